Background: an optimization exercise with open tools, aiming at small area, a short achievable clock period and few clock cycles. Do not read the settings as production practice. At most, simulation tests tie the RTL to the original design; equivalence was not proved. Runs are listed by start time; runs that overlapped did not see each other's results, and the first one shown may already differ from the original design. Not every run is shown, and edits may drop behaviour that the tests do not exercise. Function not checked in runs 2 to 4: the RTL went through the layout flow alone. Power and IR drop assume default switching activity.

File: flow/design.v
typedef enum logic[3:0] {
    ALU_NOP,
    ALU_ADD,
    ALU_SUB,
    ALU_MUL,
    ALU_DIV,
    ALU_MOD,
    ALU_CMP,
    ALU_RESERVED,
    ALU_SHL,
    ALU_SHR,
    ALU_XOR,
    ALU_AND,
    ALU_OR,
    ALU_NOT,
    ALU_BSET,
    ALU_BRESET
} ALUInstruction;
typedef enum logic[3:0] {
    FPU_NOP,
    FPU_INT_TO_FLOAT,
    FPU_FLOAT_TO_INT,
    FPU_ADD,
    FPU_SUB,
    FPU_MUL,
    FPU_DIV,
    FPU_CMP,
    FPU_FLAGS
} FPUInstruction;
typedef enum logic[2:0] {
    DATA_NOP,
    DATA_REG_TO_ACCU,
    DATA_ACCU_TO_REG,
    DATA_LOAD,
    DATA_STORE,
    DATA_SWAP,
    DATA_RESERVED0,
    DATA_RESERVED1
} DataInstruction;
typedef enum logic[3:0] {
    CONTROL_NOP,
    CONTROL_FLAG_TO_REG0,
    CONTROL_REG0_TO_FLAG,
    CONTROL_STACK_TO_REG0,
    CONTROL_REG0_TO_STACK,
    CONTROL_IP_TO_REG0,
    CONTROL_REG0_TO_IP,
    CONTROL_CPU_TO_REG1,
    CONTROL_REG1_TO_CPU,
    CONTROL_CALL_SYS,
    CONTROL_RET_USER,
    CONTROL_JUMP_REL,
    CONTROL_JUMP_ABS,
    CONTROL_CALL,
    CONTROL_RETURN
} ControlInstruction;
typedef enum logic[1:0] {
    STACK_NOP,
    STACK_PUSH,
    STACK_POP
} StackInstruction;
typedef logic[4:0] Arg;
typedef struct packed {
    logic z;
    logic nz;
    logic n;
    logic nn;
    logic c;
    logic nc;
    logic o;
    logic no;
} Conditionals;
typedef struct packed {
    logic move_bits;
    logic alu_use_carry;
    ALUInstruction alu;
    FPUInstruction fpu;
    logic accu_override;
    DataInstruction data;
    ControlInstruction control;
    StackInstruction stack;
    Arg arg_alu;
    Arg arg_fpu;
    Arg arg_data;
    Arg arg_control;
    Arg arg_stack;
    logic reserved;
    Conditionals conditionals;
} Instruction;
module ALU(
    input wire i_clk, i_rst,
    input wire i_start,
    input wire [3:0] i_inst,
    input wire[63:0] i_data0, i_data1,
    input wire i_c,
    output reg o_wait,
    output reg o_finished,
    output reg[63:0] o_result,
    output reg o_c,
    output wire o_o, o_z, o_n,
    output wire o_error_div_by_zero
);
    assign o_o = o_c & i_data0[63] & i_data1[63];
    assign o_z = o_result == 0;
    assign o_n = o_result[63];
    assign o_error_div_by_zero = ((i_inst == ALU_DIV) | (i_inst == ALU_MOD)) && (i_data1 == 0);
    reg stage;
    reg[63:0] Q, N;
    reg doing_div;
    reg[5:0] div_count;
    wire[64:0] div_shifted = {N, Q[63]};
    wire div_fits = div_shifted >= {1'b0, i_data1};
    wire[63:0] div_next_n = div_fits ? (div_shifted[63:0] - i_data1) : div_shifted[63:0];
    wire[63:0] div_next_q = {Q[62:0], div_fits};
    always @(posedge i_clk or posedge i_rst) begin
        if (i_rst) begin
            o_wait <= 0;
            o_finished <= 0;
            o_result <= 0;
            o_c <= 0;
            stage <= 0;
        end else if (o_error_div_by_zero) begin
            o_result <= 0;
            o_wait <= 0;
            o_finished <= 1;
            stage <= 0;
        end else if (o_wait || i_start) begin
            o_finished <= 0;
            case (stage)
                0: begin
                    case (i_inst)
                        ALU_ADD: begin
                            {o_c, o_result} <= i_data0 + i_data1 + i_c;
                            o_finished <= 1;
                        end
                        ALU_SUB: begin
                            {o_c, o_result} <= i_data0 - i_data1 - i_c;
                            o_finished <= 1;
                        end
                        ALU_MUL: begin
                            o_result <= i_data0 * i_data1;
                            o_finished <= 1;
                        end
                        ALU_DIV: begin
                            o_wait <= 1;
                            Q <= i_data0;
                            N <= 0;
                            div_count <= 0;
                            stage <= 1;
                            doing_div <= 1;
                        end
                        ALU_MOD: begin
                            o_wait <= 1;
                            Q <= i_data0;
                            N <= 0;
                            div_count <= 0;
                            stage <= 1;
                            doing_div <= 0;
                        end
                        ALU_CMP: begin
                            {o_c, o_result} <= i_data0 - i_data1 - i_c;
                            o_finished <= 1;
                        end
                        ALU_SHL: begin
                            {o_c, o_result} <= {i_data0, i_c} << i_data1;
                            o_finished <= 1;
                        end
                        ALU_SHR: begin
                            {o_c, o_result} <= {i_c, i_data0} >> i_data1;
                            o_finished <= 1;
                        end
                        ALU_XOR: begin
                            o_result <= i_data0 ^ i_data1;
                            o_finished <= 1;
                        end
                        ALU_AND: begin
                            o_result <= i_data0 & i_data1;
                            o_finished <= 1;
                        end
                        ALU_OR: begin
                            o_result <= i_data0 | i_data1;
                            o_finished <= 1;
                        end
                        ALU_NOT: begin
                            o_result <= ~i_data0;
                            o_finished <= 1;
                        end
                        ALU_BSET: begin
                            o_result <= i_data0 | (1 << i_data1);
                            o_finished <= 1;
                        end
                        ALU_BRESET: begin
                            o_result <= i_data0 & ~(1 << i_data1);
                            o_finished <= 1;
                        end
                    endcase
                end
                1: begin
                    Q <= div_next_q;
                    N <= div_next_n;
                    div_count <= div_count + 1;
                    if (div_count == 63) begin
                        o_wait <= 0;
                        o_finished <= 1;
                        stage <= 0;
                        if (doing_div) begin
                            o_result <= div_next_q;
                        end else begin
                            o_result <= div_next_n;
                        end
                    end
                end
            endcase
        end else begin
            o_finished <= 0;
        end
    end
endmodule
File: flow/run.sh
#!/bin/bash
# synth_recipe.tcl (not shown) runs the flow's synth.tcl, then flattens the netlist and writes it again
# the make line also repeats each setting of config.mk as NAME=value (left out here)
make -C /OpenROAD-flow-scripts/flow DESIGN_CONFIG=/design/flow/config.mk WORK_HOME=/design/flow/orfs CLKGATE_MAP_FILE= SYNTH_SCRIPT=/design/flow/synth_recipe.tcl finish
File: flow/constraint.sdc
create_clock -name core_clock -period 13.0 [get_ports {i_clk}]
set_input_delay 2.6000 -clock core_clock [delete_from_list [all_inputs] [get_ports {i_clk}]]
set_output_delay 2.6000 -clock core_clock [all_outputs]
set_load 0.01 [all_outputs]
File: flow/config.mk
export PLATFORM = sky130hd
export DESIGN_NAME = ALU
export DESIGN_NICKNAME = ALU
export VERILOG_FILES = /design/flow/design.v
export SDC_FILE = /design/flow/constraint.sdc
export NUM_CORES = 4
export LEC_CHECK = 0
export CAP_MARGIN = 40
export CORE_MARGIN = 2
export CORE_UTILIZATION = 35
export SLEW_MARGIN = 20
==> summary.md, run 1 <==
| Metric | Value |
|---|---|
| Status | finished clean |
| Clock root buffer master | clkbuf_16 |
| Max_cap viols | 0 |
| Effective utilization at floorplan | 0.352 |
| Largest net degree at the start of global routing | between 80 and 90 |
| Global-route wire length before repair | just over 800000 um |
| Critical path peak fanout | 8 |
| Top cells by area in the synthesized netlist | fa_1, inv_1, ha_1, nand2_1, nor2_1 |
| I/O pins | between 200 and 250 |
| Remaining max-slew budget at the tightest pin | 0.261 |
| Synthesis-to-finish area growth | 11.1% |
| Pre-Repair DR Iteration Count | 9 |
| Number of buffers added for setup after CTS | 0 |
| GRT overflow | 0 |
| Number of flops mapped to enable cells by yosys | approximately 140 |
| Buffer levels on the longest clock path | 3 |
| Seq/Total Area, Yosys | 0.0598 |
| Clock latency at the later pin of the worst-skew pair | about 0.7 ns |
| Highest attainable clock frequency | 80.8 MHz |
| Worst hold path class | reg -> reg |
| Final-layout setup total negative slack | 0 ns |
| Number of buffers inserted during clock tree synthesis | 28 |
| Worst path arrival time | roughly 13 ns |
| Crit end category | flip-flop |
| Most frequent cells in the layout | inv_1, fa_1, nand2_1 |
| Pins over their slew limit | 0 |
| Site Rows | 192 |
| Core Footprint | 274000 sq um |
| Most frequent cell on the critical path | fa_1 |
| Final min period | about 12 ns |
| Post-cts repair resize count | 0 |
| Vert. Die Dim | 529 um |
| Input/output buffers | ~200 |
| Worst-path cell with the longest stage delay | clkinv_1 |
| Final worst clock skew | between 0.05 and 0.06 ns |
| Yosys warning count | 1 |
| HPWL after detailed placement | 506000 um |
| Total detailed-routing wirelength | roughly 600000 um |
| Count of endpoints failing setup in the final report | 0 |
| Weighted congestion at the end of routability-driven global placement | approximately 1.2 |
| Syn Area/Cell | 7.99 sq um |
| Antenna violations before repair | 77 |
| Total track usage | 0.437 |
| CTS tree | yes |
| Async set-reset flop share out of synthesis | 0.335 |
| Fraction of final layout cells with drive strength greater than 1 | 0.0865 |
| Worst stage delay on the critical path | between 0.7 and 0.8 ns |
| Count of mapped cells out of synthesis | 12050 |
| CTS hold repair buffers | 0 |
| Per-cell via count in the routed design | 6.18 |
| Via Count | roughly 100000 |
| Share of the synthesized area in the top cell type | 0.382 |
| RSZ-0062 raised after global routing | false |
| Bufs and invs on worst path | 14 |
| Most used flip-flop cell after synthesis | edfxtp_1 |
| Die ar. | 279000 sq um |
| Clock net sink count | between 200 and 250 |
| Crit path kind | in -> reg |
| Number of endpoints with negative hold slack in the final report | 0 |
| Transition at the pin with the smallest max-transition slack | 1.08 ns |
| Number of global-route vias before repair | 96408 |
| H-tree levels | 1 |
| Number of nets in the finished design | around 15000 |
| Number of antenna-violating nets in the routed design | 0 |
| DR WL/cell | 39.0 um |
| Largest area contributor in the netlist | fa_1 |
| Clock slew at the register clock pins of the worst setup and hold paths | approximately 0.070 ns |
| Initial DRC count | 13946 |
| Mapped cell area | 96300 sq um |
| Most common cell after layout, fill and taps aside | inv_1 |
| Family with the most delay on the worst path | adder cells |
| Total of flip-flops plus latches after synthesis | just over 200 |
| Crit share post-route | 0.952 |
| Data required time of the critical path | around 14 ns |
| # DRC | 0 |
| Kind of start point of the critical path | primary input |
| Die width | ~530 um |
| Distinct cell type count of the synthesized netlist | 95 |
layer usage:
metal  part of all wire  up-vias  GRT usage  wire length, um
met3               0.13     1880      0.146            79000
met4               0.10       32      0.351            62400
met2               0.39     7324      0.595           242000
met1               0.38    49941      0.559           234000
li1                   -    38662          -                -
met5            0.00033        -          0              202
cell usage after synthesis (20+ instances only):
master     count
inv_1       2224
fa_1        1836
nand2_1     1704
nor2_1      1291
clkbuf_1     608
ha_1         566
a21oi_1      491
o21ai_0      407
xnor2_1      257
buf_1        208
nand3_1      208
mux2i_1      167
nand4_1      166
edfxtp_1     135
nor3_1       116
o211ai_1     102
a21o_1        95
xor2_1        94
nor4_1        81
a221oi_1      78
a211oi_1      75
a31oi_1       75
dfrtp_1       68
o21bai_1      65
o22ai_1       65
o221ai_1      53
o31ai_1       50
o2111ai_1     46
a2111oi_0     45
and2_1        45
mux4_2        43
and3_1        41
a221o_1       38
buf_2         32
nor2b_1       31
o21a_1        31
a22oi_1       30
mux2_2        27
clkinv_1      26
nand2b_1      26
or3_1         20
per-stage QoR:
stage                     setup slack, ns   util  std cells  instance area, sq um  hold slack (ns)
after CTS                           0.909  0.390      15777                107000            0.544
after floorplan                     0.331      -      12050                 96300            0.509
after global routing                0.533  0.391      15797                107000            0.579
after global placement              0.214  0.384      15668                105000            0.530
final                               0.627  0.391      15838                107000            0.540
after detailed placement            0.309  0.386      15725                106000            0.529
final timing paths:
check	start	end	cells past startpoint	slack (ns)
hold / removal	o_result[40]$_DFFE_PP0P_	o_result[40]$_DFFE_PP0P_	1	0.54
setup reg to reg	N[38]$_SDFFCE_PN0P_	o_result[21]$_DFFE_PP0P_	12	6.70
hold reg to reg	o_result[40]$_DFFE_PP0P_	o_result[40]$_DFFE_PP0P_	1	0.54
max in group asynchronous	i_rst	o_c$_DFFE_PP0P_	3	9.16
setup / recovery	i_data0[11]	o_result[45]$_DFFE_PP0P_	36	0.63
min in group asynchronous	i_rst	o_wait$_DFFE_PP0P_	2	2.47
cell type report:
class	instances	area (sq um)
antenna	50	125
clock buffer	33	719
clock inverter	19	293
fill	28547	167000
inverter	2258	8480
multi-input combinational	8729	79000
sequential	203	5760
tap	3589	4490
timing repair buffer	957	8160
sequential cells by signal (all words and copies together), names as in the netlist:
register and count:
o_result 64, N 64, o_finished 1, Q 64
stage 1, doing_div 1, o_c 1, div_count 6
o_wait 1
cells by family after synthesis:
logic type      count (synthesis)  share of synthesized area
simple gates                 3823                      0.169
fa+ha+maj                    2402                      0.455
compound gates               1916                      0.130
buf+inv                      3118                      0.123
xor+xnor                      351                     0.0319
flops                         203                     0.0598
mux                           237                     0.0306
Testbench counts, summed over its fixed seeds: cycles 68,288.
Power of run 1 is left out: the tool's default activity adds up to more than one toggle a clock period on the data nets, which glitch-free logic cannot reach.
==> inputs of run 2 (changes only) <==
==> flow/design.v (replaced) <==
typedef enum logic[3:0] {
    ALU_NOP,
    ALU_ADD,
    ALU_SUB,
    ALU_MUL,
    ALU_DIV,
    ALU_MOD,
    ALU_CMP,
    ALU_RESERVED,
    ALU_SHL,
    ALU_SHR,
    ALU_XOR,
    ALU_AND,
    ALU_OR,
    ALU_NOT,
    ALU_BSET,
    ALU_BRESET
} ALUInstruction;
typedef enum logic[3:0] {
    FPU_NOP,
    FPU_INT_TO_FLOAT,
    FPU_FLOAT_TO_INT,
    FPU_ADD,
    FPU_SUB,
    FPU_MUL,
    FPU_DIV,
    FPU_CMP,
    FPU_FLAGS
} FPUInstruction;
typedef enum logic[2:0] {
    DATA_NOP,
    DATA_REG_TO_ACCU,
    DATA_ACCU_TO_REG,
    DATA_LOAD,
    DATA_STORE,
    DATA_SWAP,
    DATA_RESERVED0,
    DATA_RESERVED1
} DataInstruction;
typedef enum logic[3:0] {
    CONTROL_NOP,
    CONTROL_FLAG_TO_REG0,
    CONTROL_REG0_TO_FLAG,
    CONTROL_STACK_TO_REG0,
    CONTROL_REG0_TO_STACK,
    CONTROL_IP_TO_REG0,
    CONTROL_REG0_TO_IP,
    CONTROL_CPU_TO_REG1,
    CONTROL_REG1_TO_CPU,
    CONTROL_CALL_SYS,
    CONTROL_RET_USER,
    CONTROL_JUMP_REL,
    CONTROL_JUMP_ABS,
    CONTROL_CALL,
    CONTROL_RETURN
} ControlInstruction;
typedef enum logic[1:0] {
    STACK_NOP,
    STACK_PUSH,
    STACK_POP
} StackInstruction;
typedef logic[4:0] Arg;
typedef struct packed {
    logic z;
    logic nz;
    logic n;
    logic nn;
    logic c;
    logic nc;
    logic o;
    logic no;
} Conditionals;
typedef struct packed {
    logic move_bits;
    logic alu_use_carry;
    ALUInstruction alu;
    FPUInstruction fpu;
    logic accu_override;
    DataInstruction data;
    ControlInstruction control;
    StackInstruction stack;
    Arg arg_alu;
    Arg arg_fpu;
    Arg arg_data;
    Arg arg_control;
    Arg arg_stack;
    logic reserved;
    Conditionals conditionals;
} Instruction;
module ALU(
    input wire i_clk, i_rst,
    input wire i_start,
    input wire [3:0] i_inst,
    input wire[63:0] i_data0, i_data1,
    input wire i_c,
    output reg o_wait,
    output reg o_finished,
    output reg[63:0] o_result,
    output reg o_c,
    output wire o_o, o_z, o_n,
    output wire o_error_div_by_zero
);
    assign o_o = o_c & i_data0[63] & i_data1[63];
    assign o_z = o_result == 0;
    assign o_n = o_result[63];
    wire d1_zero = i_data1 == 0;
    wire is_divmod = (i_inst == ALU_DIV) | (i_inst == ALU_MOD);
    assign o_error_div_by_zero = is_divmod && d1_zero;
    reg m_mul;           
    reg m_mod;           
    reg [63:0] ra;       
    reg [64:0] rb;       
    reg [4:0] cnt;       
    wire is_sub = (i_inst == ALU_SUB) | (i_inst == ALU_CMP);
    wire [63:0] add_b = is_sub ? ~i_data1 : i_data1;
    wire [64:0] add_s = {1'b0, i_data0} + {1'b0, add_b} + {64'd0, i_c ^ is_sub};
    wire add_c = add_s[64] ^ is_sub;
    function automatic [6:0] lzc64(input [63:0] v);
        integer i;
        reg found;
        begin
            lzc64 = 7'd64;
            found = 0;
            for (i = 63; i >= 0; i = i - 1)
                if (!found && v[i]) begin
                    lzc64 = 7'd63 - i[6:0];
                    found = 1;
                end
        end
    endfunction
    wire [6:0] lz0 = lzc64(i_data0);
    wire [6:0] lz1 = lzc64(i_data1);
    wire [7:0] jdiff = {1'b0, lz1} - {1'b0, lz0};    
    wire div_none = jdiff[7];                        
    wire [5:0] je = jdiff[5:0] | 6'd1;               
    wire is_shr = i_inst == ALU_SHR;
    reg [64:0] sh_in;
    integer k;
    always @(*) begin
        if (is_divmod)
            sh_in = {1'b0, i_data1};
        else if (is_shr)
            for (k = 0; k < 65; k = k + 1) sh_in[k] = (k == 0) ? i_c : i_data0[64 - k];
        else
            sh_in = {i_data0, i_c};
    end
    wire [6:0] sh_amt = is_divmod ? {1'b0, je} : i_data1[6:0];
    wire sh_big = !is_divmod && (i_data1[63:7] != 0);
    wire [64:0] sh_raw = sh_in << sh_amt;
    wire [64:0] sh_out = sh_big ? 65'd0 : sh_raw;
    reg [64:0] shr_out;
    always @(*)
        for (k = 0; k < 65; k = k + 1) shr_out[k] = sh_out[64 - k];
    wire [63:0] bit_mask = (i_data1[63:6] == 0) ? (64'd1 << i_data1[5:0]) : 64'd0;
    wire [63:0] mul_a   = o_wait ? ra : i_data0;
    wire [7:0]  mul_b   = o_wait ? rb[7:0] : i_data1[7:0];
    wire [63:0] mul_acc = o_wait ? o_result : 64'd0;
    wire [63:0] mul_sum = mul_acc + mul_a * mul_b;
    function automatic [3:0] nbytes(input [63:0] v);
        integer i;
        begin
            nbytes = 0;
            for (i = 0; i < 8; i = i + 1)
                if (v[8*i +: 8] != 0) nbytes = i + 1;
        end
    endfunction
    wire mul_swap = ({1'b0, nbytes(i_data0)} + 5'd1) < {1'b0, nbytes(i_data1)};
    wire [63:0] mul_ra0 = mul_swap ? {i_data1[63:8], 8'd0} : {i_data0[55:0], 8'd0};
    wire [63:0] mul_rb0 = mul_swap ? i_data0 : {8'd0, i_data1[63:8]};
    wire [65:0] dv_t1 = {2'b0, ra} - {1'b0, rb};
    wire dv_q1 = !dv_t1[65];
    wire [63:0] dv_r1 = dv_q1 ? dv_t1[63:0] : ra;
    wire [64:0] dv_d2 = rb >> 1;
    wire [65:0] dv_t2 = {2'b0, dv_r1} - {1'b0, dv_d2};
    wire dv_q2 = !dv_t2[65];
    wire [63:0] dv_r2 = dv_q2 ? dv_t2[63:0] : dv_r1;
    always @(posedge i_clk or posedge i_rst) begin
        if (i_rst) begin
            o_wait <= 0;
            o_finished <= 0;
            o_c <= 0;
        end else if (o_wait) begin
            if (m_mul) begin
                o_result <= mul_sum;
                ra <= {ra[55:0], 8'd0};
                rb <= {8'd0, rb[64:8]};
                if (rb[63:8] == 0) begin
                    o_wait <= 0;
                    o_finished <= 1;
                end
            end else begin
                ra <= dv_r2;
                rb <= {2'b0, rb[64:2]};
                cnt <= cnt - 1;
                o_result <= m_mod ? dv_r2 : {o_result[61:0], dv_q1, dv_q2};
                if (cnt == 0) begin
                    o_wait <= 0;
                    o_finished <= 1;
                end
            end
        end else if (i_start) begin
            o_finished <= 1;
            case (i_inst)
                ALU_ADD, ALU_SUB, ALU_CMP: begin
                    o_result <= add_s[63:0];
                    o_c <= add_c;
                end
                ALU_SHL: {o_c, o_result} <= sh_out;
                ALU_SHR: {o_c, o_result} <= shr_out;
                ALU_XOR: o_result <= i_data0 ^ i_data1;
                ALU_AND: o_result <= i_data0 & i_data1;
                ALU_OR: o_result <= i_data0 | i_data1;
                ALU_NOT: o_result <= ~i_data0;
                ALU_BSET: o_result <= i_data0 | bit_mask;
                ALU_BRESET: o_result <= i_data0 & ~bit_mask;
                ALU_MUL: begin
                    o_result <= mul_sum;
                    m_mul <= 1;
                    ra <= mul_ra0;
                    rb <= {1'b0, mul_rb0};
                    if (mul_rb0 != 0) begin
                        o_wait <= 1;
                        o_finished <= 0;
                    end
                end
                ALU_DIV, ALU_MOD: begin
                    m_mul <= 0;
                    m_mod <= i_inst == ALU_MOD;
                    ra <= i_data0;
                    rb <= sh_out;
                    cnt <= je[5:1];
                    if (d1_zero)
                        o_result <= 0;
                    else if (div_none)
                        o_result <= (i_inst == ALU_MOD) ? i_data0 : 64'd0;
                    else begin
                        o_result <= 0;
                        o_wait <= 1;
                        o_finished <= 0;
                    end
                end
                default: o_result <= 0;
            endcase
        end else begin
            o_finished <= 0;
        end
    end
endmodule
==> run 2 against run 1 <==
- core utilization up 0.71 points
- routed wire length down 34%
- area after synthesis down 42%
- hold slack better by 0.088 ns
- via count down 31%
- die area down 41%
- flip-flop and latch count unchanged
- global-route usage up 4.3 points
- sequential share of layout area up 4.2 points
- register-to-register slack worse by 4.5 ns
- critical endpoint is now o_result[63]$_DFFE_PP_
- highest routed layer unchanged
==> summary.md, run 2 <==
| Metric | Value |
|---|---|
| Status | finished clean |
| Final cell count without fillers | just under 10000 |
| Most frequent cells in the layout | nand2_1, nor2_1, inv_1 |
| Clock net sink count | about 200 |
| CTS hold repair buffers | 0 |
| Total area of multi-input combinational cells | ~46000 sq um |
| Die ar. | approximately 160000 sq um |
| CTS tree | yes |
| Seq/Total Area, Yosys | 0.108 |
| Reg2Reg Capture Point | ra[60]$_DFFE_PP_ |
| Origin of the worst setup path | i_data0[5] |
| Most frequent cell after synthesis | nand2_1 |
| Highest attainable clock frequency | between 90 and 100 MHz |
| Buffer levels on the longest clock path | 3 |
| Number of flops mapped to enable cells by yosys | 200 |
| Largest net degree at the start of global routing | 130 |
| Crit end category | flip-flop |
| Largest area contributor in the netlist | fa_1 |
| Async set-reset flop share out of synthesis | 0.0148 |
| Input/output buffers | approximately 210 |
| Number of endpoints with negative hold slack in the final report | 0 |
| Share of the synthesized area in the top cell type | 0.148 |
| Post-detailed-placement cell area | ~62000 sq um |
| Initial DRC count | roughly 12000 |
| Max_cap viols | 0 |
| Global-route wire length before repair | approximately 540000 um |
| Syn Area/Cell | around 7.5 sq um |
| Most used flip-flop cell after synthesis | edfxtp_1 |
| Fill cell total of the finished layout | between 15000 and 20000 |
| Via Count | slightly below 70000 |
| Worst-path cell with the longest stage delay | clkdlybuf4s50_1 |
| HPWL after detailed placement | 324000 um |
| Worst stage delay on the critical path | ~0.93 ns |
| Final-layout setup total negative slack | 0 ns |
| Total detailed-routing wirelength | 406000 um |
| Pins over their slew limit | 0 |
| GRT overflow | 0 |
| Launching point of the worst reg2reg path | rb[1]$_DFFE_PP_ |
| Crit path kind | in -> reg |
| Final worst clock skew | 0.0195 ns |
| Pre-Repair DR Iteration Count | 10 |
| Count of mapped cells out of synthesis | 7502 |
| Count of endpoints failing setup in the final report | 0 |
| Worst hold path class | reg -> reg |
| Mapped cell area | approximately 56000 sq um |
| Crit share post-route | 0.852 |
| Per-cell via count in the routed design | 6.90 |
| Min setup slack post-route | between 1.5 and 2 ns |
| Core Footprint | between 150000 and 200000 sq um |
| Effective utilization at floorplan | 0.351 |
| Distinct cell type count of the synthesized netlist | 99 |
| Data required time of the critical path | between 10 and 15 ns |
| Clock root buffer master | clkbuf_16 |
| Vert. Die Dim | approximately 400 um |
| DR WL/cell | between 40 and 50 um |
| Clock slew at the register clock pins of the worst setup and hold paths | around 0.070 ns |
| Transition at the pin with the smallest max-transition slack | 1.05 ns |
| H-tree levels | 1 |
| Site Rows | between 100 and 150 |
| Register name with the most flops | rb |
| Post-cts repair resize count | 0 |
| Number of nets in the finished design | approximately 8400 |
| Final standard cell area without fillers | ~64000 sq um |
| Count of cell instances traversed by the critical path | 25 |
| Antenna violations before repair | 58 |
| Reg2reg path depth | 28 |
| Most common cell after layout, fill and taps aside | nand2_1 |
| Kind of start point of the critical path | primary input |
| Critical path peak fanout | 8 |
| Family with the most delay on the worst path | compound AO/OA/AOI/OAI gates |
| Fraction of final layout cells with drive strength greater than 1 | 0.0967 |
| Number of flip-flops in the largest register | between 60 and 70 |
| Biggest registers after layout | rb x65, o_result x64, ra x64 |
| Number of buffers added for setup after CTS | 0 |
| RSZ-0062 raised after global routing | false |
| I/O pins | around 210 |
| Weighted congestion at the end of routability-driven global placement | ~1.1 |
| Number of global-route vias before repair | 62159 |
| Number of cells in the design after placement | between 9000 and 10000 |
| Sequential cell area | between 6000 and 7000 sq um |
| DP Worst Slack | between 1 and 1.5 ns |
| Final min period | ~11 ns |
| Number of antenna-violating nets in the routed design | 0 |
| Synthesis-to-finish area growth | 13.4% |
| Total of flip-flops plus latches after synthesis | between 200 and 250 |
| Slack of the worst reg-to-reg path | 2.16 ns |
| Number of buffers inserted during clock tree synthesis | 24 |
| # DRC | 0 |
| Yosys warning count | 1 |
| List of most frequent post-synthesis cells | nand2_1, nor2_1, inv_1, o21ai_0, a21oi_1 |
| Die width | roughly 400 um |
| Total track usage | 0.480 |
| Clock latency at the later pin of the worst-skew pair | 0.59 ns |
| Bufs and invs on worst path | 5 |
| Top cells by area in the synthesized netlist | fa_1, edfxtp_1, mux2i_1, ha_1, nand2_1 |
| Remaining max-slew budget at the tightest pin | 0.297 |
| Destination of the critical timing path | o_result[63]$_DFFE_PP_ |
| Most frequent cell on the critical path | fa_1 |
| Worst path arrival time | about 11 ns |
## run 2: metrics by stage
step	hold slack, ns	util
after floorplan	0.556	-
after global placement	0.609	0.387
after detailed placement	0.594	0.390
after CTS	0.623	0.395
after global routing	0.648	0.397
final	0.628	0.398
## run 2: area by class of cell
cell class,instances,share of cell area
multi-input combinational,6160,0.726
timing repair buffer,674,0.0914
tap,2086,0.0410
inverter,555,0.0328
antenna,46,0.00181
clock buffer,34,0.0104
clock inverter,8,0.00147
sequential,203,0.0955
## run 2: logic make-up (layout without fill, tap and decap cells)
kind of cell / after synthesis / after routing / share of synthesized area
other: 0 / 46 / 0
AOI/OAI and AO/OA: 2231 / 2231 / 0.262
buffers and inverters: 1139 / 1271 / 0.0772
DFF: 203 / 203 / 0.108
muxes: 564 / 564 / 0.104
and+or+nand+nor: 2376 / 2376 / 0.193
adders and majority gates: 691 / 691 / 0.209
xor gates and xnor gates: 298 / 298 / 0.0465
## run 2: per-layer routing
layer | track usage | vias to the layer above | wire length, um
li1 | - | 27285 | -
met5 | 0.00327 | - | 245
met2 | 0.654 | 5654 | 156000
met4 | 0.393 | 24 | 42100
met3 | 0.191 | 1512 | 55900
met1 | 0.589 | 32880 | 152000
## run 2: worst min path at each step
stage,from,to,cells after the start
2_1_floorplan,o_finished$_DFFE_PP0P_,o_finished$_DFFE_PP0P_,2
3_3_place_gp,cnt[0]$_DFFE_PP_,cnt[0]$_DFFE_PP_,1
3_5_place_dp,o_finished$_DFFE_PP0P_,o_finished$_DFFE_PP0P_,2
4_1_cts,cnt[0]$_DFFE_PP_,cnt[0]$_DFFE_PP_,1
5_1_grt,o_finished$_DFFE_PP0P_,o_finished$_DFFE_PP0P_,2
6_report,cnt[0]$_DFFE_PP_,cnt[0]$_DFFE_PP_,1
Power of run 2 is left out for the same reason.
==> inputs of run 3 (changes only) <==
--- a/flow/design.v
+++ b/flow/design.v
@@ -101,4 +101,19 @@
     output wire o_error_div_by_zero
 );
+    reg [63:0] rs, rc;   
+    reg rcin;
+    reg cadd;            
+    reg cinv;            
+    reg c_keep;          
+    reg m_mul;           
+    reg m_mod;           
+    reg [63:0] ra;       
+    reg [64:0] rb;       
+    reg [4:0] cnt;       
+    wire [64:0] res_sum = {1'b0, rs} + {1'b0, rc} + {64'd0, rcin};
+    always @(*) begin
+        o_result = res_sum[63:0];
+        o_c = cadd ? (res_sum[64] ^ cinv) : c_keep;
+    end
     assign o_o = o_c & i_data0[63] & i_data1[63];
     assign o_z = o_result == 0;
@@ -107,13 +122,4 @@
     wire is_divmod = (i_inst == ALU_DIV) | (i_inst == ALU_MOD);
     assign o_error_div_by_zero = is_divmod && d1_zero;
-    reg m_mul;           
-    reg m_mod;           
-    reg [63:0] ra;       
-    reg [64:0] rb;       
-    reg [4:0] cnt;       
-    wire is_sub = (i_inst == ALU_SUB) | (i_inst == ALU_CMP);
-    wire [63:0] add_b = is_sub ? ~i_data1 : i_data1;
-    wire [64:0] add_s = {1'b0, i_data0} + {1'b0, add_b} + {64'd0, i_c ^ is_sub};
-    wire add_c = add_s[64] ^ is_sub;
     function automatic [6:0] lzc64(input [63:0] v);
         integer i;
@@ -153,8 +159,29 @@
         for (k = 0; k < 65; k = k + 1) shr_out[k] = sh_out[64 - k];
     wire [63:0] bit_mask = (i_data1[63:6] == 0) ? (64'd1 << i_data1[5:0]) : 64'd0;
-    wire [63:0] mul_a   = o_wait ? ra : i_data0;
-    wire [7:0]  mul_b   = o_wait ? rb[7:0] : i_data1[7:0];
-    wire [63:0] mul_acc = o_wait ? o_result : 64'd0;
-    wire [63:0] mul_sum = mul_acc + mul_a * mul_b;
+    wire [63:0] mul_a = o_wait ? ra : i_data0;
+    wire [7:0]  mul_b = o_wait ? rb[7:0] : i_data1[7:0];
+    wire [63:0] acc_s = o_wait ? rs : 64'd0;
+    wire [63:0] acc_c = o_wait ? rc : 64'd0;
+    reg [63:0] pp [0:7];
+    always @(*)
+        for (k = 0; k < 8; k = k + 1) pp[k] = mul_b[k] ? (mul_a << k) : 64'd0;
+    function automatic [127:0] csa(input [63:0] a, input [63:0] b, input [63:0] c);
+        reg [63:0] s, cy;
+        begin
+            s = a ^ b ^ c;
+            cy = (a & b) | (a & c) | (b & c);
+            csa = {cy[62:0], 1'b0, s};
+        end
+    endfunction
+    wire [127:0] l1a = csa(pp[0], pp[1], pp[2]);
+    wire [127:0] l1b = csa(pp[3], pp[4], pp[5]);
+    wire [127:0] l1c = csa(pp[6], pp[7], acc_s);
+    wire [127:0] l2a = csa(l1a[63:0], l1a[127:64], l1b[63:0]);
+    wire [127:0] l2b = csa(l1b[127:64], l1c[63:0], l1c[127:64]);
+    wire [127:0] l3a = csa(l2a[63:0], l2a[127:64], l2b[63:0]);
+    wire [127:0] l4a = csa(l3a[63:0], l3a[127:64], l2b[127:64]);
+    wire [127:0] l5a = csa(l4a[63:0], l4a[127:64], acc_c);
+    wire [63:0] mul_s = l5a[63:0];
+    wire [63:0] mul_c = l5a[127:64];
     function automatic [3:0] nbytes(input [63:0] v);
         integer i;
@@ -179,69 +206,90 @@
             o_wait <= 0;
             o_finished <= 0;
-            o_c <= 0;
-        end else if (o_wait) begin
+            c_keep <= 0;
+            cadd <= 0;
+        end else begin
+            o_finished <= 0;
+            if (o_finished) begin
+                c_keep <= o_c;
+                cadd <= 0;
+            end
+            if (o_wait) begin
+                if (m_mul ? (rb[63:8] == 0) : (cnt == 0)) begin
+                    o_wait <= 0;
+                    o_finished <= 1;
+                end
+            end else if (i_start) begin
+                o_finished <= 1;
+                case (i_inst)
+                    ALU_ADD, ALU_SUB, ALU_CMP: cadd <= 1;
+                    ALU_SHL: c_keep <= sh_out[64];
+                    ALU_SHR: c_keep <= shr_out[64];
+                    ALU_MUL:
+                        if (mul_rb0 != 0) begin
+                            o_wait <= 1;
+                            o_finished <= 0;
+                        end
+                    ALU_DIV, ALU_MOD:
+                        if (!d1_zero && !div_none) begin
+                            o_wait <= 1;
+                            o_finished <= 0;
+                        end
+                    default: ;
+                endcase
+            end
+        end
+    end
+    wire is_sub = (i_inst == ALU_SUB) | (i_inst == ALU_CMP);
+    always @(posedge i_clk) begin
+        if (o_wait) begin
+            rcin <= 0;
             if (m_mul) begin
-                o_result <= mul_sum;
+                rs <= mul_s;
+                rc <= mul_c;
                 ra <= {ra[55:0], 8'd0};
                 rb <= {8'd0, rb[64:8]};
-                if (rb[63:8] == 0) begin
-                    o_wait <= 0;
-                    o_finished <= 1;
-                end
             end else begin
                 ra <= dv_r2;
                 rb <= {2'b0, rb[64:2]};
                 cnt <= cnt - 1;
-                o_result <= m_mod ? dv_r2 : {o_result[61:0], dv_q1, dv_q2};
-                if (cnt == 0) begin
-                    o_wait <= 0;
-                    o_finished <= 1;
-                end
-            end
-        end else if (i_start) begin
-            o_finished <= 1;
+                rs <= m_mod ? dv_r2 : {rs[61:0], dv_q1, dv_q2};
+                rc <= 0;
+            end
+        end else begin
+            rcin <= 0;
+            rc <= 0;
+            cinv <= is_sub;
+            m_mul <= i_inst == ALU_MUL;
+            m_mod <= i_inst == ALU_MOD;
+            cnt <= je[5:1];
             case (i_inst)
                 ALU_ADD, ALU_SUB, ALU_CMP: begin
-                    o_result <= add_s[63:0];
-                    o_c <= add_c;
-                end
-                ALU_SHL: {o_c, o_result} <= sh_out;
-                ALU_SHR: {o_c, o_result} <= shr_out;
-                ALU_XOR: o_result <= i_data0 ^ i_data1;
-                ALU_AND: o_result <= i_data0 & i_data1;
-                ALU_OR: o_result <= i_data0 | i_data1;
-                ALU_NOT: o_result <= ~i_data0;
-                ALU_BSET: o_result <= i_data0 | bit_mask;
-                ALU_BRESET: o_result <= i_data0 & ~bit_mask;
+                    rs <= i_data0;
+                    rc <= is_sub ? ~i_data1 : i_data1;
+                    rcin <= i_c ^ is_sub;
+                end
+                ALU_SHL: rs <= sh_out[63:0];
+                ALU_SHR: rs <= shr_out[63:0];
+                ALU_XOR: rs <= i_data0 ^ i_data1;
+                ALU_AND: rs <= i_data0 & i_data1;
+                ALU_OR: rs <= i_data0 | i_data1;
+                ALU_NOT: rs <= ~i_data0;
+                ALU_BSET: rs <= i_data0 | bit_mask;
+                ALU_BRESET: rs <= i_data0 & ~bit_mask;
                 ALU_MUL: begin
-                    o_result <= mul_sum;
-                    m_mul <= 1;
-                    ra <= mul_ra0;
-                    rb <= {1'b0, mul_rb0};
-                    if (mul_rb0 != 0) begin
-                        o_wait <= 1;
-                        o_finished <= 0;
-                    end
-                end
-                ALU_DIV, ALU_MOD: begin
-                    m_mul <= 0;
-                    m_mod <= i_inst == ALU_MOD;
-                    ra <= i_data0;
-                    rb <= sh_out;
-                    cnt <= je[5:1];
-                    if (d1_zero)
-                        o_result <= 0;
-                    else if (div_none)
-                        o_result <= (i_inst == ALU_MOD) ? i_data0 : 64'd0;
-                    else begin
-                        o_result <= 0;
-                        o_wait <= 1;
-                        o_finished <= 0;
-                    end
-                end
-                default: o_result <= 0;
+                    rs <= mul_s;
+                    rc <= mul_c;
+                end
+                ALU_DIV, ALU_MOD:
+                    rs <= (div_none && i_inst == ALU_MOD && !d1_zero) ? i_data0 : 64'd0;
+                default: rs <= 0;
             endcase
-        end else begin
-            o_finished <= 0;
+            if (i_inst == ALU_MUL) begin
+                ra <= mul_ra0;
+                rb <= {1'b0, mul_rb0};
+            end else begin
+                ra <= i_data0;
+                rb <= sh_out;
+            end
         end
     end
--- a/flow/config.mk
+++ b/flow/config.mk
@@ -9,3 +9,4 @@
 export CORE_MARGIN = 2
 export CORE_UTILIZATION = 35
+export SETUP_SLACK_MARGIN = 5
 export SLEW_MARGIN = 20
==> run 3 against run 2 <==
- clock skew increased by 0.036 ns
- clock-buffer cell count rose by 21
- fmax is 25% higher
- register-to-register slack improved by 3.0 ns
- global-route usage is 1.2 points higher
==> summary.md, run 3 <==
| Metric | Value |
|---|---|
| Per-cell via count in the routed design | a little under 7 |
| # DRC | 0 |
| Async set-reset flop share out of synthesis | 0.0148 |
| Share of the synthesized area in the top cell type | 0.175 |
| Clock net sink count | 270 |
| Weighted congestion at the end of routability-driven global placement | around 1.1 |
| Clock latency at the later pin of the worst-skew pair | around 0.66 ns |
| Global-route wire length before repair | ~540000 um |
| Vert. Die Dim | about 400 um |
| Number of flops mapped to enable cells by yosys | 8 |
| H-tree levels | 2 |
| Crit end category | primary output |
| Largest area contributor in the netlist | fa_1 |
| Worst hold margin | approximately 0.55 ns |
| Total track usage | 0.492 |
| Distinct cell type count of the synthesized netlist | between 90 and 100 |
| Via Count | 66583 |
| Count of mapped cells out of synthesis | 7414 |
| Reg2reg path depth | 31 |
| Seq/Total Area, Yosys | 0.101 |
| Initial DRC count | ~11000 |
| I/O pins | 207 |
| Transition at the pin with the smallest max-transition slack | 1.22 ns |
| Number of nets in the finished design | about 8500 |
| Clock root buffer master | clkbuf_16 |
| Core Footprint | approximately 150000 sq um |
| Final-layout setup total negative slack | 0 ns |
| Final min period | around 8.9 ns |
| Pre-Repair DR Iteration Count | 8 |
| Data required time of the critical path | 10.40 ns |
| Most common cell after layout, fill and taps aside | nor2_1 |
| Most used flip-flop cell after synthesis | dfxtp_1 |
| Buffer levels on the longest clock path | 3 |
| Number of cells on the worst hold path | 2 |
| Register name with the most flops | rb |
| Pins over their slew limit | 0 |
| Syn Area/Cell | between 7 and 8 sq um |
| Critical path peak fanout | 4 |
| Fill cell total of the finished layout | around 16000 |
| Status | finished clean |
| DR WL/cell | 41.3 um |
| Most frequent cell after synthesis | nor2_1 |
| Die width | a little under 400 um |
| Largest net degree at the start of global routing | 142 |
| Number of endpoints with negative hold slack in the final report | 0 |
| Post-detailed-placement cell area | 60000 sq um |
| Site Rows | around 140 |
| Effective utilization at floorplan | 0.352 |
| Die ar. | 158000 sq um |
| Count of endpoints failing setup in the final report | 0 |
| Top cells by area in the synthesized netlist | fa_1, dfxtp_1, mux2i_1, nor2_1, a21oi_1 |
| Most frequent cells in the layout | nor2_1, nand2_1, a21oi_1 |
| Antenna violations before repair | between 40 and 50 |
| RSZ-0062 raised after global routing | true |
| Synthesis-to-finish area growth | 22.5% |
| Final cell count without fillers | between 9000 and 10000 |
| Max_cap viols | 0 |
| GRT overflow | 0 |
| Total of flip-flops plus latches after synthesis | 270 |
| Final worst clock skew | about 0.055 ns |
| Crit path kind | reg -> out |
| Final standard cell area without fillers | between 60000 and 70000 sq um |
| Number of cells in the design after placement | between 9000 and 10000 |
| Number of global-route vias before repair | 62413 |
| Clock slew at the register clock pins of the worst setup and hold paths | about 0.060 ns |
| CTS tree | yes |
| Remaining max-slew budget at the tightest pin | 0.187 |
| Fraction of final layout cells with drive strength greater than 1 | 0.178 |
| Mapped cell area | about 54000 sq um |
| Number of antenna-violating nets in the routed design | 0 |
| Highest attainable clock frequency | 113 MHz |
| List of most frequent post-synthesis cells | nor2_1, nand2_1, a21oi_1, inv_1, o21ai_0 |
| Number of flip-flops in the largest register | 65 |
| Crit share post-route | 0.683 |
| Worst path arrival time | approximately 6.3 ns |
| HPWL after detailed placement | between 300000 and 400000 um |
| Total detailed-routing wirelength | slightly above 400000 um |
| Yosys warning count | 2 |
| Worst hold path class | reg -> reg |
| Number of buffers inserted during clock tree synthesis | 41 |
| Kind of start point of the critical path | flip-flop |
| Input/output buffers | between 200 and 250 |
-- run 3: changes by cell type after synthesis, sizes merged, moves of 69 or more --
cell | previous run | this run
a21o | 180 | 100
nand2 | 870 | 742
dfxtp | 0 | 258
xor2 | 143 | 69
a21oi | 509 | 620
nand3 | 165 | 96
nor2 | 719 | 862
o22ai | 45 | 129
mux2i | 460 | 385
and2 | 29 | 147
edfxtp | 200 | 8
-- run 3: cell families after synthesis --
logic type | count (synthesis) | share of synthesized area
AOI/OAI and AO/OA | 2331 | 0.280
and+or+nand+nor | 2281 | 0.187
buffers and inverters | 1163 | 0.0808
adders and majority gates | 693 | 0.225
muxes | 493 | 0.0955
DFF | 270 | 0.101
xor gates and xnor gates | 183 | 0.0295
-- run 3: final cells by class --
| type | instances | area [sq um] | area share |
|---|---|---|---|
| Sequential cell | 270 | 5600 | 0.0841 |
| Tap cell | 2044 | 2560 | 0.0385 |
| Multi-Input combinational cell | 5984 | 47300 | 0.711 |
| Antenna cell | 29 | 72.6 | 0.00109 |
| Timing Repair Buffer | 819 | 7450 | 0.112 |
| Clock buffer | 55 | 1180 | 0.0177 |
| Clock inverter | 18 | 239 | 0.00359 |
| Inverter | 566 | 2130 | 0.0321 |
-- run 3: metrics by stage --
| step | worst slack (ns) | util |
|---|---|---|
| 6_report | 4.12 | 0.432 |
| 5_1_grt | 4.04 | 0.431 |
| 4_1_cts | 4.04 | 0.419 |
| 3_5_place_dp | 2.27 | 0.389 |
| 3_3_place_gp | 2.13 | 0.386 |
| 2_1_floorplan | 5.01 | - |
-- run 3: worst max-delay path: stages (launching register included) --
cell	delay (ns)
dfxtp_4	0.37
inv_2	0.05
fa_2	0.41
fa_2	0.36
nor2b_2	0.14
o31a_2	0.18
o21ai_4	0.07
a211oi_4	0.23
buf_8	0.23
o21a_4	0.18
o2111ai_1	0.13
or4b_4	0.54
or4_4	0.66
nor4_4	0.18
nand4b_1	0.12
or4b_4	0.52
or4_4	0.44
or4b_4	0.50
nor4_2	0.14
buf_2	0.17
-- run 3: what timing repair did --
item / in CTS / in global routing
hold buffers: 0 / 0
resized for setup: 540 / 339
setup endpoints to repair: 211 / 181
buffers inserted: 126 / 81
cloned: 10 / 2
pin swaps: 82 / 107
-- run 3: path summary, 6_finish.rpt --
path | startpoint | to | slack, ns
setup / recovery | rs[0]$_DFF_P_ | o_z | 4.12
hold / removal | rs[40]$_DFF_P_ | rs[42]$_DFF_P_ | 0.55
setup reg to reg | ra[31]$_DFF_P_ | rs[22]$_DFF_P_ | 5.14
hold reg to reg | rs[40]$_DFF_P_ | rs[42]$_DFF_P_ | 0.55
max in group asynchronous | i_rst | o_wait$_DFF_PP0_ | 10.55
min in group asynchronous | i_rst | o_finished$_DFF_PP0_ | 2.22
-- run 3: metal layers --
metal,global-route usage,up-vias,wire [um]
li1,-,26886,-
met1,0.635,32862,155000
met2,0.675,5429,157000
met3,0.176,1388,55700
met4,0.345,18,35400
met5,0,-,129
Power of run 3 is left out for the same reason.
==> inputs of run 4 (changes only) <==
--- a/flow/design.v
+++ b/flow/design.v
@@ -109,5 +109,6 @@
     reg m_mod;           
     reg [63:0] ra;       
-    reg [64:0] rb;       
+    reg [63:0] rb;       
+    reg rx;              
     reg [4:0] cnt;       
     wire [64:0] res_sum = {1'b0, rs} + {1'b0, rc} + {64'd0, rcin};
@@ -160,10 +161,23 @@
     wire [63:0] bit_mask = (i_data1[63:6] == 0) ? (64'd1 << i_data1[5:0]) : 64'd0;
     wire [63:0] mul_a = o_wait ? ra : i_data0;
-    wire [7:0]  mul_b = o_wait ? rb[7:0] : i_data1[7:0];
+    wire [8:0]  mul_b = o_wait ? {rb[7:0], rx} : {1'b0, i_data1[6:0], 1'b0};
     wire [63:0] acc_s = o_wait ? rs : 64'd0;
     wire [63:0] acc_c = o_wait ? rc : 64'd0;
-    reg [63:0] pp [0:7];
-    always @(*)
-        for (k = 0; k < 8; k = k + 1) pp[k] = mul_b[k] ? (mul_a << k) : 64'd0;
+    reg [63:0] row [0:3];
+    reg [63:0] corr;
+    reg b_one, b_two, b_neg;
+    reg [63:0] b_m;
+    always @(*) begin
+        corr = 0;
+        for (k = 0; k < 4; k = k + 1) begin
+            b_one = mul_b[2*k+1] ^ mul_b[2*k];
+            b_two = (mul_b[2*k+2] & ~mul_b[2*k+1] & ~mul_b[2*k]) |
+                    (~mul_b[2*k+2] & mul_b[2*k+1] & mul_b[2*k]);
+            b_neg = mul_b[2*k+2];
+            b_m = b_one ? mul_a : b_two ? {mul_a[62:0], 1'b0} : 64'd0;
+            row[k] = (b_m ^ {64{b_neg}}) << (2*k);
+            corr[2*k] = b_neg;
+        end
+    end
     function automatic [127:0] csa(input [63:0] a, input [63:0] b, input [63:0] c);
         reg [63:0] s, cy;
@@ -174,32 +188,28 @@
         end
     endfunction
-    wire [127:0] l1a = csa(pp[0], pp[1], pp[2]);
-    wire [127:0] l1b = csa(pp[3], pp[4], pp[5]);
-    wire [127:0] l1c = csa(pp[6], pp[7], acc_s);
+    wire [127:0] l1a = csa(row[0], row[1], row[2]);
+    wire [127:0] l1b = csa(row[3], corr, acc_s);
     wire [127:0] l2a = csa(l1a[63:0], l1a[127:64], l1b[63:0]);
-    wire [127:0] l2b = csa(l1b[127:64], l1c[63:0], l1c[127:64]);
-    wire [127:0] l3a = csa(l2a[63:0], l2a[127:64], l2b[63:0]);
-    wire [127:0] l4a = csa(l3a[63:0], l3a[127:64], l2b[127:64]);
-    wire [127:0] l5a = csa(l4a[63:0], l4a[127:64], acc_c);
-    wire [63:0] mul_s = l5a[63:0];
-    wire [63:0] mul_c = l5a[127:64];
-    function automatic [3:0] nbytes(input [63:0] v);
+    wire [127:0] l3a = csa(l2a[63:0], l2a[127:64], l1b[127:64]);
+    wire [127:0] l4a = csa(l3a[63:0], l3a[127:64], acc_c);
+    wire [63:0] mul_s = l4a[63:0];
+    wire [63:0] mul_c = l4a[127:64];
+    function automatic [3:0] nsteps(input [63:0] v);
         integer i;
         begin
-            nbytes = 0;
-            for (i = 0; i < 8; i = i + 1)
-                if (v[8*i +: 8] != 0) nbytes = i + 1;
+            nsteps = (v != 0) ? 4'd1 : 4'd0;
+            for (i = 1; i < 9; i = i + 1)
+                if ((v >> (8*i - 1)) != 0) nsteps = nsteps + 4'd1;
         end
     endfunction
-    wire mul_swap = ({1'b0, nbytes(i_data0)} + 5'd1) < {1'b0, nbytes(i_data1)};
-    wire [63:0] mul_ra0 = mul_swap ? {i_data1[63:8], 8'd0} : {i_data0[55:0], 8'd0};
-    wire [63:0] mul_rb0 = mul_swap ? i_data0 : {8'd0, i_data1[63:8]};
-    wire [65:0] dv_t1 = {2'b0, ra} - {1'b0, rb};
-    wire dv_q1 = !dv_t1[65];
-    wire [63:0] dv_r1 = dv_q1 ? dv_t1[63:0] : ra;
-    wire [64:0] dv_d2 = rb >> 1;
-    wire [65:0] dv_t2 = {2'b0, dv_r1} - {1'b0, dv_d2};
-    wire dv_q2 = !dv_t2[65];
+    wire mul_swap = nsteps(i_data0) < nsteps({7'd0, i_data1[63:7]});
+    wire [63:0] mul_ra0 = mul_swap ? {i_data1[63:7], 7'd0} : {i_data0[56:0], 7'd0};
+    wire [63:0] mul_rb0 = mul_swap ? i_data0 : {7'd0, i_data1[63:7]};
+    wire dv_q1 = res_sum[64] & ~rx;
+    wire [63:0] dv_r1 = dv_q1 ? res_sum[63:0] : rs;
+    wire [64:0] dv_t2 = {1'b0, dv_r1} + {1'b0, ~rx, rc[63:1]} + 65'd1;
+    wire dv_q2 = dv_t2[64];
     wire [63:0] dv_r2 = dv_q2 ? dv_t2[63:0] : dv_r1;
+    wire [63:0] dv_q = {ra[61:0], dv_q1, dv_q2};
     always @(posedge i_clk or posedge i_rst) begin
         if (i_rst) begin
@@ -215,5 +225,5 @@
             end
             if (o_wait) begin
-                if (m_mul ? (rb[63:8] == 0) : (cnt == 0)) begin
+                if (m_mul ? (rb[63:7] == 0) : (cnt == 0)) begin
                     o_wait <= 0;
                     o_finished <= 1;
@@ -243,16 +253,25 @@
     always @(posedge i_clk) begin
         if (o_wait) begin
-            rcin <= 0;
             if (m_mul) begin
                 rs <= mul_s;
                 rc <= mul_c;
+                rcin <= 0;
                 ra <= {ra[55:0], 8'd0};
-                rb <= {8'd0, rb[64:8]};
+                rb <= {8'd0, rb[63:8]};
+                rx <= rb[7];
             end else begin
-                ra <= dv_r2;
-                rb <= {2'b0, rb[64:2]};
+                ra <= dv_q;
+                rb <= {8'd0, rb[63:8]};
                 cnt <= cnt - 1;
-                rs <= m_mod ? dv_r2 : {rs[61:0], dv_q1, dv_q2};
-                rc <= 0;
+                rx <= 0;
+                if (cnt == 0) begin
+                    rs <= m_mod ? dv_r2 : dv_q;
+                    rc <= 0;
+                    rcin <= 0;
+                end else begin
+                    rs <= dv_r2;
+                    rc <= {1'b1, ~rx, rc[63:2]};
+                    rcin <= 1;
+                end
             end
         end else begin
@@ -282,13 +301,21 @@
                 end
                 ALU_DIV, ALU_MOD:
-                    rs <= (div_none && i_inst == ALU_MOD && !d1_zero) ? i_data0 : 64'd0;
+                    if (d1_zero || div_none)
+                        rs <= (div_none && i_inst == ALU_MOD && !d1_zero) ? i_data0 : 64'd0;
+                    else begin
+                        rs <= i_data0;
+                        rc <= ~sh_out[63:0];
+                        rcin <= 1;
+                    end
                 default: rs <= 0;
             endcase
             if (i_inst == ALU_MUL) begin
                 ra <= mul_ra0;
-                rb <= {1'b0, mul_rb0};
+                rb <= mul_rb0;
+                rx <= 0;
             end else begin
-                ra <= i_data0;
-                rb <= sh_out;
+                ra <= 0;
+                rb <= 0;
+                rx <= sh_out[64];
             end
         end
--- a/flow/config.mk
+++ b/flow/config.mk
@@ -6,4 +6,5 @@
 export NUM_CORES = 4
 export LEC_CHECK = 0
+export ABC_CLOCK_PERIOD_IN_PS = 4500
 export CAP_MARGIN = 40
 export CORE_MARGIN = 2
==> run 4 against run 3 <==
- via count rose by 5.7%
- cell count down 0.35%
- hold slack got worse by 0.10 ns
- core utilization up 2.4 points
- clock-buffer cell count down 5
- synthesized cell count fell by 1.6%
- sequential share of layout area down 0.34 points
- highest routed layer unchanged
- critical path depth rose by 14
- worst setup slack worse by 0.010 ns
- fmax shrank 0.11%
- area after synthesis fell by 2.7%
- still clean on timing, DRC and antenna
- final area increased by 2.6%
==> summary.md, run 4 <==
| Metric | Value |
|---|---|
| HPWL after detailed placement | roughly 310000 um |
| Data required time of the critical path | about 13 ns |
| Most used flip-flop cell after synthesis | dfxtp_1 |
| Worst stage delay on the critical path | 0.41 ns |
| Fraction of final layout cells with drive strength greater than 1 | 0.218 |
| Worst path arrival time | roughly 9.4 ns |
| Total of flip-flops plus latches after synthesis | 270 |
| Final-layout setup total negative slack | 0 ns |
| Crit share post-route | 0.684 |
| Switching share of power | 0.600 |
| Most frequent cell on the critical path | ha_4 |
| Number of buffers inserted during clock tree synthesis | 39 |
| Worst-path cell with the longest stage delay | or3_4 |
| Number of flops mapped to enable cells by yosys | 8 |
| Total detailed-routing wirelength | 424000 um |
| P_leak | 0.0260 uW |
| Total track usage | 0.532 |
| Input/output buffers | between 200 and 250 |
| Weighted congestion at the end of routability-driven global placement | between 1 and 1.5 |
| Clock root buffer master | clkbuf_16 |
| Status | finished clean |
| Critical path peak fanout | 10 |
| Async set-reset flop share out of synthesis | 0.0148 |
| RSZ-0062 raised after global routing | true |
| DR WL/cell | around 44 um |
| Number of global-route vias before repair | ~64000 |
| Largest area contributor in the netlist | dfxtp_1 |
| NetSw | roughly 11000 uW |
| Mapped cell area | roughly 53000 sq um |
| Antenna violations before repair | between 40 and 50 |
| Clock net sink count | 270 |
| Number of antenna-violating nets in the routed design | 0 |
| Final worst clock skew | 0.0561 ns |
| Global-route wire length before repair | between 500000 and 600000 um |
| Number of nets in the finished design | 8273 |
| Die ar. | 154000 sq um |
| Distinct cell type count of the synthesized netlist | 120 |
| Number of cells in the design after placement | between 9000 and 10000 |
| Worst hold path class | reg -> reg |
| Clock latency at the later pin of the worst-skew pair | roughly 0.66 ns |
| Yosys warning count | 2 |
| Count of endpoints failing setup in the final report | 0 |
| GRT overflow | 0 |
| # DRC | 0 |
| Max_cap viols | 0 |
| I/O pins | 207 |
| Syn Area/Cell | just over 7 sq um |
| Vert. Die Dim | slightly below 400 um |
| Per-cell via count in the routed design | 7.21 |
| Crit end category | flip-flop |
| List of most frequent post-synthesis cells | nand2_1, clkbuf_1, a21oi_1, o21ai_0, nor2_1 |
| Crit path kind | in -> reg |
| Worst voltage drop across the vdd grid | roughly 0.32 mV |
| Most frequent cell after synthesis | nand2_1 |
| Largest net degree at the start of global routing | 125 |
| Clock slew at the register clock pins of the worst setup and hold paths | 0.07 ns |
| Internal portion of total power | between 7000 and 8000 uW |
| Power density of the placed cells | about 260 nW/um^2 |
| Final cell count without fillers | between 9000 and 10000 |
| Clock share of power | 0.065 |
| Synthesis-to-finish area growth | 29.3% |
| Transition at the pin with the smallest max-transition slack | between 1 and 1.5 ns |
| Core Footprint | between 100000 and 150000 sq um |
| Site Rows | 142 |
| Buffer levels on the longest clock path | 3 |
| Highest attainable clock frequency | between 100 and 150 MHz |
| Count of mapped cells out of synthesis | 7296 |
| Number of endpoints with negative hold slack in the final report | 0 |
| Seq/Total Area, Yosys | 0.104 |
| Most common cell after layout, fill and taps aside | buf_4 |
| Initial DRC count | roughly 11000 |
| Final min period | 8.89 ns |
| Via Count | around 70000 |
| Most frequent cells in the layout | buf_4, nand2_1, a21oi_1 |
| Fill cell total of the finished layout | around 15000 |
| Remaining max-slew budget at the tightest pin | 0.234 |
| Top cells by area in the synthesized netlist | dfxtp_1, fa_1, mux2i_1, a21oi_1, ha_1 |
| Effective utilization at floorplan | 0.352 |
| CTS tree | yes |
| Combinational group share of total power | 0.859 |
| Pins over their slew limit | 0 |
| H-tree levels | 2 |
| Kind of start point of the critical path | primary input |
| Pre-Repair DR Iteration Count | 7 |
| Die width | around 390 um |
| Share of the synthesized area in the top cell type | 0.0978 |
| Part of the power in registers | 0.075 |
==> run 4: what timing repair did <==
action                     CTS  global route
cloned                      29             6
setup endpoints to repair  272           249
pin swaps                  119           100
setup buffers              209            85
resized for setup          791           306
hold buffers                 0             0
==> run 4: critical path, delay by kind of cell <==
family / cells / cell delay (ns)
mux: 5 / 1.24
compound gates: 4 / 0.46
fa+ha+maj: 8 / 2.05
xor+xnor: 1 / 0.12
simple gates: 8 / 1.48
buf+inv: 7 / 1.36
==> run 4: kinds of logic (layout without fill, tap and decap cells) <==
logic type                 after synthesis  in the layout  share of synthesized area
AOI/OAI and AO/OA                     2695           2698                      0.339
buffers and inverters                 1120           1517                     0.0834
and+or+nand+nor                       1889           1892                      0.169
other                                    0             32                          0
DFF                                    270            270                      0.104
adders and majority gates              574            574                      0.165
muxes                                  462            466                     0.0918
xor gates and xnor gates               286            286                     0.0477
==> run 4: power groups by stage <==
stage / sequential, uW / combinational (uW) / clock (uW)
floorplan: 1130 / 7400 / 0
global placement: 1330 / 13600 / 0
detailed placement: 1330 / 13600 / 0
CTS: 1320 / 14300 / 1160
global route: 1350 / 15800 / 1190
finish: 1360 / 15500 / 1180
==> run 4: cell type report <==
class	count	area, sq um	area share
repair buffers	1078	10700	0.157
diodes	32	80.1	0.00117
multi-input cells	5916	46700	0.684
well taps	2016	2520	0.0370
clock buffers	50	1080	0.0158
inverters	367	1430	0.0209
clock inverters	22	236	0.00347
flip-flops and latches	270	5510	0.0808
==> run 4: path summary, 6_finish.rpt <==
kind | to | slack (ns) | cells past startpoint | start
max | ra[53]$_DFF_P_ | 4.11 | 33 | i_data0[34]
min | rb[25]$_DFF_P_ | 0.45 | 2 | rb[33]$_DFF_P_
max reg2reg | rs[14]$_DFF_P_ | 5.08 | 31 | rs[0]$_DFF_P_
min reg2reg | rb[25]$_DFF_P_ | 0.45 | 2 | rb[33]$_DFF_P_
max in group asynchronous | o_wait$_DFF_PP0_ | 10.51 | 2 | i_rst
min in group asynchronous | o_finished$_DFF_PP0_ | 2.22 | 2 | i_rst
==> run 4: metrics by stage <==
step | util | setup WS [ns] | total power, uW | instance area [sq um] | hold WS [ns]
6_report | 0.456 | 4.11 | 18000 | 68200 | 0.453
5_1_grt | 0.455 | 4.02 | 18300 | 68200 | 0.477
4_1_cts | 0.441 | 4.16 | 16800 | 66100 | 0.454
3_5_place_dp | 0.398 | 1.40 | 14900 | 59500 | 0.449
3_3_place_gp | 0.394 | 1.09 | 14900 | 59000 | 0.449
2_1_floorplan | - | 4.00 | 8530 | 53000 | 0.429
==> run 4: metal layers <==
metal  GRT usage  wire length, um  vias up
met4       0.476            46900       28
met2       0.729           165000     6109
met1       0.630           154000    34406
met3       0.217            58500     1774
li1            -                -    28035
met5      0.0108              375        -
==> inputs of run 5 (changes only) <==
--- a/flow/design.v
+++ b/flow/design.v
@@ -112,4 +112,5 @@
     reg rx;              
     reg [4:0] cnt;       
+    reg dv_align;        
     wire [64:0] res_sum = {1'b0, rs} + {1'b0, rc} + {64'd0, rcin};
     always @(*) begin
@@ -118,30 +119,25 @@
     end
     assign o_o = o_c & i_data0[63] & i_data1[63];
-    assign o_z = o_result == 0;
+    wire [63:0] z_p = rs ^ rc;
+    wire [63:0] z_k = rs | rc;
+    assign o_z = (z_p ^ {z_k[62:0], rcin}) == 64'd0;
     assign o_n = o_result[63];
+    integer k;
     wire d1_zero = i_data1 == 0;
     wire is_divmod = (i_inst == ALU_DIV) | (i_inst == ALU_MOD);
     assign o_error_div_by_zero = is_divmod && d1_zero;
-    function automatic [6:0] lzc64(input [63:0] v);
-        integer i;
-        reg found;
-        begin
-            lzc64 = 7'd64;
-            found = 0;
-            for (i = 63; i >= 0; i = i - 1)
-                if (!found && v[i]) begin
-                    lzc64 = 7'd63 - i[6:0];
-                    found = 1;
-                end
-        end
-    endfunction
-    wire [6:0] lz0 = lzc64(i_data0);
-    wire [6:0] lz1 = lzc64(i_data1);
+    wire [6:0] lz0, lz1;
+    lzc64 u_lz0(.v(i_data0), .lz(lz0));
+    lzc64 u_lz1(.v(i_data1), .lz(lz1));
     wire [7:0] jdiff = {1'b0, lz1} - {1'b0, lz0};    
-    wire div_none = jdiff[7];                        
+    reg [63:0] d0_below;     
+    always @(*) begin
+        d0_below[63] = i_data0[63];
+        for (k = 62; k >= 0; k = k - 1) d0_below[k] = d0_below[k+1] | i_data0[k];
+    end
+    wire div_none = (i_data1 & ~d0_below) != 0;
     wire [5:0] je = jdiff[5:0] | 6'd1;               
     wire is_shr = i_inst == ALU_SHR;
     reg [64:0] sh_in;
-    integer k;
     always @(*) begin
         if (is_divmod)
@@ -152,5 +148,5 @@
             sh_in = {i_data0, i_c};
     end
-    wire [6:0] sh_amt = is_divmod ? {1'b0, je} : i_data1[6:0];
+    wire [6:0] sh_amt = is_divmod ? {1'b0, cnt, 1'b1} : i_data1[6:0];
     wire sh_big = !is_divmod && (i_data1[63:7] != 0);
     wire [64:0] sh_raw = sh_in << sh_amt;
@@ -165,43 +161,41 @@
     wire [63:0] acc_c = o_wait ? rc : 64'd0;
     reg [63:0] row [0:3];
-    reg [63:0] corr;
-    reg b_one, b_two, b_neg;
+    reg [3:0] neg;
+    reg b_one, b_two;
     reg [63:0] b_m;
     always @(*) begin
-        corr = 0;
         for (k = 0; k < 4; k = k + 1) begin
             b_one = mul_b[2*k+1] ^ mul_b[2*k];
             b_two = (mul_b[2*k+2] & ~mul_b[2*k+1] & ~mul_b[2*k]) |
                     (~mul_b[2*k+2] & mul_b[2*k+1] & mul_b[2*k]);
-            b_neg = mul_b[2*k+2];
+            neg[k] = mul_b[2*k+2];
             b_m = b_one ? mul_a : b_two ? {mul_a[62:0], 1'b0} : 64'd0;
-            row[k] = (b_m ^ {64{b_neg}}) << (2*k);
-            corr[2*k] = b_neg;
+            row[k] = (b_m << (2*k)) ^ {64{neg[k]}};
         end
     end
-    function automatic [127:0] csa(input [63:0] a, input [63:0] b, input [63:0] c);
+    function automatic [127:0] csa(input [63:0] a, input [63:0] b, input [63:0] c, input ci);
         reg [63:0] s, cy;
         begin
             s = a ^ b ^ c;
             cy = (a & b) | (a & c) | (b & c);
-            csa = {cy[62:0], 1'b0, s};
+            csa = {cy[62:0], ci, s};
         end
     endfunction
-    wire [127:0] l1a = csa(row[0], row[1], row[2]);
-    wire [127:0] l1b = csa(row[3], corr, acc_s);
-    wire [127:0] l2a = csa(l1a[63:0], l1a[127:64], l1b[63:0]);
-    wire [127:0] l3a = csa(l2a[63:0], l2a[127:64], l1b[127:64]);
-    wire [127:0] l4a = csa(l3a[63:0], l3a[127:64], acc_c);
-    wire [63:0] mul_s = l4a[63:0];
-    wire [63:0] mul_c = l4a[127:64];
-    function automatic [3:0] nsteps(input [63:0] v);
-        integer i;
-        begin
-            nsteps = (v != 0) ? 4'd1 : 4'd0;
-            for (i = 1; i < 9; i = i + 1)
-                if ((v >> (8*i - 1)) != 0) nsteps = nsteps + 4'd1;
+    wire [127:0] l1a = csa(row[0], row[1], row[2], neg[0]);
+    wire [127:0] l1b = csa(row[3], acc_s, acc_c, neg[1]);
+    wire [127:0] l2a = csa(l1a[63:0], l1a[127:64], l1b[63:0], neg[2]);
+    wire [127:0] l3a = csa(l2a[63:0], l2a[127:64], l1b[127:64], neg[3]);
+    wire [63:0] mul_s = l3a[63:0];
+    wire [63:0] mul_c = l3a[127:64];
+    reg [8:0] ns0, ns1;
+    always @(*) begin
+        ns0[0] = i_data0 != 0;
+        ns1[0] = i_data1[63:7] != 0;
+        for (k = 1; k < 9; k = k + 1) begin
+            ns0[k] = (i_data0 >> (8*k - 1)) != 0;
+            ns1[k] = (i_data1 >> (8*k + 6)) != 0;
         end
-    endfunction
-    wire mul_swap = nsteps(i_data0) < nsteps({7'd0, i_data1[63:7]});
+    end
+    wire mul_swap = |(ns1 & ~ns0);
     wire [63:0] mul_ra0 = mul_swap ? {i_data1[63:7], 7'd0} : {i_data0[56:0], 7'd0};
     wire [63:0] mul_rb0 = mul_swap ? i_data0 : {7'd0, i_data1[63:7]};
@@ -225,5 +219,5 @@
             end
             if (o_wait) begin
-                if (m_mul ? (rb[63:7] == 0) : (cnt == 0)) begin
+                if (m_mul ? (rb[63:7] == 0) : (!dv_align && cnt == 0)) begin
                     o_wait <= 0;
                     o_finished <= 1;
@@ -251,13 +245,58 @@
     end
     wire is_sub = (i_inst == ALU_SUB) | (i_inst == ALU_CMP);
+    wire is_mul = i_inst == ALU_MUL;
+    wire sel_mul = o_wait ? m_mul : is_mul;
+    reg [63:0] rs_o, rc_o;
+    reg rcin_o;
+    always @(*) begin
+        rs_o = 64'd0;
+        rc_o = 64'd0;
+        rcin_o = 0;
+        if (o_wait) begin
+            if (dv_align) begin
+                rs_o = i_data0;
+                rc_o = ~sh_out[63:0];
+                rcin_o = 1;
+            end else if (cnt == 0) begin
+                rs_o = m_mod ? dv_r2 : dv_q;
+            end else begin
+                rs_o = dv_r2;
+                rc_o = {1'b1, ~rx, rc[63:2]};
+                rcin_o = 1;
+            end
+        end else begin
+            case (i_inst)
+                ALU_ADD, ALU_SUB, ALU_CMP: begin
+                    rs_o = i_data0;
+                    rc_o = is_sub ? ~i_data1 : i_data1;
+                    rcin_o = i_c ^ is_sub;
+                end
+                ALU_SHL: rs_o = sh_out[63:0];
+                ALU_SHR: rs_o = shr_out[63:0];
+                ALU_XOR: rs_o = i_data0 ^ i_data1;
+                ALU_AND: rs_o = i_data0 & i_data1;
+                ALU_OR: rs_o = i_data0 | i_data1;
+                ALU_NOT: rs_o = ~i_data0;
+                ALU_BSET: rs_o = i_data0 | bit_mask;
+                ALU_BRESET: rs_o = i_data0 & ~bit_mask;
+                ALU_DIV, ALU_MOD:
+                    rs_o = (!d1_zero && (i_inst == ALU_MOD || !div_none)) ? i_data0 : 64'd0;
+                default: ;
+            endcase
+        end
+    end
     always @(posedge i_clk) begin
+        rs <= sel_mul ? mul_s : rs_o;
+        rc <= sel_mul ? mul_c : rc_o;
+        rcin <= sel_mul ? 1'b0 : rcin_o;
         if (o_wait) begin
             if (m_mul) begin
-                rs <= mul_s;
-                rc <= mul_c;
-                rcin <= 0;
                 ra <= {ra[55:0], 8'd0};
                 rb <= {8'd0, rb[63:8]};
                 rx <= rb[7];
+            end else if (dv_align) begin
+                dv_align <= 0;
+                ra <= 0;
+                rx <= sh_out[64];
             end else begin
                 ra <= dv_q;
@@ -265,50 +304,12 @@
                 cnt <= cnt - 1;
                 rx <= 0;
-                if (cnt == 0) begin
-                    rs <= m_mod ? dv_r2 : dv_q;
-                    rc <= 0;
-                    rcin <= 0;
-                end else begin
-                    rs <= dv_r2;
-                    rc <= {1'b1, ~rx, rc[63:2]};
-                    rcin <= 1;
-                end
             end
         end else begin
-            rcin <= 0;
-            rc <= 0;
+            dv_align <= 1;
             cinv <= is_sub;
-            m_mul <= i_inst == ALU_MUL;
+            m_mul <= is_mul;
             m_mod <= i_inst == ALU_MOD;
             cnt <= je[5:1];
-            case (i_inst)
-                ALU_ADD, ALU_SUB, ALU_CMP: begin
-                    rs <= i_data0;
-                    rc <= is_sub ? ~i_data1 : i_data1;
-                    rcin <= i_c ^ is_sub;
-                end
-                ALU_SHL: rs <= sh_out[63:0];
-                ALU_SHR: rs <= shr_out[63:0];
-                ALU_XOR: rs <= i_data0 ^ i_data1;
-                ALU_AND: rs <= i_data0 & i_data1;
-                ALU_OR: rs <= i_data0 | i_data1;
-                ALU_NOT: rs <= ~i_data0;
-                ALU_BSET: rs <= i_data0 | bit_mask;
-                ALU_BRESET: rs <= i_data0 & ~bit_mask;
-                ALU_MUL: begin
-                    rs <= mul_s;
-                    rc <= mul_c;
-                end
-                ALU_DIV, ALU_MOD:
-                    if (d1_zero || div_none)
-                        rs <= (div_none && i_inst == ALU_MOD && !d1_zero) ? i_data0 : 64'd0;
-                    else begin
-                        rs <= i_data0;
-                        rc <= ~sh_out[63:0];
-                        rcin <= 1;
-                    end
-                default: rs <= 0;
-            endcase
-            if (i_inst == ALU_MUL) begin
+            if (is_mul) begin
                 ra <= mul_ra0;
                 rb <= mul_rb0;
@@ -317,7 +318,38 @@
                 ra <= 0;
                 rb <= 0;
-                rx <= sh_out[64];
+                rx <= 0;
             end
         end
     end
 endmodule
+module lzc64(input wire [63:0] v, output wire [6:0] lz);
+    wire [63:0] l0 = ~v;
+    wire [32*2-1:0] l1;
+    wire [16*3-1:0] l2;
+    wire [8*4-1:0] l3;
+    wire [4*5-1:0] l4;
+    wire [2*6-1:0] l5;
+    genvar i;
+    for (i = 0; i < 32; i = i + 1) begin : g1
+        wire h = l0[2*i+1], lo = l0[2*i];
+        assign l1[2*i +: 2] = h ? {lo, ~lo} : 2'b00;
+    end
+    for (i = 0; i < 16; i = i + 1) begin : g2
+        wire [1:0] h = l1[4*i+2 +: 2], lo = l1[4*i +: 2];
+        assign l2[3*i +: 3] = h[1] ? {lo[1], ~lo[1], lo[0]} : {1'b0, h};
+    end
+    for (i = 0; i < 8; i = i + 1) begin : g3
+        wire [2:0] h = l2[6*i+3 +: 3], lo = l2[6*i +: 3];
+        assign l3[4*i +: 4] = h[2] ? {lo[2], ~lo[2], lo[1:0]} : {1'b0, h};
+    end
+    for (i = 0; i < 4; i = i + 1) begin : g4
+        wire [3:0] h = l3[8*i+4 +: 4], lo = l3[8*i +: 4];
+        assign l4[5*i +: 5] = h[3] ? {lo[3], ~lo[3], lo[2:0]} : {1'b0, h};
+    end
+    for (i = 0; i < 2; i = i + 1) begin : g5
+        wire [4:0] h = l4[10*i+5 +: 5], lo = l4[10*i +: 5];
+        assign l5[6*i +: 6] = h[4] ? {lo[4], ~lo[4], lo[3:0]} : {1'b0, h};
+    end
+    wire [5:0] h6 = l5[11:6], lo6 = l5[5:0];
+    assign lz = h6[5] ? {lo6[5], ~lo6[5], lo6[4:0]} : {1'b0, h6};
+endmodule
--- a/flow/config.mk
+++ b/flow/config.mk
@@ -6,5 +6,4 @@
 export NUM_CORES = 4
 export LEC_CHECK = 0
-export ABC_CLOCK_PERIOD_IN_PS = 4500
 export CAP_MARGIN = 40
 export CORE_MARGIN = 2
==> run 5 against run 4 <==
- core utilization decreased by 5.7 points
- critical path depth decreased by 19
- global-route usage decreased by 1.6 points
- register-to-register slack improved by 0.04 ns
- area after synthesis increased by 3.4%
- sequential share of layout area increased by 1.9 points
- via count increased by 0.42%
- clock skew decreased by 0.0069 ns
==> summary.md, run 5 <==
| Metric | Value |
|---|---|
| Number of global-route vias before repair | ~65000 |
| Hold Path Origin | ra[2]$_SDFF_PP0_ |
| Total area of multi-input combinational cells | ~44000 sq um |
| CTS hold repair buffers | 0 |
| Initial DRC count | roughly 13000 |
| Site Rows | ~140 |
| Clock latency at the later pin of the worst-skew pair | between 0.6 and 0.7 ns |
| Number of flops mapped to enable cells by yosys | between 70 and 80 |
| Hold worst-path end | ra[4]$_SDFF_PP0_ |
| Number of cells on the worst hold path | 1 |
| # DRC | 0 |
| Remaining max-slew budget at the tightest pin | 0.206 |
| Sequential cell area | 6160 sq um |
| Top cells by area in the synthesized netlist | fa_1, dfxtp_1, o21ai_0, nand2_1, ha_1 |
| Area fraction in and, or, nand and nor cells after synthesis | 0.168 |
| Synth Area in Compound Gates | 0.356 |
| Pins over their slew limit | 0 |
| Data required time of the critical path | approximately 13 ns |
| RSZ-0062 raised after global routing | false |
| Final min period | 8.17 ns |
| Yosys warning count | 2 |
| Most frequent cell after synthesis | nand2_1 |
| Pre-Repair DR Iteration Count | 13 |
| DR WL/cell | around 44 um |
| H-tree levels | 2 |
| Critical path peak fanout | 55 |
| Total track usage | 0.515 |
| Most frequent cells in the layout | nand2_1, o21ai_0, nor2_1 |
| Reg2reg path depth | 25 |
| Status | finished clean |
| Total of flip-flops plus latches after synthesis | 271 |
| Most common cell after layout, fill and taps aside | nand2_1 |
| Synthesis-to-finish area growth | 12.8% |
| Crit share post-route | 0.629 |
| Fraction of final layout cells with drive strength greater than 1 | 0.104 |
| Per-cell via count in the routed design | around 7.4 |
| Largest family of logic cells by synthesized area | compound AO/OA/AOI/OAI gates |
| Number of buffers inserted during clock tree synthesis | 39 |
| Transition at the pin with the smallest max-transition slack | about 1.2 ns |
| Kind of start point of the critical path | primary input |
| Syn Area/Cell | approximately 7 sq um |
| Core Footprint | ~150000 sq um |
| Fill cell total of the finished layout | roughly 16000 |
| Adder-cell share of the synthesized area | 0.148 |
| Most used flip-flop cell after synthesis | dfxtp_1 |
| Async set-reset flop share out of synthesis | 0.0148 |
| Final-layout setup total negative slack | 0 ns |
| Highest attainable clock frequency | between 100 and 150 MHz |
| Weighted congestion at the end of routability-driven global placement | ~1.1 |
| Seq/Total Area, Yosys | 0.113 |
| Global-route wire length before repair | approximately 570000 um |
| Count of mapped cells out of synthesis | between 7000 and 8000 |
| Number of endpoints with negative hold slack in the final report | 0 |
| Input/output buffers | around 210 |
| Worst hold path class | reg -> reg |
| Antenna violations before repair | 40 |
| Die width | roughly 400 um |
| Reg2Reg Capture Point | rs[21]$_DFF_P_ |
| Mapped cell area | 54600 sq um |
| Launching point of the worst reg2reg path | rc[2]$_DFF_P_ |
| Clock root buffer master | clkbuf_16 |
| GRT overflow | 0 |
| Largest net degree at the start of global routing | about 170 |
| Vert. Die Dim | 399 um |
| Share of the synthesized area in the top cell type | 0.0939 |
| Crit end category | flip-flop |
| Clock net sink count | approximately 270 |
| CTS tree | yes |
| Number of nets in the finished design | a little over 8000 |
| Post-synthesis xor/xnor area fraction | 0.0590 |
| Buffer levels on the longest clock path | 3 |
| Worst path arrival time | between 8 and 9 ns |
| Post-synthesis mux area share | 0.0595 |
| Via Count | 70647 |
| Slack of the worst reg-to-reg path | just over 5 ns |
| HPWL after detailed placement | roughly 310000 um |
| Clock slew at the register clock pins of the worst setup and hold paths | 0.07 ns |
| I/O pins | slightly above 200 |
| Count of endpoints failing setup in the final report | 0 |
| List of most frequent post-synthesis cells | nand2_1, clkbuf_1, o21ai_0, nor2_1, inv_1 |
| Final worst clock skew | about 0.049 ns |
| Die ar. | around 160000 sq um |
| Effective utilization at floorplan | 0.354 |
| Number of antenna-violating nets in the routed design | 0 |
| Total detailed-routing wirelength | 425000 um |
| Max_cap viols | 0 |
| Distinct cell type count of the synthesized netlist | between 100 and 150 |
| Crit path kind | in -> reg |
| Largest area contributor in the netlist | fa_1 |
## run 5: worst max-delay path: stages
cell and delay [ns]:
buf_4 0.56, buf_4 0.62, nand4bb_2 0.29, buf_4 0.33, mux2_2 0.39, o221ai_1 0.72
nor2_1 0.26, a211oi_2 0.54, a21oi_1 0.19, o21ai_0 0.34, o22ai_1 0.19, a21o_1 0.47
a221oi_1 0.95, o22ai_1 0.15
## run 5: repair_timing
item                                    4_1_cts  5_1_grt
setup buffers                                 5        6
endpoints found under the setup margin       50       58
pin swaps                                     4        2
cloned                                        0        3
gates resized for setup                      20       34
## run 5: logic make-up after synthesis
family / Yosys count
muxes: 288
and+or+nand+nor: 2007
AOI/OAI and AO/OA: 2847
DFF: 271
adders and majority gates: 501
xor gates and xnor gates: 368
other: 1
buffers and inverters: 1358
## run 5: area by class of cell
type,count,share of cell area
flip-flops and latches,271,0.100
clock buffers,48,0.0174
diodes,17,0.000691
multi-input cells,6018,0.712
repair buffers,651,0.0922
well taps,2044,0.0415
clock inverters,21,0.00384
inverters,533,0.0328
## run 5: worst max-delay path by stage
stage / startpoint / to / slack (ns)
global placement: i_data1[5] / rs[53]$_DFF_P_ / 3.73
global route: i_data0[40] / rs[16]$_DFF_P_ / 5.01
floorplan: i_data1[0] / rs[50]$_DFF_P_ / 5.96
CTS: rc[2]$_DFF_P_ / rs[44]$_DFF_P_ / 5.01
finish: i_inst[2] / rs[7]$_DFF_P_ / 4.83
detailed placement: i_data1[5] / rs[57]$_DFF_P_ / 3.65
## run 5: per-stage QoR
stage	setup slack [ns]	hold WS (ns)	area [sq um]	std cells	util
floorplan	5.96	0.464	54600	7647	-
CTS	5.01	0.528	61000	9553	0.395
global placement	3.73	0.483	59100	9419	0.382
global route	5.01	0.547	61500	9588	0.399
finish	4.83	0.536	61600	9603	0.399
detailed placement	3.65	0.518	59600	9479	0.386
## run 5: per-layer routing
metal	vias to the layer above	wire length [um]	GRT usage
met1	34287	149000	0.602
met5	-	490	0.0133
met2	6446	165000	0.701
met3	1913	61900	0.227
li1	27971	-	-
met4	30	48200	0.464
Testbench counts for the RTL of run 5, summed over its fixed seeds: cycles 41,653.
Power of run 5 is not shown: the default activity estimate is doubtful for this run.
==> inputs of run 6 (changes only) <==
--- a/flow/design.v
+++ b/flow/design.v
@@ -298,4 +298,5 @@
                 dv_align <= 0;
                 ra <= 0;
+                rb <= 0;
                 rx <= sh_out[64];
             end else begin
==> flow/flow/run.sh (new file) <==
#!/bin/bash
set -euo pipefail
cp standard.sh standard_copy.log
bash standard.sh SETUP_SLACK_MARGIN=7 finish > standard_flow.log 2>&1
==> flow/standard.sh (new file) <==
#!/bin/bash
# synth_recipe.tcl (not shown) runs the flow's synth.tcl, then flattens the netlist and writes it again
# the make line also repeats each setting of config.mk as NAME=value (left out here)
make -C /OpenROAD-flow-scripts/flow DESIGN_CONFIG=/design/flow/config.mk WORK_HOME=/design/flow/orfs CLKGATE_MAP_FILE= SYNTH_SCRIPT=/design/flow/synth_recipe.tcl "${@:-finish}"
--- a/flow/config.mk
+++ b/flow/config.mk
@@ -9,4 +9,3 @@
 export CORE_MARGIN = 2
 export CORE_UTILIZATION = 35
-export SETUP_SLACK_MARGIN = 5
 export SLEW_MARGIN = 20
removed: flow/run.sh
==> run 6 against run 5 <==
- register-to-register slack improved by 1.1 ns
- flip-flop and latch count unchanged
- still clean
- area after synthesis decreased by 0.95%
- critical endpoint is now o_result[59]
- sequential share of layout area decreased by 2.5 points
- worst setup slack improved by 1.2 ns
==> summary.md, run 6 <==
| Metric | Value |
|---|---|
| Status | finished clean |
| Async set-reset flop share out of synthesis | 0.0148 |
| Number of flops mapped to enable cells by yosys | 7 |
| RSZ-0062 raised after global routing | true |
| Syn Area/Cell | ~7 sq um |
| Number of global-route vias before repair | between 60000 and 70000 |
| Number of nets in the finished design | between 8000 and 9000 |
| Clock latency at the later pin of the worst-skew pair | slightly below 0.7 ns |
| Die ar. | about 160000 sq um |
| Count of endpoints failing setup in the final report | 0 |
| Number of endpoints with negative hold slack in the final report | 0 |
| Distinct cell type count of the synthesized netlist | approximately 110 |
| Most frequent cell after synthesis | o21ai_0 |
| Most frequent cell on the critical path | buf_6 |
| Crit share post-route | 0.537 |
| Most frequent cells in the layout | nand2_1, buf_4, o21ai_0 |
| DP Worst Slack | 4.25 ns |
| Most used flip-flop cell after synthesis | dfxtp_1 |
| Initial DRC count | between 10000 and 15000 |
| Final-layout setup total negative slack | 0 ns |
| GRT overflow | 0 |
| Largest area contributor in the netlist | dfxtp_1 |
| Critical path peak fanout | 3 |
| Synthesis-to-finish area growth | 39.5% |
| CTS hold repair buffers | 0 |
| Met1 Use GR | 0.623 |
| Final min period | around 7.0 ns |
| Clock net sink count | 271 |
| Count of mapped cells out of synthesis | 7763 |
| DR WL/cell | about 46 um |
| Highest attainable clock frequency | between 100 and 150 MHz |
| Most common cell after layout, fill and taps aside | nand2_1 |
| Effective utilization at floorplan | 0.352 |
| Grt met2 use | 0.763 |
| Buffer levels on the longest clock path | 3 |
| Worst hold path class | reg -> reg |
| Site Rows | between 100 and 150 |
| Pre-Repair DR Iteration Count | 13 |
| Global-route wire length before repair | around 620000 um |
| Clock root buffer master | clkbuf_16 |
| Worst path arrival time | between 4 and 5 ns |
| Remaining max-slew budget at the tightest pin | 0.305 |
| Most congested layer reported by global routing | met2 |
| Final standard cell area without fillers | 75400 sq um |
| Top cells by area in the synthesized netlist | dfxtp_1, fa_1, o21ai_0, a21oi_1, nand2_1 |
| Transition at the pin with the smallest max-transition slack | 1.04 ns |
| I/O pins | a little over 200 |
| Core Footprint | ~150000 sq um |
| Final worst clock skew | between 0.05 and 0.06 ns |
| # DRC | 0 |
| Min setup slack post-route | 6.02 ns |
| Seq/Total Area, Yosys | 0.102 |
| Worst stage delay on the critical path | between 0.4 and 0.5 ns |
| H-tree levels | 2 |
| Via Count | 77551 |
| Per-cell via count in the routed design | 7.45 |
| Share of the synthesized area in the top cell type | 0.0963 |
| Kind of start point of the critical path | flip-flop |
| Yosys warning count | 2 |
| Weighted congestion at the end of routability-driven global placement | ~1.1 |
| Total track usage | 0.563 |
| Max_cap viols | 0 |
| Crit end category | primary output |
| Largest net degree at the start of global routing | 144 |
| Post-detailed-placement cell area | just under 60000 sq um |
| Input/output buffers | a little over 200 |
| Total of flip-flops plus latches after synthesis | roughly 270 |
| GRT met3 Usage | 0.285 |
| HPWL after detailed placement | 319000 um |
| Data required time of the critical path | 10.40 ns |
| Crit path kind | reg -> out |
| Total detailed-routing wirelength | between 400000 and 500000 um |
| CTS tree | yes |
| Antenna violations before repair | 48 |
| Number of antenna-violating nets in the routed design | 0 |
| Number of buffers inserted during clock tree synthesis | 40 |
| Worst hold margin | 0.459 ns |
| Worst-path cell with the longest stage delay | fa_2 |
| Die width | a little under 400 um |
| Vert. Die Dim | just under 400 um |
| Cell chain of the critical path | fa_2 > buf_6 > buf_6 > buf_6 > buf_6 > buf_6 > a211oi_4 > o211ai_1 > buf_4 > buf_6 > nand3_4 > a21oi_4 > o41ai_2 > buf_4 > buf_6 > buf_12 > o21ai_4 > buf_6 > buf_6 > xor2_4 > buf_2 |
| List of most frequent post-synthesis cells | o21ai_0, nand2_1, a21oi_1, clkbuf_1, nor2_1 |
| Mapped cell area | between 50000 and 60000 sq um |
| Pins over their slew limit | 0 |
| Fraction of final layout cells with drive strength greater than 1 | 0.281 |
| Clock slew at the register clock pins of the worst setup and hold paths | about 0.06 ns |
run 6: worst max-delay path, delay by kind of cell, from the launching register on:
family | cells | cell delay [ns]
AOI/OAI and AO/OA | 5 | 0.74
and+or+nand+nor | 1 | 0.09
adders and majority gates | 1 | 0.43
xor gates and xnor gates | 1 | 0.40
buffers and inverters | 13 | 1.72
DFF | 1 | 0.34
run 6: per-layer routing:
metal	up-vias	part of all wire
li1	29754	-
met1	37319	0.33
met2	7761	0.38
met3	2679	0.16
met4	38	0.13
met5	-	0.0011
run 6: layout make-up:
class,instances,area (sq um)
fill,14882,78300
multi-input combinational,6171,49700
timing repair buffer,1290,13800
sequential,271,5700
tap,2044,2560
inverter,527,2050
clock buffer,54,1120
clock inverter,19,328
antenna,34,85.1
run 6: what timing repair did:
action | CTS | global route
cloned | 42 | 21
buffers inserted | 408 | 216
pin swaps | 245 | 248
setup endpoints to repair | 311 | 289
gates resized for setup | 1780 | 612
run 6: path summary, 6_finish.rpt:
path | endpoint | cells after the start | slack (ns) | start
worst min-delay path | rb[48]$_DFF_P_ | 2 | 0.46 | rb[56]$_SDFF_PP0_
max in group asynchronous | o_wait$_DFF_PP0_ | 2 | 10.72 | i_rst
worst max-delay path | o_result[59] | 21 | 6.02 | rs[0]$_DFF_P_
worst max register to register | rs[60]$_DFF_P_ | 33 | 6.18 | rs[0]$_DFF_P_
min in group asynchronous | o_wait$_DFF_PP0_ | 2 | 2.11 | i_rst
worst min register to register | rb[48]$_DFF_P_ | 2 | 0.46 | rb[56]$_SDFF_PP0_
run 6: cell families after synthesis:
group	count (synthesis)	synth area share
compound gates	3089	0.375
simple gates	1938	0.163
buf+inv	1332	0.0971
fa+ha+maj	455	0.141
xor+xnor	369	0.0598
mux	308	0.0626
flops	271	0.102
other cells	1	0.0000694
run 6: through the flow:
step	std cells	util
floorplan	7769	-
global placement	9524	0.380
detailed placement	9590	0.384
CTS	10113	0.457
global route	10383	0.490
finish	10410	0.491
Testbench counts for the RTL of run 6, summed over its fixed seeds: cycles 41,653.
Power of run 6 is not shown: the default activity estimate is doubtful for this run.
==> inputs of run 7 (changes only) <==
==> flow/flow/run.sh (replaced) <==
#!/bin/bash
set -euo pipefail
cp standard.sh standard_copy.log
bash standard.sh SETUP_SLACK_MARGIN=6 finish > standard_flow.log 2>&1
==> run 7 against run 6 <==
- register-to-register slack worse by 0.07 ns
- clock-buffer cell count stayed put
- synthesized cell count stayed put
- core utilization is 8.1 points lower
- area after synthesis stayed put
- first-iteration DRC count is 9.3% lower
- sequential share of layout area is 1.3 points higher
- routed wire length is 12% lower
- clock skew is 0.018 ns higher
- final area is 17% lower
==> summary.md, run 7 <==
| Metric | Value |
|---|---|
| Post-detailed-placement cell area | 58700 sq um |
| Mapped cell area | about 54000 sq um |
| Distinct cell type count of the synthesized netlist | roughly 110 |
| I/O pins | about 210 |
| Number of flops mapped to enable cells by yosys | 7 |
| Launching point of the worst reg2reg path | rs[57]$_DFF_P_ |
| Die width | 397 um |
| Antenna violations before repair | 33 |
| Most used flip-flop cell after synthesis | dfxtp_1 |
| Fill cell total of the finished layout | 16163 |
| Final min period | 7.24 ns |
| Worst hold path class | reg -> reg |
| Share of the synthesized area in the top cell type | 0.0963 |
| Die ar. | approximately 160000 sq um |
| Hold Path Origin | rb[56]$_SDFF_PP0_ |
| Crit end category | flip-flop |
| List of most frequent post-synthesis cells | o21ai_0, nand2_1, a21oi_1, clkbuf_1, nor2_1 |
| Clock latency at the later pin of the worst-skew pair | between 0.6 and 0.7 ns |
| Number of buffers inserted during clock tree synthesis | 39 |
| Status | finished clean |
| Clock root buffer master | clkbuf_16 |
| Most frequent cells in the layout | o21ai_0, nand2_1, a21oi_1 |
| Crit path kind | in -> reg |
| HPWL after detailed placement | 308000 um |
| Top cells by area in the synthesized netlist | dfxtp_1, fa_1, o21ai_0, a21oi_1, nand2_1 |
| Per-cell via count in the routed design | approximately 7.3 |
| Largest net degree at the start of global routing | around 150 |
| Via Count | around 71000 |
| Fraction of final layout cells with drive strength greater than 1 | 0.134 |
| Remaining max-slew budget at the tightest pin | 0.225 |
| Seq/Total Area, Yosys | 0.102 |
| Critical path peak fanout | 77 |
| Transition at the pin with the smallest max-transition slack | around 1.2 ns |
| Pre-Repair DR Iteration Count | 12 |
| Worst path arrival time | 7.82 ns |
| Data required time of the critical path | around 14 ns |
| Async set-reset flop share out of synthesis | 0.0148 |
| Site Rows | 144 |
| CTS tree | yes |
| Number of antenna-violating nets in the routed design | 0 |
| Clock slew at the register clock pins of the worst setup and hold paths | roughly 0.060 ns |
| Syn Area/Cell | between 6 and 7 sq um |
| Highest attainable clock frequency | 138 MHz |
| Total track usage | 0.508 |
| Weighted congestion at the end of routability-driven global placement | roughly 1.2 |
| Count of mapped cells out of synthesis | about 7800 |
| Buffer levels on the longest clock path | 3 |
| Final standard cell area without fillers | ~63000 sq um |
| Number of nets in the finished design | 8284 |
| Final-layout setup total negative slack | 0 ns |
| Number of endpoints with negative hold slack in the final report | 0 |
| Count of endpoints failing setup in the final report | 0 |
| Origin of the worst setup path | i_inst[2] |
| Input/output buffers | 206 |
| Most common cell after layout, fill and taps aside | o21ai_0 |
| Synthesis-to-finish area growth | 16.4% |
| Largest area contributor in the netlist | dfxtp_1 |
| Crit share post-route | 0.557 |
| Yosys warning count | 2 |
| DR WL/cell | approximately 43 um |
| Clock net sink count | about 270 |
| Total detailed-routing wirelength | 418000 um |
| Effective utilization at floorplan | 0.352 |
| Kind of start point of the critical path | primary input |
| Total of flip-flops plus latches after synthesis | roughly 270 |
| Pins over their slew limit | 0 |
| GRT overflow | 0 |
| Core Footprint | about 150000 sq um |
| Max_cap viols | 0 |
| Vert. Die Dim | between 300 and 400 um |
| Number of global-route vias before repair | approximately 65000 |
| Global-route wire length before repair | roughly 560000 um |
| Most frequent cell after synthesis | o21ai_0 |
| RSZ-0062 raised after global routing | true |
| Initial DRC count | between 10000 and 15000 |
| H-tree levels | 2 |
| Final worst clock skew | between 0.06 and 0.07 ns |
| CTS hold repair buffers | 0 |
| # DRC | 0 |
==> run 7: changes by cell type in the layout (fill, tap and decap cells not counted), sizes merged, moves of 6 or more <==
cell	change
inv	+12
bufbuf	-21
dlymetal6s2s	+6
clkinvlp	-11
clkdlybuf4s50	+62
buf	-625
clkbuf	-27
==> run 7: through the flow <==
stage                     instances  hold WS, ns  setup slack, ns  utilization
final                          9796        0.455             5.76        0.410
after global routing           9769        0.480             5.81        0.409
after CTS                      9700        0.456             5.86        0.402
after detailed placement       9572        0.445             4.12        0.382
after global placement         9511        0.444             3.86        0.378
after floorplan                7769        0.425             6.23            -
==> run 7: what timing repair did <==
action	CTS	global route
pin swaps	32	31
endpoints found under the setup margin	189	102
gates resized for setup	415	199
gates cloned	4	4
setup buffers	55	25
==> run 7: layout make-up <==
class,instances,area [sq um],area share
Clock buffer,54,1130,0.0180
Multi-Input combinational cell,6169,45000,0.715
Timing Repair Buffer,687,6310,0.100
Sequential cell,271,5580,0.0886
Inverter,527,2000,0.0317
Antenna cell,29,72.6,0.00115
Clock inverter,15,273,0.00433
Tap cell,2044,2560,0.0406
==> run 7: worst paths after layout <==
| kind | slack (ns) | endpoint | depth (start not counted) |
|---|---|---|---|
| max | 5.76 | rs[58]$_DFF_P_ | 14 |
| min | 0.46 | rb[48]$_DFF_P_ | 2 |
| max reg2reg | 6.11 | rs[60]$_DFF_P_ | 28 |
| min reg2reg | 0.46 | rb[48]$_DFF_P_ | 2 |
| max in group asynchronous | 10.67 | o_wait$_DFF_PP0_ | 2 |
| min in group asynchronous | 2.13 | o_wait$_DFF_PP0_ | 2 |
==> run 7: cell families after synthesis <==
kind of cell    Yosys count  share of synthesized area
compound gates         3089                      0.375
mux                     308                     0.0626
buf+inv                1332                     0.0971
fa+ha+maj               455                      0.141
simple gates           1938                      0.163
flops                   271                      0.102
xor+xnor                369                     0.0598
other cells               1                  0.0000694
==> run 7: per-layer routing <==
layer	vias up	global-route usage	share of wire
li1	28450	-	-
met4	12	0.418	0.11
met1	34612	0.605	0.36
met3	1712	0.237	0.15
met5	-	0.0103	0.00049
met2	6585	0.686	0.38
==> run 7: worst max-delay path, stage by stage <==
cell and delay, ns:
buf_12 0.20, buf_8 0.25, nand2b_4 0.28, a21oi_4 0.37
buf_8 0.44, o21ai_0 0.35, mux4_2 0.55, a21o_1 0.20
mux2i_1 0.70, mux2i_1 0.39, o221ai_1 0.59, buf_4 0.40
a221oi_1 0.20, a21oi_1 0.19
Power of run 7 is not shown: the default activity estimate is doubtful for this run.
==> inputs of run 8 (changes only) <==
--- a/flow/design.v
+++ b/flow/design.v
@@ -280,6 +280,9 @@
                 ALU_BSET: rs_o = i_data0 | bit_mask;
                 ALU_BRESET: rs_o = i_data0 & ~bit_mask;
-                ALU_DIV, ALU_MOD:
-                    rs_o = (!d1_zero && (i_inst == ALU_MOD || !div_none)) ? i_data0 : 64'd0;
+                ALU_DIV, ALU_MOD: begin
+                    rs_o = i_data0;
+                    rc_o = (i_inst == ALU_DIV || d1_zero) ? ~i_data0 : 64'd0;
+                    rcin_o = i_inst == ALU_DIV || d1_zero;
+                end
                 default: ;
             endcase
==> run 8 against run 7 <==
- critical path depth did not move
- core utilization rose by 0.92 points
- synthesized cell count is 4.6% lower
- sequential share of layout area up 0.10 points
- clock-buffer cell count shrank 4
- worst setup slack got worse by 0.071 ns
- routed wire length decreased by 3.3%
- global-route usage shrank 0.25 points
- register-to-register slack worse by 0.13 ns
==> summary.md, run 8 <==
| Metric | Value |
|---|---|
| Final worst clock skew | between 0.04 and 0.05 ns |
| Final min period | between 7 and 8 ns |
| Global-route wire length before repair | roughly 540000 um |
| Die ar. | between 150000 and 200000 sq um |
| Final standard cell area without fillers | around 63000 sq um |
| Clock slew at the register clock pins of the worst setup and hold paths | 0.07 ns |
| Status | finished clean |
| RSZ-0062 raised after global routing | true |
| Most frequent cells in the layout | nand2_1, o21ai_0, inv_1 |
| Remaining max-slew budget at the tightest pin | 0.189 |
| Number of flops mapped to enable cells by yosys | 7 |
| Vert. Die Dim | ~390 um |
| Crit end category | flip-flop |
| Clock root buffer master | clkbuf_16 |
| Kind of start point of the critical path | primary input |
| Buffer levels on the longest clock path | 3 |
| Critical path peak fanout | 60 |
| Largest area contributor in the netlist | dfxtp_1 |
| Yosys warning count | 2 |
| GRT overflow | 0 |
| Most used flip-flop cell after synthesis | dfxtp_1 |
| Weighted congestion at the end of routability-driven global placement | ~1.1 |
| Cell chain of the critical path | clkbuf_8 > buf_12 > or3b_4 > a21oi_4 > buf_6 > nor2_1 > a22oi_1 > mux2i_1 > a22oi_1 > o221ai_1 > buf_4 > nand2_1 > a31oi_1 > a211o_1 |
| HPWL after detailed placement | 300000 um |
| Async set-reset flop share out of synthesis | 0.0148 |
| Most common cell after layout, fill and taps aside | nand2_1 |
| Worst-path cell with the longest stage delay | a22oi_1 |
| Final cell count without fillers | 9475 |
| Number of nets in the finished design | 7993 |
| Largest net degree at the start of global routing | 123 |
| Die width | roughly 390 um |
| Input/output buffers | 206 |
| Number of global-route vias before repair | between 60000 and 70000 |
| Mapped cell area | between 50000 and 60000 sq um |
| Data required time of the critical path | roughly 14 ns |
| Per-cell via count in the routed design | between 7 and 8 |
| Count of mapped cells out of synthesis | ~7400 |
| Share of the synthesized area in the top cell type | 0.0985 |
| Site Rows | about 140 |
| Total of flip-flops plus latches after synthesis | roughly 270 |
| Worst voltage drop across the vdd grid | about 0.14 mV |
| Worst stage delay on the critical path | 0.95 ns |
| H-tree levels | 2 |
| Initial DRC count | between 10000 and 15000 |
| Synthesis-to-finish area growth | 18.8% |
| Final-layout setup total negative slack | 0 ns |
| Via Count | ~68000 |
| Most frequent cell after synthesis | nand2_1 |
| Number of cells in the design after placement | approximately 9200 |
| I/O pins | between 200 and 250 |
| Number of antenna-violating nets in the routed design | 0 |
| P_leak | 0.0238 uW |
| Seq/Total Area, Yosys | 0.104 |
| DR WL/cell | ~43 um |
| Crit share post-route | 0.563 |
| Total track usage | 0.505 |
| # DRC | 0 |
| Count of endpoints failing setup in the final report | 0 |
| Top cells by area in the synthesized netlist | dfxtp_1, fa_1, o21ai_0, mux2i_1, nand2_1 |
| Effective utilization at floorplan | 0.352 |
| Crit path kind | in -> reg |
| Antenna violations before repair | 32 |
| Distinct cell type count of the synthesized netlist | 104 |
| Number of endpoints with negative hold slack in the final report | 0 |
| Highest attainable clock frequency | 137 MHz |
| CTS tree | yes |
| Worst hold path class | reg -> reg |
| List of most frequent post-synthesis cells | nand2_1, clkbuf_1, o21ai_0, nor2_1, inv_1 |
| Clock latency at the later pin of the worst-skew pair | about 0.67 ns |
| Worst path arrival time | roughly 8 ns |
| Most frequent cell on the critical path | a22oi_1 |
| Post-detailed-placement cell area | 57700 sq um |
| Max_cap viols | 0 |
| Power density of the placed cells | 312 nW/um^2 |
| Clock net sink count | roughly 270 |
| Transition at the pin with the smallest max-transition slack | between 1 and 1.5 ns |
| Pins over their slew limit | 0 |
| Fraction of final layout cells with drive strength greater than 1 | 0.150 |
| Total detailed-routing wirelength | between 400000 and 500000 um |
| Pre-Repair DR Iteration Count | 8 |
| Core Footprint | ~150000 sq um |
| Syn Area/Cell | between 7 and 8 sq um |
| Number of buffers inserted during clock tree synthesis | 37 |
run 8: cell types whose count changed after synthesis, moves of 29 or more:
cell,previous run,this run
a21oi_1,607,502
a22oi_1,223,187
maj3_1,2,45
mux2i_1,205,273
nand2_1,726,695
nand3_1,221,127
o211ai_1,128,87
o21ai_0,810,567
o21ai_1,9,87
o221ai_1,77,233
o22a_1,33,62
o22ai_1,257,207
o311ai_0,12,52
xor2_1,120,72
run 8: repair_timing:
action                     in CTS  in global routing
setup buffers                  31                 94
setup endpoints to repair     166                149
pin swaps                      32                 43
hold buffers                    0                  0
resized for setup             336                346
gates cloned                    7                 10
run 8: critical path, delay by kind of cell:
kind,cells,cell delay [ns]
simple gates,3,0.74
buf+inv,4,1.38
mux,1,0.19
compound gates,6,2.77
run 8: metal layers:
layer	wire length [um]	GRT usage	part of all wire	vias to the layer above
li1	-	-	-	27489
met4	46900	0.464	0.12	22
met2	163000	0.720	0.40	5888
met3	53300	0.212	0.13	1836
met5	156	0	0.00039	-
met1	141000	0.569	0.35	33022
run 8: cell type report:
type	count	area [sq um]
diodes	26	65.1
clock buffers	50	1090
clock inverters	18	164
fillers	15577	87200
inverters	531	2020
multi-input cells	5815	44100
flip-flops and latches	271	5630
well taps	2016	2520
repair buffers	748	7200
run 8: worst paths after layout:
path	depth (start not counted)	endpoint	slack [ns]	start
setup / recovery	14	rs[6]$_DFF_P_	5.69	i_inst[2]
hold / removal	2	rb[51]$_DFF_P_	0.46	rb[59]$_SDFF_PP0_
setup reg to reg	24	rs[36]$_DFF_P_	5.98	rc[59]$_DFF_P_
hold reg to reg	2	rb[51]$_DFF_P_	0.46	rb[59]$_SDFF_PP0_
max in group asynchronous	2	o_wait$_DFF_PP0_	10.72	i_rst
min in group asynchronous	2	o_wait$_DFF_PP0_	2.11	i_rst
run 8: logic make-up after synthesis:
group	share of synthesized area
simple gates	0.151
flops	0.104
mux	0.0737
buf+inv	0.0994
compound gates	0.369
other cells	0.0000709
xor+xnor	0.0504
fa+ha+maj	0.152
run 8: metrics by stage:
step	power [uW]	worst slack [ns]	utilization	hold slack [ns]
floorplan	10700	6.17	-	0.425
global placement	16700	3.82	0.381	0.440
detailed placement	16700	3.81	0.385	0.450
CTS	18400	5.74	0.403	0.461
global route	20700	5.86	0.418	0.477
finish	19600	5.69	0.419	0.455
run 8: power by group:
group | total, uW | switching [uW] | internal (uW) | leakage (uW)
clock network | 1120 | 508 | 615 | 0.000615
registers | 1670 | 549 | 1130 | 0.00228
logic | 16800 | 10800 | 5990 | 0.0209
total | 19600 | 11900 | 7730 | 0.0238
Testbench counts for the RTL of run 8, summed over its fixed seeds: cycles 41,653.

## what the ideal ports hide
The results above use ideal ports. As a check the final layouts listed here were re-extracted and re-timed, cells and wires unchanged.
Step 1 (the two cells are an assumption about what drives the block):
set clk [get_ports {i_clk}]
set_driving_cell -lib_cell sky130_fd_sc_hd__clkbuf_16 $clk
set_driving_cell -lib_cell sky130_fd_sc_hd__buf_2 [delete_from_list [all_inputs] $clk]
Step 2, shift: input delay + t, output delay - t, t = (earliest + latest rising clock arrival at the registers) / 2. This alone moves slack from input paths to output paths.
Three values: no drivers, after step 1, after step 2; two values: the first two.
run	t (ns)	setup WS [ns]	clock arrival spread, ns	worst slew at a driven data input, ns
run 1	0.738	0.627 / 0.670 / -0.068	0.055 / 0.055	0.30
run 2	0.643	1.919 / 1.955 / 1.311	0.021 / 0.021	0.20
run 3	0.720	4.116 / 4.027 / 4.175	0.055 / 0.055	0.07
run 4	0.713	4.106 / 4.168 / 3.455	0.058 / 0.058	0.12
run 5	0.727	4.828 / 4.889 / 4.162	0.050 / 0.050	0.07
run 6	0.738	6.015 / 5.932 / 5.551	0.051 / 0.051	0.50
run 7	0.734	5.757 / 5.791 / 5.058	0.068 / 0.069	0.11
run 8	0.727	5.686 / 5.717 / 4.990	0.044 / 0.044	0.15
With both steps, setup timing fails in run 1, where it was met with ideal ports. For run 7, which loses most, drivers alone change the setup slack by +0.034 ns; drivers and shift together by -0.699 ns.
